What follows belongs to an exercise in optimizing a design on an open flow for small area; a production flow would make more cautious choices.
In this exercise RTL edits were held to simulation tests only and were not proved equivalent to the original.
Runs are listed by start time; runs that overlapped did not see each other's results, and the first one shown may already differ from the original design.
Some runs may be left out. An edit can pass the tests and still lose a function that they never use.

File: design/flow/run.sh
#!/bin/bash
# synth_recipe.tcl (not shown) runs the flow's synth.tcl, then flattens the netlist and writes it again
# the make line also repeats each setting of config.mk as NAME=value (left out here)
make -C /OpenROAD-flow-scripts/flow DESIGN_CONFIG=/design/flow/config.mk WORK_HOME=/design/flow/orfs CLKGATE_MAP_FILE= SYNTH_SCRIPT=/design/flow/synth_recipe.tcl finish
File: design/flow/config.mk
export PLATFORM = sky130hd
export DESIGN_NAME = vliw_top
export DESIGN_NICKNAME = vliw_top
export VERILOG_FILES = /design/flow/design.v
export SDC_FILE = /design/flow/constraint.sdc
export NUM_CORES = 4
export LEC_CHECK = 0
export CAP_MARGIN = 20
export CORE_MARGIN = 2
export CORE_UTILIZATION = 40
export PLACE_DENSITY = 0.6
export SLEW_MARGIN = 20
File: design/flow/constraint.sdc
create_clock -name core_clock -period 10.0 [get_ports {clk}]
set_input_delay 2.0000 -clock core_clock [delete_from_list [all_inputs] [get_ports {clk}]]
set_output_delay 2.0000 -clock core_clock [all_outputs]
set_load 0.01 [all_outputs]
File: design/flow/design.v
module vliw_top(input clk, input reset, output [31:0] imem_addr, input [31:0] imem_data, output [31:0] A, output [31:0] B);
  wire p3_memWrite, p3_regWrite1, p3_regWrite2;
  wire [31:0] p3_memOut, p3_aluOut;
  wire p3_overflow, p3_carry, p3_neg, p3_zero;
  wire p3_NFlagWrite, p3_ZFlagWrite, p3_CFlagWrite, p3_VFlagWrite;
  wire [2:0] p3_writeReg1, p3_writeReg2;
  wire [31:0] pcOut, pc_adderOut, IR;
  wire [31:0] p0_pc, p0_intr;
  wire [31:0] regOut1, regOut2, regOut3, regOut4;
  wire [1:0] pc_in, aluOp;
  wire regWrite1, regWrite2, branch,  jump,  add_shift_bar, memRead, memWrite, IF_Flush;
  wire EPCWrite1, EPCWrite2, causeWrite1, causeWrite2, exception1, exception2;
  wire NFlagWrite1, NFlagWrite2, ZFlagWrite1, ZFlagWrite2, CFlagWrite1, CFlagWrite2, VFlagWrite1, VFlagWrite2;
  wire [31:0] t0, memOffset, shiftImm, addImm;
  wire [31:0] t1, t2, bAddress, jAddress, bvalue, PC1;
  wire [31:0] PC2;
  wire p1_regWrite1, p1_regWrite2, p1_add_shift_bar, p1_memRead, p1_memWrite;
  wire [1:0] p1_aluOp;
  wire p1_EPCWrite1, p1_EPCWrite2, p1_CauseWrite1, p1_CauseWrite2, p1_NFlagWrite1, p1_NFlagWrite2, p1_ZFlagWrite1, p1_ZFlagWrite2, p1_CFlagWrite1, p1_CFlagWrite2, p1_VFlagWrite1, p1_VFlagWrite2;
  wire [31:0] p1_p0_pc, p1_regOut1, p1_regOut2, p1_regOut3, p1_regOut4;
  wire [2:0] p1_writeReg1, p1_writeReg2, p1_writeReg3, p1_rn1, p1_rn2;
  wire [31:0] p1_memOffset, p1_shiftImm, p1_addImm;
wire  hd_stall, PC_write, if_id_write;
  wire overflow_mem, carry_mem;
  wire [31:0] adder_out;
  wire [31:0] mux_aluIn1, mux_aluIn2, aluOut;
  wire overflow_r, carry_r, neg_r, zero_r;
  wire OVERFLOW;
  wire [31:0] PC_final;
  wire [1:0] pc_in_sel;
  mux2to1_2bit mux_pc_in(pc_in, 2'b11, overflow_mem | overflow_r, pc_in_sel);
  mux4to1_32bit mux_pc(pc_adderOut, PC1, PC2, 32'd60, pc_in_sel, PC_final);
  register32bit_n PC( clk, reset, PC_write, 1'b1, PC_final, pcOut );
  adder PC_add(pcOut, 32'b0000_0000_0000_0000_0000_0000_0000_0100, pc_adderOut);
  assign imem_addr = pcOut;
  assign IR = imem_data;
  IF_ID if_id( clk, reset, if_id_write, 1'b1, IF_Flush | overflow_mem | overflow_r | exception1 | exception2, pc_adderOut, IR, p0_pc, p0_intr);
  registerFile RegFile(clk, reset, p3_regWrite1, p3_regWrite2, p0_intr[15:13], p0_intr[12:10], p0_intr[31:29], p0_intr[23:21], 
	p3_writeReg1, p3_writeReg2, p3_memOut, p3_aluOut, regOut1, regOut2, regOut3, regOut4 );
  ctrlCkt Ctrlckt( p0_intr[25:16], p0_intr[9:0], pc_in, regWrite1, regWrite2, 
  branch,  jump,  add_shift_bar, aluOp, memRead, memWrite, IF_Flush, 
  EPCWrite1, EPCWrite2, causeWrite1, causeWrite2, exception1, exception2, 
  NFlagWrite1, NFlagWrite2, ZFlagWrite1, ZFlagWrite2, CFlagWrite1, CFlagWrite2, VFlagWrite1, VFlagWrite2);
  hazardDetection hd(p1_memRead, add_shift_bar, p1_writeReg1, p0_intr[23:21], p0_intr[31:29],
  p0_intr[15:13], p0_intr[12:10], memRead, memWrite,
  hd_stall, PC_write, if_id_write);
  signExt5to32 sext_1( p0_intr[9:5], t0);
  leftshift32_2 lshift_1(t0, memOffset);  
  signExt5to32 sext_2( p0_intr[25:21], shiftImm);
  signExt8to32 sext_3( p0_intr[31:24], addImm);
  signExt8to32 sext_4( p0_intr[15:8], t1);
  leftshift32_2 lshift_2(t1, bAddress);
  signExt11to32 sext_5( p0_intr[15:5], t2);
  leftshift32_2 lshift_3(t2, jAddress);
  adder branch_add(p0_pc, bAddress, bvalue);
  assign PC2 = {p0_pc[31:28],jAddress[27:0]};
  mux2to1_32bit branch_mux(p0_pc, bvalue, branch & OVERFLOW , PC1);
  wire mux_regWrite1, mux_regWrite2, mux_memRead, mux_memWrite, mux_NFlagWrite1, mux_NFlagWrite2, mux_ZFlagWrite1, mux_ZFlagWrite2, mux_CFlagWrite1, mux_CFlagWrite2, mux_VFlagWrite1, mux_VFlagWrite2; 
  mux2to1_1bit ctrl_mux_1(regWrite1, 1'b0, hd_stall | exception1 | exception2  | overflow_r | overflow_mem, mux_regWrite1);
  mux2to1_1bit ctrl_mux_2(regWrite2, 1'b0, hd_stall | exception1 | exception2 |overflow_mem | overflow_r , mux_regWrite2);
  mux2to1_1bit ctrl_mux_3(memRead, 1'b0, hd_stall | exception1 | exception2 |overflow_mem | overflow_r, mux_memRead);
  mux2to1_1bit ctrl_mux_4(memWrite, 1'b0, hd_stall | exception1 | exception2 |overflow_mem | overflow_r, mux_memWrite);
  mux2to1_1bit ctrl_mux_5(NFlagWrite1, 1'b0, hd_stall | exception1 | exception2 |overflow_mem | overflow_r, mux_NFlagWrite1);
  mux2to1_1bit ctrl_mux_6(NFlagWrite2, 1'b0, hd_stall | exception1 | exception2 |overflow_mem | overflow_r, mux_NFlagWrite2);
  mux2to1_1bit ctrl_mux_7(ZFlagWrite1, 1'b0, hd_stall | exception1 | exception2 |overflow_mem | overflow_r, mux_ZFlagWrite1);
  mux2to1_1bit ctrl_mux_8(ZFlagWrite2, 1'b0, hd_stall | exception1 | exception2 |overflow_mem | overflow_r, mux_ZFlagWrite2);
  mux2to1_1bit ctrl_mux_9(CFlagWrite1, 1'b0, hd_stall | exception1 | exception2 |overflow_mem | overflow_r, mux_CFlagWrite1);
  mux2to1_1bit ctrl_mux_10(CFlagWrite2, 1'b0, hd_stall | exception1 | exception2 |overflow_mem | overflow_r, mux_CFlagWrite2);
  mux2to1_1bit ctrl_mux_11(VFlagWrite1, 1'b0, hd_stall | exception1 | exception2 |overflow_mem | overflow_r, mux_VFlagWrite1);
  mux2to1_1bit ctrl_mux_12(VFlagWrite2, 1'b0, hd_stall | exception1 | exception2 |overflow_mem | overflow_r, mux_VFlagWrite2);
  ID_EX if_ex(clk, reset, 1'b1, 1'b1, mux_regWrite1, mux_regWrite2, add_shift_bar, aluOp, mux_memRead, mux_memWrite, 
  EPCWrite1, EPCWrite2, causeWrite1, causeWrite2, mux_NFlagWrite1, mux_NFlagWrite2, mux_ZFlagWrite1, mux_ZFlagWrite2, mux_CFlagWrite1, mux_CFlagWrite2, mux_VFlagWrite1, mux_VFlagWrite2, 
  p0_pc, regOut1, regOut2, regOut3, regOut4,
  p0_intr[15:13], p0_intr[31:29],
  p0_intr[12:10],  p0_intr[23:21],  p0_intr[28:26], memOffset, shiftImm, addImm,
  p1_regWrite1, p1_regWrite2, p1_add_shift_bar, p1_aluOp, p1_memRead, p1_memWrite, 
  p1_EPCWrite1, p1_EPCWrite2, p1_CauseWrite1, p1_CauseWrite2, p1_NFlagWrite1, p1_NFlagWrite2, p1_ZFlagWrite1, p1_ZFlagWrite2, p1_CFlagWrite1, p1_CFlagWrite2, p1_VFlagWrite1, p1_VFlagWrite2,
  p1_p0_pc, p1_regOut1, p1_regOut2, p1_regOut3, p1_regOut4,
  p1_rn1, p1_rn2,
  p1_writeReg1, p1_writeReg2, p1_writeReg3, p1_memOffset, p1_shiftImm, p1_addImm);
  wire [31:0] EPC;
  register32bit_n EPC_reg( clk, reset, p1_EPCWrite1 | p1_EPCWrite2 | overflow_mem | overflow_r, 1'b1, p1_p0_pc, EPC );
  wire cause_value;
  wire CAUSE;
  mux2to1_1bit mux_Cause(1'b0, 1'b1, overflow_mem | overflow_r, cause_value);
  register1bit CAUSE_reg( clk, reset, p1_CauseWrite1 | p1_CauseWrite2 | overflow_mem | overflow_r, 1'b1, cause_value, CAUSE );
  wire p2_regWrite1, p2_regWrite2, p2_memRead, p2_memWrite;
  wire p2_NFlagWrite, p2_ZFlagWrite, p2_CFlagWrite, p2_VFlagWrite, p2_Overflow, p2_Carry, p2_Neg, p2_Zero;
  wire [31:0] p2_adderOut, p2_AluOut, p2_str;
  wire [2:0] p2_writeReg1, p2_muxOut;
  wire [31:0] mux_fwdc, mux_fwda, mux_fwdb, mux_fwdd;
  wire [2:0] fwdc, fwda, fwdb, fwdd;
  mux4to1_32bit FwdC(p1_regOut1, p2_AluOut, p3_aluOut, p3_memOut, fwdc, mux_fwdc);
  mux4to1_32bit FwdA(p1_regOut3, p2_AluOut, p3_aluOut, p3_memOut, fwda, mux_fwda);
  mux4to1_32bit FwdB(p1_regOut4, p2_AluOut, p3_aluOut, p3_memOut, fwdb, mux_fwdb);
  mux4to1_32bit FwdD(p1_regOut2, p2_AluOut, p3_aluOut, p3_memOut, fwdd, mux_fwdd);
  adder_mem Adder_mem(mux_fwdc, p1_memOffset, overflow_mem, carry_mem, adder_out);
  mux2to1_32bit mux_alu1(mux_fwda, p1_addImm, p1_add_shift_bar, mux_aluIn1);
  mux2to1_32bit mux_alu2(p1_shiftImm, mux_fwdb, p1_add_shift_bar, mux_aluIn2);
  alu ALU(mux_aluIn1, mux_aluIn2, p1_aluOp, overflow_r, carry_r, neg_r, zero_r, aluOut);
  wire [2:0] p1_muxOut;
  mux2to1_3bit mux_writeReg(p1_writeReg3, p1_writeReg2, p1_add_shift_bar, p1_muxOut);
  wire mux_p1_regWrite1, mux_p1_regWrite2, mux_p1_memRead, mux_p1_memWrite, NFlagWrite, ZFlagWrite, CFlagWrite, VFlagWrite;
  mux2to1_1bit ctrl1_mux_1(p1_regWrite1, 1'b0, overflow_mem | overflow_r, mux_p1_regWrite1);
  mux2to1_1bit ctrl1_mux_2(p1_regWrite2, 1'b0, overflow_mem | overflow_r, mux_p1_regWrite2);
  mux2to1_1bit ctrl1_mux_3(p1_memRead, 1'b0, overflow_mem | overflow_r, mux_p1_memRead);
  mux2to1_1bit ctrl1_mux_4(p1_memWrite, 1'b0, overflow_mem | overflow_r, mux_p1_memWrite);
  mux2to1_1bit ctrl1_mux_5(p1_NFlagWrite1 | p1_NFlagWrite2, 1'b0, overflow_mem | overflow_r, NFlagWrite);
  mux2to1_1bit ctrl1_mux_6(p1_ZFlagWrite1 | p1_ZFlagWrite2, 1'b0, overflow_mem | overflow_r, ZFlagWrite);
  mux2to1_1bit ctrl1_mux_7(p1_CFlagWrite1 | p1_CFlagWrite2, 1'b0, overflow_mem | overflow_r, CFlagWrite);
  EX_MEM ex_mem(clk, reset, 1'b1, 1'b1, mux_p1_regWrite1, mux_p1_regWrite2, mux_p1_memRead, mux_p1_memWrite,
  NFlagWrite,  ZFlagWrite,  CFlagWrite, p1_VFlagWrite1 | p1_VFlagWrite2,  overflow_mem | overflow_r,  carry_mem | carry_r,  neg_r,  zero_r,  
  adder_out, aluOut,  mux_fwdd,  p1_writeReg1,  p1_muxOut,
	p2_regWrite1, p2_regWrite2, p2_memRead, p2_memWrite, p2_NFlagWrite, p2_ZFlagWrite,  
	p2_CFlagWrite, p2_VFlagWrite, p2_Overflow, p2_Carry, p2_Neg, p2_Zero,
	p2_adderOut, p2_AluOut, p2_str, p2_writeReg1, p2_muxOut );
  wire [31:0] memOut;
  DataMem Data_mem(clk, reset, p2_memWrite, p2_memRead, p2_adderOut, p2_str, memOut );
  wire Neg, Zero;
  compareAndSetFlag cmp(memOut, p2_Neg, p2_Zero, Neg, Zero);
  MEM_WB mem_wb( clk, reset, 1'b1, 1'b1, p2_memWrite, p2_regWrite1, p2_regWrite2,
  p2_Overflow, p2_Carry, Neg , Zero,
  p2_NFlagWrite, p2_ZFlagWrite, p2_CFlagWrite, p2_VFlagWrite, 
  memOut, p2_AluOut, 
  p2_writeReg1, p2_muxOut,
  p3_memWrite, p3_regWrite1, p3_regWrite2, 
  p3_overflow, p3_carry, p3_neg, p3_zero, 
  p3_NFlagWrite, p3_ZFlagWrite, p3_CFlagWrite, p3_VFlagWrite,
  p3_memOut, p3_aluOut, 
  p3_writeReg1, p3_writeReg2);
  Forwarding fwd_ckt(p2_regWrite2, p2_muxOut, p1_writeReg2, p1_rn2, p1_rn1, 
	p3_regWrite2, p3_writeReg2, p3_writeReg1, p1_writeReg1, 
	fwda, fwdb, fwdc, fwdd);
	wire NEGATIVE, ZERO, CARRY;
	register1bit_flag Overflow_reg( clk, reset, p3_VFlagWrite, 1'b1, p3_overflow, OVERFLOW );
	register1bit_flag Negative_reg( clk, reset, p3_NFlagWrite, 1'b1, p3_neg, NEGATIVE );
	register1bit_flag Zero_reg( clk, reset, p3_ZFlagWrite, 1'b1, p3_zero, ZERO );
	register1bit_flag Carry_reg( clk, reset, p3_CFlagWrite, 1'b1, p3_carry, CARRY );
 assign A = p3_memOut;
 assign B = p3_aluOut;
endmodule
module D_ff_Mem (input clk, input reset, input regWrite, input decOut1b,input init, input d, output reg q);
	always @ (negedge clk)
	begin
	if(reset==1)
		q<=init;
	else
		if(regWrite == 1 && decOut1b==1) begin q<=d; end
	end
endmodule
module register_Mem(input clk,input reset,input regWrite,input decOut1b,input [31:0]init, input [31:0] d_in, output [31:0] q_out);
	D_ff_Mem dMem0 (clk,reset,regWrite,decOut1b,init[0],d_in[0],q_out[0]);
	D_ff_Mem dMem1 (clk,reset,regWrite,decOut1b,init[1],d_in[1],q_out[1]);
	D_ff_Mem dMem2 (clk,reset,regWrite,decOut1b,init[2],d_in[2],q_out[2]);
	D_ff_Mem dMem3 (clk,reset,regWrite,decOut1b,init[3],d_in[3],q_out[3]);
	D_ff_Mem dMem4 (clk,reset,regWrite,decOut1b,init[4],d_in[4],q_out[4]);
	D_ff_Mem dMem5 (clk,reset,regWrite,decOut1b,init[5],d_in[5],q_out[5]);
	D_ff_Mem dMem6 (clk,reset,regWrite,decOut1b,init[6],d_in[6],q_out[6]);
	D_ff_Mem dMem7 (clk,reset,regWrite,decOut1b,init[7],d_in[7],q_out[7]);
	D_ff_Mem dMem8 (clk,reset,regWrite,decOut1b,init[8],d_in[8],q_out[8]);
	D_ff_Mem dMem9 (clk,reset,regWrite,decOut1b,init[9],d_in[9],q_out[9]);
	D_ff_Mem dMem10 (clk,reset,regWrite,decOut1b,init[10],d_in[10],q_out[10]);
	D_ff_Mem dMem11 (clk,reset,regWrite,decOut1b,init[11],d_in[11],q_out[11]);
	D_ff_Mem dMem12 (clk,reset,regWrite,decOut1b,init[12],d_in[12],q_out[12]);
	D_ff_Mem dMem13 (clk,reset,regWrite,decOut1b,init[13],d_in[13],q_out[13]);
	D_ff_Mem dMem14 (clk,reset,regWrite,decOut1b,init[14],d_in[14],q_out[14]);
	D_ff_Mem dMem15 (clk,reset,regWrite,decOut1b,init[15],d_in[15],q_out[15]);
	D_ff_Mem dMem16 (clk,reset,regWrite,decOut1b,init[16],d_in[16],q_out[16]);
	D_ff_Mem dMem17 (clk,reset,regWrite,decOut1b,init[17],d_in[17],q_out[17]);
	D_ff_Mem dMem18 (clk,reset,regWrite,decOut1b,init[18],d_in[18],q_out[18]);
	D_ff_Mem dMem19 (clk,reset,regWrite,decOut1b,init[19],d_in[19],q_out[19]);
	D_ff_Mem dMem20 (clk,reset,regWrite,decOut1b,init[20],d_in[20],q_out[20]);
	D_ff_Mem dMem21 (clk,reset,regWrite,decOut1b,init[21],d_in[21],q_out[21]);
	D_ff_Mem dMem22 (clk,reset,regWrite,decOut1b,init[22],d_in[22],q_out[22]);
	D_ff_Mem dMem23 (clk,reset,regWrite,decOut1b,init[23],d_in[23],q_out[23]);
	D_ff_Mem dMem24 (clk,reset,regWrite,decOut1b,init[24],d_in[24],q_out[24]);
	D_ff_Mem dMem25 (clk,reset,regWrite,decOut1b,init[25],d_in[25],q_out[25]);
	D_ff_Mem dMem26 (clk,reset,regWrite,decOut1b,init[26],d_in[26],q_out[26]);
	D_ff_Mem dMem27 (clk,reset,regWrite,decOut1b,init[27],d_in[27],q_out[27]);
	D_ff_Mem dMem28 (clk,reset,regWrite,decOut1b,init[28],d_in[28],q_out[28]);
	D_ff_Mem dMem29 (clk,reset,regWrite,decOut1b,init[29],d_in[29],q_out[29]);
	D_ff_Mem dMem30 (clk,reset,regWrite,decOut1b,init[30],d_in[30],q_out[30]);
	D_ff_Mem dMem31 (clk,reset,regWrite,decOut1b,init[31],d_in[31],q_out[31]);
endmodule
module decoder4to16( input [3:0] destReg, output reg [15:0] decOut);
	always @(*)
	case(destReg)
			4'b0000: decOut=16'b0000000000000001; 
			4'b0001: decOut=16'b0000000000000010;
			4'b0010: decOut=16'b0000000000000100;
			4'b0011: decOut=16'b0000000000001000;
			4'b0100: decOut=16'b0000000000010000;
			4'b0101: decOut=16'b0000000000100000;
			4'b0110: decOut=16'b0000000001000000;
			4'b0111: decOut=16'b0000000010000000;
			4'b1000: decOut=16'b0000000100000000; 
			4'b1001: decOut=16'b0000001000000000;
			4'b1010: decOut=16'b0000010000000000;
			4'b1011: decOut=16'b0000100000000000;
			4'b1100: decOut=16'b0001000000000000;
			4'b1101: decOut=16'b0010000000000000;
			4'b1110: decOut=16'b0100000000000000;
			4'b1111: decOut=16'b1000000000000000;
	endcase
endmodule
module mux16to1( input [31:0] outR0,outR1,outR2,outR3,outR4,outR5,outR6,outR7,outR8,outR9,outR10,outR11,outR12,outR13,outR14,outR15, input [3:0] Sel, output reg [31:0] outBus );
	always @(*)
	case (Sel)
				4'b0000: outBus=outR0;
				4'b0001: outBus=outR1;
				4'b0010: outBus=outR2;
				4'b0011: outBus=outR3;
				4'b0100: outBus=outR4;
				4'b0101: outBus=outR5;
				4'b0110: outBus=outR6;
				4'b0111: outBus=outR7;
				4'b1000: outBus=outR8;
				4'b1001: outBus=outR9;
				4'b1010: outBus=outR10;
				4'b1011: outBus=outR11;
				4'b1100: outBus=outR12;
				4'b1101: outBus=outR13;
				4'b1110: outBus=outR14;
				4'b1111: outBus=outR15;
	endcase
endmodule
module D_ff (input clk, input reset, input regWrite1, input decOut1b1, input regWrite2, input decOut1b2, input d1, input d2, output reg q);
	always @ (posedge clk)
	begin
	if(reset==1'b1)
		q<=0;
	else
		if(regWrite1 == 1'b1 && decOut1b1 ==1'b1) begin q<=d1; end
		if(regWrite2 == 1'b1 && decOut1b2 ==1'b1) begin q<=d2; end
	end
endmodule
module register32bit( input clk, input reset, input regWrite1, input decOut1b1, input regWrite2, input decOut1b2, input [31:0] writeData1, input [31:0] writeData2, output  [31:0] outR );
	D_ff d0(clk, reset, regWrite1, decOut1b1, regWrite2, decOut1b2, writeData1[0], writeData2[0], outR[0]);
	D_ff d1(clk, reset, regWrite1, decOut1b1, regWrite2, decOut1b2, writeData1[1], writeData2[1], outR[1]);
	D_ff d2(clk, reset, regWrite1, decOut1b1, regWrite2, decOut1b2, writeData1[2], writeData2[2], outR[2]);
	D_ff d3(clk, reset, regWrite1, decOut1b1, regWrite2, decOut1b2, writeData1[3], writeData2[3], outR[3]);
	D_ff d4(clk, reset, regWrite1, decOut1b1, regWrite2, decOut1b2, writeData1[4], writeData2[4], outR[4]);
	D_ff d5(clk, reset, regWrite1, decOut1b1, regWrite2, decOut1b2, writeData1[5], writeData2[5], outR[5]);
	D_ff d6(clk, reset, regWrite1, decOut1b1, regWrite2, decOut1b2, writeData1[6], writeData2[6], outR[6]);
	D_ff d7(clk, reset, regWrite1, decOut1b1, regWrite2, decOut1b2, writeData1[7], writeData2[7], outR[7]);
	D_ff d8(clk, reset, regWrite1, decOut1b1, regWrite2, decOut1b2, writeData1[8], writeData2[8], outR[8]);
	D_ff d9(clk, reset, regWrite1, decOut1b1, regWrite2, decOut1b2, writeData1[9], writeData2[9], outR[9]);
	D_ff d10(clk, reset, regWrite1, decOut1b1, regWrite2, decOut1b2, writeData1[10], writeData2[10], outR[10]);
	D_ff d11(clk, reset, regWrite1, decOut1b1, regWrite2, decOut1b2, writeData1[11], writeData2[11], outR[11]);
	D_ff d12(clk, reset, regWrite1, decOut1b1, regWrite2, decOut1b2, writeData1[12], writeData2[12], outR[12]);
	D_ff d13(clk, reset, regWrite1, decOut1b1, regWrite2, decOut1b2, writeData1[13], writeData2[13], outR[13]);
	D_ff d14(clk, reset, regWrite1, decOut1b1, regWrite2, decOut1b2, writeData1[14], writeData2[14], outR[14]);
	D_ff d15(clk, reset, regWrite1, decOut1b1, regWrite2, decOut1b2, writeData1[15], writeData2[15], outR[15]);
  D_ff d16(clk, reset, regWrite1, decOut1b1, regWrite2, decOut1b2, writeData1[16], writeData2[16], outR[16]);
	D_ff d17(clk, reset, regWrite1, decOut1b1, regWrite2, decOut1b2, writeData1[17], writeData2[17], outR[17]);
	D_ff d18(clk, reset, regWrite1, decOut1b1, regWrite2, decOut1b2, writeData1[18], writeData2[18], outR[18]);
	D_ff d19(clk, reset, regWrite1, decOut1b1, regWrite2, decOut1b2, writeData1[19], writeData2[19], outR[19]);
	D_ff d20(clk, reset, regWrite1, decOut1b1, regWrite2, decOut1b2, writeData1[20], writeData2[20], outR[20]);
	D_ff d21(clk, reset, regWrite1, decOut1b1, regWrite2, decOut1b2, writeData1[21], writeData2[21], outR[21]);
	D_ff d22(clk, reset, regWrite1, decOut1b1, regWrite2, decOut1b2, writeData1[22], writeData2[22], outR[22]);
	D_ff d23(clk, reset, regWrite1, decOut1b1, regWrite2, decOut1b2, writeData1[23], writeData2[23], outR[23]);
  D_ff d24(clk, reset, regWrite1, decOut1b1, regWrite2, decOut1b2, writeData1[24], writeData2[24], outR[24]);
	D_ff d25(clk, reset, regWrite1, decOut1b1, regWrite2, decOut1b2, writeData1[25], writeData2[25], outR[25]);
	D_ff d26(clk, reset, regWrite1, decOut1b1, regWrite2, decOut1b2, writeData1[26], writeData2[26], outR[26]);
	D_ff d27(clk, reset, regWrite1, decOut1b1, regWrite2, decOut1b2, writeData1[27], writeData2[27], outR[27]);
	D_ff d28(clk, reset, regWrite1, decOut1b1, regWrite2, decOut1b2, writeData1[28], writeData2[28], outR[28]);
	D_ff d29(clk, reset, regWrite1, decOut1b1, regWrite2, decOut1b2, writeData1[29], writeData2[29], outR[29]);
	D_ff d30(clk, reset, regWrite1, decOut1b1, regWrite2, decOut1b2, writeData1[30], writeData2[30], outR[30]);
	D_ff d31(clk, reset, regWrite1, decOut1b1, regWrite2, decOut1b2, writeData1[31], writeData2[31], outR[31]);
endmodule
module registerSet( input clk, input reset, input regWrite1, input [7:0] decOut1, input regWrite2, input [7:0] decOut2, input [31:0] writeData1, input [31:0] writeData2, output [31:0] outR0,outR1,outR2,outR3,outR4,outR5,outR6,outR7 );
		register32bit r0( clk, reset, regWrite1, decOut1[0], regWrite2, decOut2[0], writeData1, writeData2, outR0 );
		register32bit r1( clk, reset, regWrite1, decOut1[1], regWrite2, decOut2[1], writeData1, writeData2, outR1 );
		register32bit r2( clk, reset, regWrite1, decOut1[2], regWrite2, decOut2[2], writeData1, writeData2, outR2 );
		register32bit r3( clk, reset, regWrite1, decOut1[3], regWrite2, decOut2[3], writeData1, writeData2, outR3 );
		register32bit r4( clk, reset, regWrite1, decOut1[4], regWrite2, decOut2[4], writeData1, writeData2, outR4 );
		register32bit r5( clk, reset, regWrite1, decOut1[5], regWrite2, decOut2[5], writeData1, writeData2, outR5 );
		register32bit r6( clk, reset, regWrite1, decOut1[6], regWrite2, decOut2[6], writeData1, writeData2, outR6 );
		register32bit r7( clk, reset, regWrite1, decOut1[7], regWrite2, decOut2[7], writeData1, writeData2, outR7 );
endmodule
module decoder3to8( input [2:0] destReg, output reg [7:0] decOut);
  always @(*)
    begin
      case(destReg)
        3'b000: decOut = 8'b00000001;
        3'b001: decOut = 8'b00000010;
        3'b010: decOut = 8'b00000100;
        3'b011: decOut = 8'b00001000;
        3'b100: decOut = 8'b00010000;
        3'b101: decOut = 8'b00100000;
        3'b110: decOut = 8'b01000000;
        3'b111: decOut = 8'b10000000;
    endcase
  end
endmodule
module mux8to1(input [31:0] outR0,outR1,outR2,outR3,outR4,outR5,outR6,outR7, input [2:0] Sel, output reg [31:0] muxOut );
  always @(*)
  begin
    case(Sel)
      3'b000 : muxOut = outR0;
      3'b001 : muxOut = outR1;
      3'b010 : muxOut = outR2;
      3'b011 : muxOut = outR3;
      3'b100 : muxOut = outR4;
      3'b101 : muxOut = outR5;
      3'b110 : muxOut = outR6;
      3'b111 : muxOut = outR7;
  endcase
end
endmodule
module registerFile(input clk, input reset, input regWrite1, input regWrite2, input [2:0] srcRegA, input [2:0] srcRegB, input [2:0] srcRegC, input [2:0] srcRegD, 
	input [2:0] writeReg1,  input [2:0] writeReg2, input [31:0] writeData1, input [31:0] writeData2, output [31:0] outBusA, output [31:0] outBusB, output [31:0] outBusC, output [31:0] outBusD );
 	wire [7:0] decOut1;
 	wire [7:0] decOut2;
	wire [31:0] outR0,outR1,outR2,outR3,outR4,outR5,outR6,outR7; 
	decoder3to8 decoder1_insideRegisterFile(writeReg1, decOut1);
	decoder3to8 decoder2_insideRegisterFile(writeReg2, decOut2);
  registerSet rSet0(clk, reset, regWrite1, decOut1, regWrite2, decOut2, writeData1, writeData2, outR0,outR1,outR2,outR3,outR4,outR5,outR6,outR7);
 	mux8to1 m1_insideRegisterFile(outR0,outR1,outR2,outR3,outR4,outR5,outR6,outR7,srcRegA,outBusA);
 	mux8to1 m2_insideRegisterFile(outR0,outR1,outR2,outR3,outR4,outR5,outR6,outR7,srcRegB,outBusB);
 	mux8to1 m3_insideRegisterFile(outR0,outR1,outR2,outR3,outR4,outR5,outR6,outR7,srcRegC,outBusC);
 	mux8to1 m4_insideRegisterFile(outR0,outR1,outR2,outR3,outR4,outR5,outR6,outR7,srcRegD,outBusD);
endmodule
module D_ff_n(input clk, input reset, input regWrite, input decOut1b, input d, output reg q);
	always @ (negedge clk)
	begin
	if(reset==1'b1)
		q<=0;
	else
		if(regWrite == 1'b1 && decOut1b==1'b1) begin q<=d; end
	end
endmodule
module D_ff_n_1(input clk, input reset, input flush, input regWrite, input decOut1b, input d, output reg q);
	always @ (negedge clk)
	begin
	if(reset==1'b1 || flush==1'b1)
		q<=0;
	else
		if(regWrite == 1'b1 && decOut1b==1'b1) begin q<=d; end
	end
endmodule
module register32bit_n( input clk, input reset, input regWrite, input decOut1b, input [31:0] writeData, output  [31:0] outR );
	D_ff_n d0(clk, reset, regWrite, decOut1b, writeData[0], outR[0]);
	D_ff_n d1(clk, reset, regWrite, decOut1b, writeData[1], outR[1]);
	D_ff_n d2(clk, reset, regWrite, decOut1b, writeData[2], outR[2]);
	D_ff_n d3(clk, reset, regWrite, decOut1b, writeData[3], outR[3]);
	D_ff_n d4(clk, reset, regWrite, decOut1b, writeData[4], outR[4]);
	D_ff_n d5(clk, reset, regWrite, decOut1b, writeData[5], outR[5]);
	D_ff_n d6(clk, reset, regWrite, decOut1b, writeData[6], outR[6]);
	D_ff_n d7(clk, reset, regWrite, decOut1b, writeData[7], outR[7]);
	D_ff_n d8(clk, reset, regWrite, decOut1b, writeData[8], outR[8]);
	D_ff_n d9(clk, reset, regWrite, decOut1b, writeData[9], outR[9]);
	D_ff_n d10(clk, reset, regWrite, decOut1b, writeData[10], outR[10]);
	D_ff_n d11(clk, reset, regWrite, decOut1b, writeData[11], outR[11]);
	D_ff_n d12(clk, reset, regWrite, decOut1b, writeData[12], outR[12]);
	D_ff_n d13(clk, reset, regWrite, decOut1b, writeData[13], outR[13]);
	D_ff_n d14(clk, reset, regWrite, decOut1b, writeData[14], outR[14]);
	D_ff_n d15(clk, reset, regWrite, decOut1b, writeData[15], outR[15]);
	D_ff_n d16(clk, reset, regWrite, decOut1b, writeData[16], outR[16]);
	D_ff_n d17(clk, reset, regWrite, decOut1b, writeData[17], outR[17]);
	D_ff_n d18(clk, reset, regWrite, decOut1b, writeData[18], outR[18]);
	D_ff_n d19(clk, reset, regWrite, decOut1b, writeData[19], outR[19]);
	D_ff_n d20(clk, reset, regWrite, decOut1b, writeData[20], outR[20]);
	D_ff_n d21(clk, reset, regWrite, decOut1b, writeData[21], outR[21]);
	D_ff_n d22(clk, reset, regWrite, decOut1b, writeData[22], outR[22]);
	D_ff_n d23(clk, reset, regWrite, decOut1b, writeData[23], outR[23]);
	D_ff_n d24(clk, reset, regWrite, decOut1b, writeData[24], outR[24]);
	D_ff_n d25(clk, reset, regWrite, decOut1b, writeData[25], outR[25]);
	D_ff_n d26(clk, reset, regWrite, decOut1b, writeData[26], outR[26]);
	D_ff_n d27(clk, reset, regWrite, decOut1b, writeData[27], outR[27]);
	D_ff_n d28(clk, reset, regWrite, decOut1b, writeData[28], outR[28]);
	D_ff_n d29(clk, reset, regWrite, decOut1b, writeData[29], outR[29]);
	D_ff_n d30(clk, reset, regWrite, decOut1b, writeData[30], outR[30]);
	D_ff_n d31(clk, reset, regWrite, decOut1b, writeData[31], outR[31]);
endmodule
module register32bit_n_1( input clk, input reset, input flush, input regWrite, input decOut1b, input [31:0] writeData, output  [31:0] outR );
	D_ff_n_1 d0(clk, reset, flush, regWrite, decOut1b, writeData[0], outR[0]);
	D_ff_n_1 d1(clk, reset, flush, regWrite, decOut1b, writeData[1], outR[1]);
	D_ff_n_1 d2(clk, reset, flush, regWrite, decOut1b, writeData[2], outR[2]);
	D_ff_n_1 d3(clk, reset, flush, regWrite, decOut1b, writeData[3], outR[3]);
	D_ff_n_1 d4(clk, reset, flush, regWrite, decOut1b, writeData[4], outR[4]);
	D_ff_n_1 d5(clk, reset, flush, regWrite, decOut1b, writeData[5], outR[5]);
	D_ff_n_1 d6(clk, reset, flush, regWrite, decOut1b, writeData[6], outR[6]);
	D_ff_n_1 d7(clk, reset, flush, regWrite, decOut1b, writeData[7], outR[7]);
	D_ff_n_1 d8(clk, reset, flush, regWrite, decOut1b, writeData[8], outR[8]);
	D_ff_n_1 d9(clk, reset, flush, regWrite, decOut1b, writeData[9], outR[9]);
	D_ff_n_1 d10(clk, reset, flush, regWrite, decOut1b, writeData[10], outR[10]);
	D_ff_n_1 d11(clk, reset, flush, regWrite, decOut1b, writeData[11], outR[11]);
	D_ff_n_1 d12(clk, reset, flush, regWrite, decOut1b, writeData[12], outR[12]);
	D_ff_n_1 d13(clk, reset, flush, regWrite, decOut1b, writeData[13], outR[13]);
	D_ff_n_1 d14(clk, reset, flush, regWrite, decOut1b, writeData[14], outR[14]);
	D_ff_n_1 d15(clk, reset, flush, regWrite, decOut1b, writeData[15], outR[15]);
	D_ff_n_1 d16(clk, reset, flush, regWrite, decOut1b, writeData[16], outR[16]);
	D_ff_n_1 d17(clk, reset, flush, regWrite, decOut1b, writeData[17], outR[17]);
	D_ff_n_1 d18(clk, reset, flush, regWrite, decOut1b, writeData[18], outR[18]);
	D_ff_n_1 d19(clk, reset, flush, regWrite, decOut1b, writeData[19], outR[19]);
	D_ff_n_1 d20(clk, reset, flush, regWrite, decOut1b, writeData[20], outR[20]);
	D_ff_n_1 d21(clk, reset, flush, regWrite, decOut1b, writeData[21], outR[21]);
	D_ff_n_1 d22(clk, reset, flush, regWrite, decOut1b, writeData[22], outR[22]);
	D_ff_n_1 d23(clk, reset, flush, regWrite, decOut1b, writeData[23], outR[23]);
	D_ff_n_1 d24(clk, reset, flush, regWrite, decOut1b, writeData[24], outR[24]);
	D_ff_n_1 d25(clk, reset, flush, regWrite, decOut1b, writeData[25], outR[25]);
	D_ff_n_1 d26(clk, reset, flush, regWrite, decOut1b, writeData[26], outR[26]);
	D_ff_n_1 d27(clk, reset, flush, regWrite, decOut1b, writeData[27], outR[27]);
	D_ff_n_1 d28(clk, reset, flush, regWrite, decOut1b, writeData[28], outR[28]);
	D_ff_n_1 d29(clk, reset, flush, regWrite, decOut1b, writeData[29], outR[29]);
	D_ff_n_1 d30(clk, reset, flush, regWrite, decOut1b, writeData[30], outR[30]);
	D_ff_n_1 d31(clk, reset, flush, regWrite, decOut1b, writeData[31], outR[31]);
endmodule
module register1bit( input clk, input reset, input regWrite, input decOut1b, input writeData, output outR );
	D_ff_n d0(clk, reset, regWrite, decOut1b, writeData, outR);
endmodule
module D_ff_flag(input clk, input reset, input regWrite, input decOut1b, input d, output reg q);
	always @ (posedge clk)
	begin
	if(reset==1'b1)
		q<=0;
	else
		if(regWrite == 1'b1 && decOut1b==1'b1) begin q<=d; end
	end
endmodule
module register1bit_flag( input clk, input reset, input regWrite, input decOut1b, input writeData, output outR );
	D_ff_flag d0(clk, reset, regWrite, decOut1b, writeData, outR);
endmodule
module register2bit( input clk, input reset, input regWrite, input decOut1b, input [1:0]writeData, output [1:0] outR );
	D_ff_n d0(clk, reset, regWrite, decOut1b, writeData[0], outR[0]);
	D_ff_n d1(clk, reset, regWrite, decOut1b, writeData[1], outR[1]);
endmodule
module register3bit( input clk, input reset, input regWrite, input decOut1b, input [2:0]writeData, output [2:0] outR );
	D_ff_n d0(clk, reset, regWrite, decOut1b, writeData[0], outR[0]);
	D_ff_n d1(clk, reset, regWrite, decOut1b, writeData[1], outR[1]);
	D_ff_n d2(clk, reset, regWrite, decOut1b, writeData[2], outR[2]);
endmodule
module adder(input [31:0] in1, input [31:0] in2, output reg [31:0] adder_out);
	always @(*)
		adder_out = in1 +in2;
endmodule  
module signExt5to32( input [4:0] offset, output reg [31:0] signExtOffset);
	always @(*)
	begin
			signExtOffset={{27{offset[4]}},offset[4:0]};
	end
endmodule
module signExt8to32( input [7:0] offset, output reg [31:0] signExtOffset);
	always @(*)
	begin
			signExtOffset={{24{offset[7]}},offset[7:0]};
	end
endmodule
module signExt11to32( input [10:0] offset, output reg [31:0] signExtOffset);
	always @(*)
	begin
			signExtOffset={{21{offset[10]}},offset[10:0]};
	end
endmodule
module leftshift32_1(input [31:0] offset, output reg [31:0] leftShiftOffset);
  always @(*)
  begin
    leftShiftOffset = offset << 1;
  end
endmodule  
module leftshift32_2(input [31:0] offset, output reg [31:0] leftShiftOffset);
  always @(*)
  begin
    leftShiftOffset = offset << 2;
  end
endmodule  
module mux2to1_2bit(input [1:0] in1, input [1:0] in2, input sel, output reg [1:0] muxout);
	 always @(*)
	 begin
		case(sel)
			1'b0 : muxout = in1;
			1'b1 : muxout = in2;			
		endcase
	 end
endmodule
module mux4to1_32bit(input [31:0] in1, input [31:0] in2, input [31:0] in3,input [31:0] in4, input [1:0] sel, output reg [31:0] muxout);
	 always @(*)
	 begin
		case(sel)
			2'b00 : muxout = in1;
			2'b01 : muxout = in2;
			2'b10 : muxout = in3;
			2'b11 : muxout = in4;
		endcase
	 end
endmodule
module mux2to1_1bit(input in1, input in2, input sel, output reg muxout);
	 always @(*)
	 begin
		case(sel)
			1'b0 : muxout = in1;
			1'b1 : muxout = in2;			
		endcase
	 end
endmodule
module mux2to1_3bit(input [2:0] in1, input [2:0] in2, input sel, output reg [2:0] muxout);
	 always @(*)
	 begin
		case(sel)
			1'b0 : muxout = in1;
			1'b1 : muxout = in2;			
		endcase
	 end
endmodule
module mux2to1_32bit(input [31:0] in1, input [31:0] in2, input sel, output reg [31:0] muxout);
	 always @(*)
	 begin
		case(sel)
			1'b0 : muxout = in1;
			1'b1 : muxout = in2;			
		endcase
	 end
endmodule
module alu(input [31:0] aluIn1, input [31:0] aluIn2, input [1:0] aluOp, output reg overflow, output reg carry, output reg neg, output reg zero, output reg [31:0] aluOut);
 reg [32:0] temp;
 reg [31:0] overflow_check;
 wire overflow1;
	always @(*)
	begin
		temp = 33'd0;
		overflow_check = 32'd0;
		case(aluOp)
			2'b00: begin
			       aluOut = aluIn1 + aluIn2;
			       temp = aluIn1 + aluIn2;
			       if((aluIn1[31]==aluIn2[31]) && (aluIn1[31]!=aluOut[31]))  overflow = 1'b1;
			       else                                                      overflow = 1'b0;
			       if(temp[32] == 1) carry = 1'b1;
			       else              carry = 1'b0;
			       if(aluOut[31] == 1)    neg = 1'b1;
			       else              neg = 1'b0;
			       if(aluOut == 0)   zero = 1'b1;
			       else              zero = 1'b0;
			       end	
			2'b01: begin
			       aluOut = aluIn2 - aluIn1;
			       overflow_check = ~(aluIn1) + 1;
			       if(aluIn1 < aluIn2) carry = 1'b1; 
			       else                carry = 1'b0;
			       if((aluIn1[31]==overflow_check[31]) && (aluIn1[31]!=aluOut[31]))  overflow = 1'b1;
			       else                                                      overflow = 1'b0;
			       if(aluIn1 == 32'b1000_0000_0000_0000_0000_0000_0000_0000 && aluIn2 == 32'd0) overflow = 1'b1;
			       if(aluOut[31] == 1)    neg = 1'b1;
			       else              neg = 1'b0;
			       if(aluOut == 0)   zero = 1'b1;
			       else              zero = 1'b0;
			       end
			2'b10: begin
			       aluOut = aluIn1 >> aluIn2;
			       if(aluIn2 >= 32)  carry = aluIn1[31];
			       else              carry = aluIn1[aluIn2-1];
			       if(aluOut[31] == 1)    neg = 1'b1;
			       else              neg = 1'b0;
			       if(aluOut == 0)   zero = 1'b1;
			       else              zero = 1'b0;
			       overflow = 1'b0;
			       end
			2'b11: begin
			       aluOut = ~(aluIn1) + 1;
			       if( ((aluOut[31]==0) && (aluIn1[31]!=aluOut[31])) || aluIn1 == 32'b1000_0000_0000_0000_0000_0000_0000_0000 )  
			         overflow = 1'b1;
			       else    
			         overflow = 1'b0;
			       if(aluIn1 != 0)   carry = 1'b1;
			       else              carry = 1'b0;
			       if(aluOut[31] == 1)    neg = 1'b1;
			       else              neg = 1'b0;
			       if(aluOut == 0)   zero = 1'b1;
			       else              zero = 1'b0;  
			       end  
		endcase
	end
	assign overflow1 = overflow;
endmodule
module adder_mem(input [31:0] in1, input [31:0] in2, output reg overflow, output reg carry, output reg [31:0] adder_out);
reg [32:0] temp;
always @(*)
  begin
		adder_out = in1 +in2;
		temp = in1 + in2;
	  if((in1[31]==in2[31]) && (in1[31]!=adder_out[31]))  overflow = 1'b1;
	  else                                                overflow = 1'b0;
	  if(temp[32] == 1) carry = 1'b1;
		else              carry = 1'b0;
	end		
endmodule  
module compareAndSetFlag(input [31:0] memOut, input neg_prev, input zero_prev, output reg N_Final, output reg Z_Final);
    always @(*)
    begin
        if(memOut<0)
        begin
            N_Final = 1;
            Z_Final = zero_prev;
        end
        else if(memOut==0)
        begin
            N_Final = neg_prev;
            Z_Final = 1;
        end
        else
        begin 
            Z_Final = zero_prev;
            N_Final = neg_prev;
        end            
    end
endmodule
module ctrlCkt( input [9:0] opcode_rtype, input [9:0] opcode_memtype, output reg [1:0] pc_in, output reg regWrite1, output reg regWrite2, 
output reg branch, output reg jump, output reg add_shift_bar, output reg[1:0] aluOp, output reg memRead, output reg memWrite, output reg IF_Flush, 
output reg EPCWrite1, output reg EPCWrite2, output reg causeWrite1, output reg causeWrite2, output reg exception1, output reg exception2, 
output reg NFlagWrite1, output reg NFlagWrite2, output reg ZFlagWrite1, output reg ZFlagWrite2, output reg CFlagWrite1, output reg CFlagWrite2, output reg VFlagWrite1, output reg VFlagWrite2);
  reg[1:0] pc_in1;
  reg[1:0] pc_in2;
 always @(*)
  begin
      pc_in1 = 2'b00; pc_in2 = 2'b00;
      regWrite1 = 1'b0; regWrite2 = 1'b0; branch = 1'b0; jump = 1'b0;
      add_shift_bar = 1'b0; aluOp = 2'b00; memRead = 1'b0; memWrite = 1'b0; IF_Flush = 1'b0;
      EPCWrite1 = 1'b0; EPCWrite2 = 1'b0; causeWrite1 = 1'b0; causeWrite2 = 1'b0;
      exception1 = 1'b0; exception2 = 1'b0;
      NFlagWrite1 = 1'b0; NFlagWrite2 = 1'b0; ZFlagWrite1 = 1'b0; ZFlagWrite2 = 1'b0;
      CFlagWrite1 = 1'b0; CFlagWrite2 = 1'b0; VFlagWrite1 = 1'b0; VFlagWrite2 = 1'b0;
      case(opcode_memtype[4:0])  
        5'b10001:      
          begin
            pc_in1 = 2'b00;
            regWrite1 = 1'b1;
            branch = 0;
            jump = 0;
            memRead = 1'b1;
            memWrite = 1'b0;
            IF_Flush = 1'b0;
            EPCWrite1 = 1'b0;
            causeWrite1 = 1'b0;
            exception1 = 1'b0;
            NFlagWrite1 = 1'b1;
            ZFlagWrite1 = 1'b1;
            CFlagWrite1 = 1'b1;
            VFlagWrite1 = 1'b1;
          end
         5'b10000:   
          begin
            pc_in1 = 2'b00;
            regWrite1 = 1'b0;
            branch = 0;
            jump = 0;
            memRead = 1'b0;
            memWrite = 1'b1;
            IF_Flush = 1'b0;
            EPCWrite1 = 1'b0;
            causeWrite1 = 1'b0;
            exception1 = 1'b0;
            NFlagWrite1 = 1'b0;
            ZFlagWrite1 = 1'b0;
            CFlagWrite1 = 1'b1;
            VFlagWrite1 = 1'b1;
          end 
        5'b11100:  
          begin 
            pc_in1 = 2'b10;
            regWrite1 = 1'b0;
            branch = 0;
            jump = 1;
            memRead = 1'b0;
            memWrite = 1'b0;
            IF_Flush = 1'b1;
            EPCWrite1 = 1'b0;
            causeWrite1 = 1'b0;
            exception1 = 1'b0;
            NFlagWrite1 = 1'b0;
            ZFlagWrite1 = 1'b0;
            CFlagWrite1 = 1'b0;
            VFlagWrite1 = 1'b0;
          end
        5'b11011:  
          begin
            pc_in1 = 2'b01;
            regWrite1 = 1'b0;
            branch = 1;
            jump = 0;
            memRead = 1'b0;
            memWrite = 1'b0;
            IF_Flush = 1'b1;
            case(opcode_memtype[7:5])
              3'b001:
              begin
                EPCWrite1 = 1'b0;
                causeWrite1 = 1'b0;
                exception1 = 1'b0;
              end
              default:
              begin
                pc_in1 = 2'b11;
                EPCWrite1 = 1'b1;
                causeWrite1 = 1'b1;
                exception1 = 1'b1;
              end
            endcase
            NFlagWrite1 = 1'b0;
            ZFlagWrite1 = 1'b0;
            CFlagWrite1 = 1'b0;
            VFlagWrite1 = 1'b0;
          end
          5'b00000:
          begin
                pc_in1 = 2'b00;
                VFlagWrite1 = 1'b0;
                IF_Flush = 1'b0; 
                exception1 = 1'b0; 
                NFlagWrite1 = 1'b0;
                ZFlagWrite1 = 1'b0;
                CFlagWrite1 = 1'b0;
                EPCWrite1 = 1'b0;
                causeWrite1 = 1'b0;             
          end      
          default:
          begin
            pc_in1 = 2'b11;
            IF_Flush = 1'b0;
            EPCWrite1 = 1'b1;
            causeWrite1 = 1'b1;
            exception1 = 1'b1;
          end
      endcase  
      case(opcode_rtype[4:0])
        5'b00100:      
          begin
            pc_in2 = 2'b00;
            regWrite2 = 1'b1;
            add_shift_bar = 1'b1;
            aluOp = 2'b00;
            EPCWrite2 = 1'b0;
            causeWrite2 = 1'b0;
            exception2 = 1'b0;
            NFlagWrite2 = 1'b1;
            ZFlagWrite2 = 1'b1;
            CFlagWrite2 = 1'b1;
            VFlagWrite2 = 1'b1;
          end
        5'b00101:      
          begin
            pc_in2 = 2'b00;
            regWrite2 = 1'b1;
            add_shift_bar = 1'b1;
            aluOp = 2'b01;
            EPCWrite2 = 1'b0;
            causeWrite2 = 1'b0;
            exception2 = 1'b0;
            NFlagWrite2 = 1'b1;
            ZFlagWrite2 = 1'b1;
            CFlagWrite2 = 1'b1;
            VFlagWrite2 = 1'b1;
          end
        5'b00010:      
          begin
            pc_in2 = 2'b00;
            regWrite2 = 1'b1;
            add_shift_bar = 1'b0;
            aluOp = 2'b10;
            EPCWrite2 = 1'b0;
            causeWrite2 = 1'b0;
            exception2 = 1'b0;
            NFlagWrite2 = 1'b1;
            ZFlagWrite2 = 1'b1;
            CFlagWrite2 = 1'b1;
            VFlagWrite2 = 1'b0;
          end
        5'b01000:      
          begin
            pc_in2 = 2'b00;
            regWrite2 = 1'b1;
            add_shift_bar = 1'b0;
            aluOp = 2'b11;
            case(opcode_rtype[9:5])
              5'b00110: 
              begin
                EPCWrite2 = 1'b0;
                causeWrite2 = 1'b0;
                exception2 = 1'b0;
              end
              default:
              begin
                EPCWrite2 = 1'b1;
                causeWrite2 = 1'b1;
                exception2 = 1'b1;
              end
            endcase         
            NFlagWrite2 = 1'b1;
            ZFlagWrite2 = 1'b1;
            CFlagWrite2 = 1'b1;
            VFlagWrite2 = 1'b1;
          end  
          5'b00000:
          begin
                pc_in2 = 2'b00;
                VFlagWrite2 = 1'b0;
                exception2 = 1'b0;     
                NFlagWrite2 = 1'b0;
                ZFlagWrite2 = 1'b0;
                CFlagWrite2 = 1'b0;    
                EPCWrite2 = 1'b0;
                causeWrite2 = 1'b0;
          end
          default:
              begin
                pc_in2 = 2'b11;
                EPCWrite2 = 1'b1;
                causeWrite2 = 1'b1;
                exception2 = 1'b1;
              end
      endcase
      pc_in = pc_in1 | pc_in2;
  end
endmodule
module IF_ID(input clk, input reset,input regWrite, input decOut1b, input flush, input [31:0] pc, input [31:0] instr, output [31:0] p0_pc, output [31:0] p0_intr);
	register32bit_n_1 r0( clk, reset, flush, regWrite, decOut1b, pc, p0_pc);
	register32bit_n_1 r1( clk, reset, flush, regWrite, decOut1b,  instr	, p0_intr);
endmodule
module ID_EX(input clk, input reset,input regWrite, input decOut1b, input regWrite1, input regWrite2, input add_shift_bar, input [1:0] aluOp, input memRead, input memWrite, 
  input EPCWrite1, input EPCWrite2, input CauseWrite1, input CauseWrite2, input NFlagWrite1, input NFlagWrite2, input ZFlagWrite1, input ZFlagWrite2, input CFlagWrite1, input CFlagWrite2, input VFlagWrite1, input VFlagWrite2, 
  input [31:0] p0_pc, input [31:0] regOut1, input [31:0] regOut2, input [31:0] regOut3, input [31:0] regOut4,
  input [2:0] rn1, input [2:0] rn2,
  input [2:0] writeReg1, input [2:0] writeReg2, input [2:0] writeReg3, input [31:0] memOffset, input [31:0] shiftImm, input [31:0] addImm,
  output p1_regWrite1, output p1_regWrite2, output p1_add_shift_bar, output [1:0] p1_aluOp, output p1_memRead, output p1_memWrite, 
  output p1_EPCWrite1, output p1_EPCWrite2, output p1_CauseWrite1, output p1_CauseWrite2, output p1_NFlagWrite1, output p1_NFlagWrite2, output p1_ZFlagWrite1, output p1_ZFlagWrite2, output p1_CFlagWrite1, output p1_CFlagWrite2, output p1_VFlagWrite1, output p1_VFlagWrite2,
  output [31:0] p1_p0_pc, output [31:0] p1_regOut1, output [31:0] p1_regOut2, output [31:0] p1_regOut3, output [31:0] p1_regOut4,
  output [2:0] p1_rn1, output [2:0] p1_rn2,
  output [2:0] p1_writeReg1, output [2:0] p1_writeReg2, output [2:0] p1_writeReg3, output [31:0] p1_memOffset, output [31:0] p1_shiftImm, output [31:0] p1_addImm);
  register1bit r0(clk, reset, regWrite, decOut1b, regWrite1, p1_regWrite1 );
  register1bit r1(clk, reset, regWrite, decOut1b, regWrite2, p1_regWrite2 );
  register1bit r2(clk, reset, regWrite, decOut1b, add_shift_bar, p1_add_shift_bar );
  register2bit r3(clk, reset, regWrite, decOut1b, aluOp, p1_aluOp );
  register1bit r4(clk, reset, regWrite, decOut1b, memRead, p1_memRead );
  register1bit r5(clk, reset, regWrite, decOut1b, memWrite, p1_memWrite );
  register1bit r6(clk, reset, regWrite, decOut1b, EPCWrite1, p1_EPCWrite1 );
  register1bit r7(clk, reset, regWrite, decOut1b, EPCWrite2, p1_EPCWrite2 );
  register1bit r8(clk, reset, regWrite, decOut1b, CauseWrite1, p1_CauseWrite1 );
  register1bit r9(clk, reset, regWrite, decOut1b, CauseWrite2, p1_CauseWrite2 );
  register1bit r10(clk, reset, regWrite, decOut1b, NFlagWrite1, p1_NFlagWrite1 );
  register1bit r11(clk, reset, regWrite, decOut1b, NFlagWrite2, p1_NFlagWrite2 );
  register1bit r12(clk, reset, regWrite, decOut1b, ZFlagWrite1, p1_ZFlagWrite1 );
  register1bit r13(clk, reset, regWrite, decOut1b, ZFlagWrite2, p1_ZFlagWrite2 );
  register1bit r14(clk, reset, regWrite, decOut1b, CFlagWrite1, p1_CFlagWrite1 );
  register1bit r15(clk, reset, regWrite, decOut1b, CFlagWrite2, p1_CFlagWrite2 );
  register1bit r16(clk, reset, regWrite, decOut1b, VFlagWrite1, p1_VFlagWrite1 );
  register1bit r17(clk, reset, regWrite, decOut1b, VFlagWrite2, p1_VFlagWrite2 );
  register32bit_n r18(clk, reset, regWrite, decOut1b, p0_pc, p1_p0_pc );
  register32bit_n r19(clk, reset, regWrite, decOut1b, regOut1, p1_regOut1 );
  register32bit_n r20(clk, reset, regWrite, decOut1b, regOut2, p1_regOut2 );
  register32bit_n r21(clk, reset, regWrite, decOut1b, regOut3, p1_regOut3 );
  register32bit_n r22(clk, reset, regWrite, decOut1b, regOut4, p1_regOut4 );
  register3bit r23(clk, reset, regWrite, decOut1b, writeReg1, p1_writeReg1 );
  register3bit r24(clk, reset, regWrite, decOut1b, writeReg2, p1_writeReg2 );
  register3bit r25(clk, reset, regWrite, decOut1b, writeReg3, p1_writeReg3 );
  register32bit_n r26(clk, reset, regWrite, decOut1b, memOffset, p1_memOffset );
  register32bit_n r27(clk, reset, regWrite, decOut1b, shiftImm, p1_shiftImm );
  register32bit_n r28(clk, reset, regWrite, decOut1b, addImm, p1_addImm );
  register3bit r29(clk, reset, regWrite, decOut1b, rn1, p1_rn1 );
  register3bit r30(clk, reset, regWrite, decOut1b, rn2, p1_rn2 );
endmodule
module EX_MEM(input clk, input reset, input regWrite, input decOut1b, input p1_regWrite1, input p1_regWrite2, input p1_memRead, input p1_memWrite,
   input p1_NFlagWrite,  input p1_ZFlagWrite,  input p1_CFlagWrite,  input p1_VFlagWrite,  input p1_Overflow,  input p1_Carry,  input p1_Neg,  input p1_Zero,  
   input [31:0] p1_adderOut, input [31:0] p1_AluOut,  input [31:0] p1_str,  input [2:0] p1_writeReg1,  input [2:0] p1_muxOut,
	output p2_regWrite1, output p2_regWrite2, output p2_memRead, output p2_memWrite, output p2_NFlagWrite, output p2_ZFlagWrite,  
	output p2_CFlagWrite, output p2_VFlagWrite, output p2_Overflow, output p2_Carry, output p2_Neg, output p2_Zero, output [31:0] p2_adderOut, 
	output [31:0] p2_AluOut, output [31:0] p2_str, output [2:0] p2_writeReg1, output [2:0] p2_muxOut );
	register1bit rp2_regWrite1 ( clk, reset, regWrite, decOut1b, p1_regWrite1, p2_regWrite1 );
	register1bit rp2_regWrite2 ( clk, reset, regWrite, decOut1b, p1_regWrite2, p2_regWrite2 );
	register1bit rp2_memRead ( clk, reset, regWrite, decOut1b, p1_memRead, p2_memRead );
	register1bit rp2_memWrite ( clk, reset, regWrite, decOut1b, p1_memWrite, p2_memWrite );
	register1bit rp2_NFlagWrite ( clk, reset, regWrite, decOut1b, p1_NFlagWrite, p2_NFlagWrite );
  register1bit rp2_ZFlagWrite ( clk, reset, regWrite, decOut1b, p1_ZFlagWrite, p2_ZFlagWrite );
  register1bit rp2_CFlagWrite ( clk, reset, regWrite, decOut1b, p1_CFlagWrite, p2_CFlagWrite );
  register1bit rp2_VFlagWrite ( clk, reset, regWrite, decOut1b, p1_VFlagWrite, p2_VFlagWrite );
  register1bit rp2_Overflow ( clk, reset, regWrite, decOut1b, p1_Overflow, p2_Overflow );
  register1bit rp2_Carry ( clk, reset, regWrite, decOut1b, p1_Carry, p2_Carry );
  register1bit rp2_Neg ( clk, reset, regWrite, decOut1b, p1_Neg, p2_Neg );
  register1bit rp2_Zero ( clk, reset, regWrite, decOut1b, p1_Zero, p2_Zero );
  register32bit_n rp2_adderOut ( clk, reset, regWrite, decOut1b, p1_adderOut, p2_adderOut );
  register32bit_n rp2_AluOut ( clk, reset, regWrite, decOut1b, p1_AluOut, p2_AluOut );
  register32bit_n rp2_str ( clk, reset, regWrite, decOut1b, p1_str, p2_str );
  register3bit rp2_writeReg1 ( clk, reset, regWrite, decOut1b, p1_writeReg1, p2_writeReg1 );
  register3bit rp2_muxOut ( clk, reset, regWrite, decOut1b, p1_muxOut, p2_muxOut );
endmodule  
module MEM_WB(input clk, input reset,input regWrite, input decOut1b, input p2_memWrite, input p2_regWrite1, input p2_regWrite2,
 input p2_overflow, input p2_carry, input p2_neg, input p2_zero, 
 input p2_NFlagWrite, input p2_ZFlagWrite, input p2_CFlagWrite, input p2_VFlagWrite,
 input [31:0] memOut, input [31:0] p2_aluOut, 
 input [2:0] p2_writeReg1, input [2:0] p2_muxOut,
 output p3_memWrite, output p3_regWrite1, output p3_regWrite2, 
 output p3_overflow, output p3_carry, output p3_neg, output p3_zero,
 output p3_NFlagWrite, output p3_ZFlagWrite, output p3_CFlagWrite, output p3_VFlagWrite,
 output [31:0] p3_memOut, output [31:0] p3_aluOut, 
 output [2:0] p3_writeReg1, output [2:0] p3_writeReg2);
  register1bit r0(clk, reset, regWrite, decOut1b, p2_memWrite, p3_memWrite );
  register1bit r1(clk, reset, regWrite, decOut1b, p2_regWrite1, p3_regWrite1 );
  register1bit r2(clk, reset, regWrite, decOut1b, p2_regWrite2, p3_regWrite2 );
  register1bit r3(clk, reset, regWrite, decOut1b, p2_overflow, p3_overflow );
  register1bit r4(clk, reset, regWrite, decOut1b, p2_carry, p3_carry );
  register1bit r5(clk, reset, regWrite, decOut1b, p2_neg, p3_neg );
  register1bit r6(clk, reset, regWrite, decOut1b, p2_zero, p3_zero );
  register32bit_n r7(clk, reset, regWrite, decOut1b, memOut, p3_memOut );
  register32bit_n r8(clk, reset, regWrite, decOut1b, p2_aluOut, p3_aluOut );
  register3bit r9(clk, reset, regWrite, decOut1b, p2_writeReg1, p3_writeReg1 );
  register3bit r10(clk, reset, regWrite, decOut1b, p2_muxOut, p3_writeReg2 );
  register1bit r11(clk, reset, regWrite, decOut1b, p2_NFlagWrite, p3_NFlagWrite );
  register1bit r12(clk, reset, regWrite, decOut1b, p2_ZFlagWrite, p3_ZFlagWrite );
  register1bit r13(clk, reset, regWrite, decOut1b, p2_CFlagWrite, p3_CFlagWrite );
  register1bit r14(clk, reset, regWrite, decOut1b, p2_VFlagWrite, p3_VFlagWrite );
 endmodule
module Forwarding (input Ex_Mem_Regwrite, input [2:0] Ex_Mem_RegRd_2, input [2:0] Id_Ex_RegRd2, input [2:0] Id_Ex_RegRn2, input [2:0] Id_Ex_RegRn1, 
					input Mem_Wb_Regwrite, input [2:0] Mem_Wb_RegRd_3, input [2:0] Mem_Wb_RegRd_3_ld_wb, input [2:0] Id_Ex_RegRd1, output reg [1:0] FwdA, output reg [1:0] FwdB,
					output reg [1:0] FwdC, output reg [1:0] FwdD);
	always @(*)
		begin
			if(Ex_Mem_Regwrite && Ex_Mem_RegRd_2 != 3'b000 && Ex_Mem_RegRd_2 == Id_Ex_RegRd2)
				FwdB=2'b01;
			else if(Mem_Wb_Regwrite && Mem_Wb_RegRd_3 != 3'b000 && Mem_Wb_RegRd_3 == Id_Ex_RegRd2)
				FwdB=2'b10;
			else if(Mem_Wb_Regwrite && Mem_Wb_RegRd_3 != 3'b000 && Mem_Wb_RegRd_3_ld_wb == Id_Ex_RegRd2)   
		    FwdB = 2'b11;
			else		
				FwdB=2'b00;
			if(Ex_Mem_Regwrite && Ex_Mem_RegRd_2 != 3'b000 && Ex_Mem_RegRd_2 == Id_Ex_RegRn2)
				FwdA=2'b01;
			else if(Mem_Wb_Regwrite && Mem_Wb_RegRd_3 != 3'b000 && Mem_Wb_RegRd_3 == Id_Ex_RegRn2)
				FwdA=2'b10;
		  else if(Mem_Wb_Regwrite && Mem_Wb_RegRd_3 != 3'b000 && Mem_Wb_RegRd_3_ld_wb == Id_Ex_RegRn2)   
		    FwdA = 2'b11;
			else
				FwdA=2'b00;
			if(Ex_Mem_Regwrite && Ex_Mem_RegRd_2 != 3'b000 && Ex_Mem_RegRd_2 == Id_Ex_RegRn1)
				FwdC=2'b01;
			else if(Mem_Wb_Regwrite && Mem_Wb_RegRd_3 != 3'b000 && Mem_Wb_RegRd_3 == Id_Ex_RegRn1)
				FwdC=2'b10;
		  else if(Mem_Wb_Regwrite && Mem_Wb_RegRd_3 != 3'b000 && Mem_Wb_RegRd_3_ld_wb == Id_Ex_RegRn1)   
		    FwdC = 2'b11;
			else
				FwdC=2'b00;
			if(Ex_Mem_Regwrite && Ex_Mem_RegRd_2 != 3'b000 && Ex_Mem_RegRd_2 == Id_Ex_RegRd1)
				FwdD=2'b01;
			else if(Mem_Wb_Regwrite && Mem_Wb_RegRd_3 != 3'b000 && Mem_Wb_RegRd_3 == Id_Ex_RegRd1)
				FwdD=2'b10;
			else if(Mem_Wb_Regwrite && Mem_Wb_RegRd_3 != 3'b000 && Mem_Wb_RegRd_3_ld_wb == Id_Ex_RegRd1)   
		    FwdD = 2'b11;
			else
				FwdD=2'b00;
		end
endmodule
module hazardDetection(input id_ex_memread1, input add_shift_bar, input [2:0] id_ex_regRd_load_5, input [2:0] if_id_regRd_add_6, input [2:0] if_id_regRm_shift, 
input [2:0] if_id_rn1, input [2:0] if_id_rd1, input memRead, input memWrite,
output reg id_ex_control_value, output reg pc_write, output reg if_id_write);
    always @(*)
    begin
        if (id_ex_memread1==1 && ( (add_shift_bar==1 && (id_ex_regRd_load_5==if_id_regRd_add_6)) || (add_shift_bar==0 && (id_ex_regRd_load_5==if_id_regRm_shift)) ) )
            begin
                id_ex_control_value=1;
                pc_write=0;
                if_id_write=0;
            end
      else if(id_ex_memread1==1 && ( ((memRead | memWrite)&&(id_ex_regRd_load_5 == if_id_rn1)) | ( memWrite && (id_ex_regRd_load_5 == if_id_rd1) ) ))
            begin
                id_ex_control_value=1;
                pc_write=0;
                if_id_write=0;
            end
        else
            begin
                id_ex_control_value=0;
                pc_write=1;
                if_id_write=1;
            end  
    end
endmodule
module DataMem(input clk, input reset,input memWrite,input memRead, input [31:0] pc, input [31:0] dataIn,output [31:0] IR );
	wire [31:0] Qout0, Qout1, Qout2, Qout3, Qout4, Qout5, Qout6, Qout7,
					Qout8, Qout9, Qout10, Qout11, Qout12, Qout13, Qout14, Qout15;
	wire [15:0]	decOut;
	decoder4to16 dec0( pc[5:2], decOut);
	register_Mem r0(clk,reset,memWrite,decOut[0],32'd1,dataIn,Qout0);
	register_Mem r1(clk,reset,memWrite,decOut[1],32'd3,dataIn,Qout1); 
	register_Mem r2(clk,reset,memWrite,decOut[2],32'd7,dataIn,Qout2); 
	register_Mem r3(clk,reset,memWrite,decOut[3],32'd6,dataIn,Qout3); 
	register_Mem r4(clk,reset,memWrite,decOut[4],32'd15,dataIn,Qout4);
	register_Mem r5(clk,reset,memWrite,decOut[5],32'd2,dataIn,Qout5); 
	register_Mem r6(clk,reset,memWrite,decOut[6],32'd0,dataIn,Qout6); 
	register_Mem r7(clk,reset,memWrite,decOut[7],32'd23,dataIn,Qout7); 
	register_Mem r8(clk,reset,memWrite,decOut[8],32'd1,dataIn,Qout8); 
	register_Mem r9(clk,reset,memWrite,decOut[9],32'd4,dataIn,Qout9);
	register_Mem r10(clk,reset,memWrite,decOut[10],32'd9,dataIn,Qout10); 
	register_Mem r11(clk,reset,memWrite,decOut[11],32'd8,dataIn,Qout11);
	register_Mem r12(clk,reset,memWrite,decOut[12],32'd0,dataIn,Qout12); 
	register_Mem r13(clk,reset,memWrite,decOut[13],32'd5,dataIn,Qout13); 
	register_Mem r14(clk,reset,memWrite,decOut[14],32'd4,dataIn,Qout14); 
	register_Mem r15(clk,reset,memWrite,decOut[15],32'b1000_0000_0000_0000_0000_0000_0000_0000,dataIn,Qout15);  
	mux16to1 mMem (Qout0,Qout1,Qout2,Qout3,Qout4,Qout5,Qout6,Qout7,Qout8,Qout9,Qout10,Qout11,Qout12,Qout13,Qout14,Qout15,pc[5:2],IR);
endmodule
==> results of run 1 <==
-- metal layers --
metal	vias to the layer above	part of all wire, %	global-route usage, %
met4	10	7.7	25.32
met2	4871	42	51.87
met5	-	0.029	0
met3	1165	13	11.63
met1	32869	38	44.14
li1	30295	-	-
-- cells by family (layout without fill, tap and decap cells) --
group,count (synthesis),after routing,share of synthesized area [%]
AOI/OAI and AO/OA,2593,2593,24.79
muxes,290,290,5.564
DFF,1207,1207,40.52
other,0,9,0
and+or+nand+nor,2808,2808,18.07
buffers and inverters,991,1706,6.364
xor gates and xnor gates,173,173,2.297
adders and majority gates,124,124,2.398
-- worst max-delay path by stage --
| stage | endpoint | slack [ns] | cells after the start |
|---|---|---|---|
| floorplan | PC.d0.q | 1.73 | 5 |
| global placement | if_id.r0.d11.q | 1.17 | 6 |
| detailed placement | if_id.r0.d5.q | 1.16 | 6 |
| CTS | B[8] | 0.62 | 1 |
| global route | B[8] | 0.54 | 1 |
| finish | B[8] | 0.56 | 1 |
-- layout by cell type (no fill, tap or decap), types with 72 or more instances in the layout --
| cell | instances |
|---|---|
| a221oi_1 | 114 |
| nand3_1 | 147 |
| nand2_1 | 1656 |
| clkbuf_16 | 145 |
| buf_4 | 223 |
| ha_1 | 120 |
| xnor2_1 | 107 |
| clkdlybuf4s50_1 | 128 |
| nor3_1 | 81 |
| a22oi_1 | 192 |
| o22ai_1 | 86 |
| o21ai_0 | 582 |
| mux2i_1 | 172 |
| inv_1 | 1104 |
| nor2b_1 | 72 |
| edfxtp_1 | 256 |
| a211oi_1 | 133 |
| dfxtp_1 | 938 |
| nor2_1 | 504 |
| a21oi_1 | 970 |
-- layout make-up --
class | count | area share [%]
antenna | 9 | 0.02923
clock buffer | 153 | 4.775
multi-input combinational | 5988 | 45.88
clock inverter | 1057 | 6.392
inverter | 141 | 0.6967
sequential | 1207 | 34.74
timing repair buffer | 355 | 3.933
tap | 2189 | 3.555
-- per-stage QoR --
step / util (%) / instances / cell area [um^2] / hold WS (ns) / setup slack [ns]
2_1_floorplan: - / 8186 / 65960 / 0.4050 / 1.730
3_3_place_gp: 41.60 / 9881 / 68400 / 0.4291 / 1.165
3_5_place_dp: 41.60 / 9881 / 68400 / 0.4209 / 1.162
4_1_cts: 46.83 / 11090 / 77000 / 0.3983 / 0.6164
5_1_grt: 46.84 / 11091 / 77030 / 0.4502 / 0.5409
6_report: 46.86 / 11099 / 77050 / 0.4115 / 0.5562
==> flow_summary.json, run 1 <==
{
  "crit_required_ns": 8.00,
  "crit_start": "mem_wb.r8.d8.q",
  "clk_transition_reported_paths_ns": 0.05,
  "cts_tree": "built",
  "die_y_um": 410.1,
  "hp-start": "ex_mem.rp2_writeReg1.d0.q",
  "setup_viol": 0,
  "vias": 69210,
  "syn-instance-count": 8186,
  "cts_sinks": 1207,
  "drc": 0,
  "clockBufferDepth": 3,
  "timing.rr.end": "if_id.r0.d4.q",
  "cp_slowest_cell": "clkdlybuf4s50_1",
  "synth_area_mm2": 0.06596,
  "r2r_cells": 20,
  "grt_pass1_vias": 66653,
  "hold_viol": 0,
  "max_slew_margin_pct": 11.19,
  "die_w_um": 410.1,
  "multi_input_area_mm2": 0.03535,
  "vias_per_cell": 6.236,
  "fp-row-count": 149,
  "yosys.cell_types.count": 109,
  "crit_path_end_kind": "output pin",
  "tns_ns": 0,
  "crit_path_start_kind": "register",
  "async_reset_ff_share_pct": 0,
  "ff2ff_setup_slack_ns": 1.77,
  "crit_buf_inv": 1,
  "cp_cell_sequence": "clkdlybuf4s50_1",
  "synth_edf_count": 256,
  "r2r_start": "ex_mem.rp2_muxOut.d2.q",
  "ios": 130,
  "grt_antenna_before_repair": 13,
  "insertion_delay_ns": 0.84,
  "drive_gt1_share_pct": 8.752,
  "yosys.area.top_type_share_pct": 28.86,
  "maxCapViolCount": 0,
  "die_area_mm2": 0.1682,
  "worst_pin_slew_ns": 1.332,
  "dr.pass1.iters": 9,
  "yosys_warnings": 33,
  "largest_register_ffs": 16,
  "grt-ovfl-total": 0,
  "yosys.area.top_type": "dfxtp_1",
  "clock-root-buffer": "clkbuf_16",
  "port_buffers": 129,
  "outcome": "no timing/DRC/antenna violations",
  "hold_path_class": "reg2reg",
  "htreeDepth": 4,
  "regArea_mm2": 0.02676,
  "yosysMostFrequentCell": "nand2_1",
  "hold_depth": 1,
  "path_delay_family": "buffers and inverters",
  "place_hpwl_um": 196000,
  "holdPathEnd": "RegFile.decOut1[2]",
  "slowest_delay_ns": 0.94,
  "synthTopCellsByArea": "dfxtp_1 29%, edfxtp_1 12%, nand2_1 9.6%, a21oi_1 7.4%, o21ai_0 4.4%",
  "synth_flop_cell": "dfxtp_1",
  "numCtsBuffers": 142,
  "post_cts_buffers": 0,
  "grt_pass1_wl_um": 445200,
  "synth.avg_cell_area_um2": 8.058,
  "ant_nets": 0,
  "routabilityCongestion": 1.022,
  "critical_path_class": "reg2out",
  "initialDrtViolationCount": 9984,
  "grt.total_usage_pct": 35.60,
  "area_growth_syn_to_layout_pct": 16.81,
  "worstPathMaxFanout": 13,
  "wl_per_cell_um": 27.97,
  "start_util_pct": 40.11,
  "rsz0062_at_grt": "no",
  "fin_nets": 8943,
  "final_max_slew_viol_count": 0,
  "ys_ff_latch": 1207,
  "cp_data_arrival_time_ns": 7.44,
  "core_area_mm2": 0.1644,
  "netlist_top_cells_count": "1682 x nand2_1, 970 x a21oi_1, 951 x dfxtp_1",
  "final.fill_count": 16169,
  "postCtsResizedCells": 0,
  "drt-total-wl_um": 310500,
  "clock_skew_ns": 0.09336,
  "yosysSeqAreaShare_pct": 40.52,
  "holdBufCountCts": 0,
  "grt_start_max_net_pins": 232
}
Power of run 1 is not shown: the default activity estimate is doubtful for this run.
==> run 2: changes to the inputs <==
==> design/flow/design.v (replaced) <==
module vliw_top(input clk, input reset, output [31:0] imem_addr, input [31:0] imem_data, output [31:0] A, output [31:0] B);
  reg [29:0] pc;                        
  reg [31:0] ir;                        
  reg        e_ld, e_rw2, e_st, e_vw, e_asb;
  reg  [1:0] e_op;
  reg  [2:0] e_rn1, e_rd1;
  reg  [4:0] e_off;
  reg [10:0] e_s2;                      
  reg        rst_q;                     
  reg        m_rw1, m_rw2, m_st, m_vw, m_ov;
  reg  [3:0] m_addr;
  reg [31:0] m_alu, m_str;
  reg  [2:0] m_wr1, m_wr2;
  reg        w_rw1, w_rw2, w_ov, w_vw;
  reg [31:0] w_mem, w_alu;
  reg  [2:0] w_wr1, w_wr2;
  reg        vflag;
  reg [255:0] rf;
  reg [511:0] dm;
  assign imem_addr = {pc, 2'b00};
  assign A = w_mem;
  assign B = w_alu;
  wire [4:0] op1 = ir[4:0];
  wire [4:0] op2 = ir[20:16];
  wire d_ld  = op1 == 5'b10001;
  wire d_st  = op1 == 5'b10000;
  wire d_j   = op1 == 5'b11100;
  wire d_br  = op1 == 5'b11011;
  wire d_n1  = op1 == 5'b00000;
  wire br_ok = ir[7:5] == 3'b001;
  wire exc1  = (d_br & ~br_ok) | ~(d_ld | d_st | d_j | d_br | d_n1);
  wire d_add = op2 == 5'b00100;
  wire d_sub = op2 == 5'b00101;
  wire d_sh  = op2 == 5'b00010;
  wire d_neg = op2 == 5'b01000;
  wire d_n2  = op2 == 5'b00000;
  wire und2  = ~(d_add | d_sub | d_sh | d_neg | d_n2);
  wire exc2  = und2 | (d_neg & (ir[25:21] != 5'b00110));
  wire d_asb = d_add | d_sub;
  wire [1:0] d_op = {d_sh | d_neg, d_sub | d_neg};
  wire d_rw2 = d_add | d_sub | d_sh | d_neg;
  wire d_vw  = d_ld | d_st | d_add | d_sub | d_neg;
  wire stall = e_ld & ( (d_asb ? (e_rd1 == ir[23:21]) : (e_rd1 == ir[31:29]))
                      | ((d_ld | d_st) & (e_rd1 == ir[15:13]))
                      | (d_st & (e_rd1 == ir[12:10])) );
  wire ovf;                             
  wire kill  = stall | exc1 | exc2 | ovf;
  wire flush = d_j | d_br | exc1 | exc2 | ovf;
  wire p_exc = exc1 | und2;             
  wire p_br  = d_br & br_ok;            
  wire [29:0] inc = p_br ? (vflag ? {{22{ir[15]}}, ir[15:8]} : 30'd0) : 30'd1;
  wire [29:0] pc_sum = pc + inc;
  wire [29:0] pc_next = (ovf | p_exc) ? 30'd15 :
                        d_j ? {pc[29:26], {15{ir[15]}}, ir[15:5]} : pc_sum;
  always @(negedge clk) begin
    if (reset) pc <= 30'd0;
    else if (!stall) pc <= pc_next;
    if (reset | flush) ir <= 32'd0;
    else if (!stall) ir <= imem_data;
    rst_q <= reset;
  end
  always @(negedge clk) begin
    if (reset) begin
      e_ld <= 1'b0; e_rw2 <= 1'b0; e_st <= 1'b0; e_vw <= 1'b0; e_asb <= 1'b0; e_op <= 2'b00;
      e_off <= 5'd0; e_s2 <= 11'd0;
    end else begin
      e_ld  <= d_ld & ~kill;
      e_rw2 <= d_rw2 & ~kill;
      e_st  <= d_st & ~kill;
      e_vw  <= d_vw & ~kill;
      e_asb <= d_asb;
      e_op  <= d_op;
      e_off <= ir[9:5];
      e_s2  <= ir[31:21];
    end
    e_rn1 <= ir[15:13];
    e_rd1 <= ir[12:10];
  end
  function [31:0] rsel(input [255:0] r, input [2:0] a);
    rsel = r[a*32 +: 32];
  endfunction
  wire m_fwd_ok = m_rw2 & (m_wr2 != 3'd0);
  wire w_fwd_ok = w_rw2 & (w_wr2 != 3'd0);
  function [31:0] fwd(input [2:0] a, input [31:0] rv);
    if (m_fwd_ok && m_wr2 == a)      fwd = m_alu;
    else if (w_fwd_ok && w_wr2 == a) fwd = w_alu;
    else if (w_fwd_ok && w_wr1 == a) fwd = w_mem;
    else                             fwd = rv;
  endfunction
  wire [2:0]  a_x = e_asb ? e_s2[2:0] : e_s2[10:8];
  wire [31:0] r_c = rst_q ? 32'd0 : rsel(rf, e_rn1);
  wire [31:0] r_d = rst_q ? 32'd0 : rsel(rf, e_rd1);
  wire [31:0] r_x = rst_q ? 32'd0 : rsel(rf, a_x);
  wire [31:0] C = fwd(e_rn1, r_c);
  wire [31:0] D = fwd(e_rd1, r_d);
  wire [31:0] X = fwd(a_x, r_x);
  wire [31:0] O = {{25{e_off[4]}}, e_off, 2'b00};
  wire [31:0] asum = C + O;
  wire ovf_m = (C[31] == O[31]) & (asum[31] != C[31]);
  wire [31:0] Y = e_asb ? {{24{e_s2[10]}}, e_s2[10:3]} : {{27{e_s2[4]}}, e_s2[4:0]};
  wire is_sub = e_op == 2'b01;
  wire is_neg = e_op == 2'b11;
  wire [31:0] ax = is_neg ? 32'd0 : X;
  wire [31:0] by = is_neg ? ~X : (is_sub ? ~Y : Y);
  wire [31:0] sum = ax + by + {31'd0, is_sub | is_neg};
  wire [31:0] shr = e_s2[4] ? 32'd0 : (X >> e_s2[3:0]);
  wire [31:0] alu = (e_op == 2'b10) ? shr : sum;
  reg ovf_r;
  always @(*) begin
    case (e_op)
      2'b00: ovf_r = (X[31] == Y[31]) & (sum[31] != X[31]);
      2'b01: ovf_r = (e_s2[10:3] == 8'd0) & X[31];
      2'b10: ovf_r = 1'b0;
      default: ovf_r = X[31];
    endcase
  end
  assign ovf = ovf_m | ovf_r;
  always @(negedge clk) begin
    if (reset) begin
      m_rw1 <= 1'b0; m_rw2 <= 1'b0; m_st <= 1'b0; m_vw <= 1'b0; m_ov <= 1'b0;
      m_addr <= 4'd0; m_alu <= 32'd0;
    end else begin
      m_rw1 <= e_ld & ~ovf;
      m_rw2 <= e_rw2 & ~ovf;
      m_st  <= e_st & ~ovf;
      m_vw  <= e_vw;
      m_ov  <= ovf;
      m_addr <= asum[5:2];
      m_alu <= alu;
    end
    m_str <= D;
    m_wr1 <= e_rd1;
    m_wr2 <= e_asb ? e_s2[2:0] : e_s2[7:5];
  end
  function [31:0] dinit(input integer w);
    case (w)
      0: dinit = 32'd1;   1: dinit = 32'd3;   2: dinit = 32'd7;   3: dinit = 32'd6;
      4: dinit = 32'd15;  5: dinit = 32'd2;   6: dinit = 32'd0;   7: dinit = 32'd23;
      8: dinit = 32'd1;   9: dinit = 32'd4;  10: dinit = 32'd9;  11: dinit = 32'd8;
     12: dinit = 32'd0;  13: dinit = 32'd5;  14: dinit = 32'd4;
      default: dinit = 32'h8000_0000;
    endcase
  endfunction
  wire [31:0] wd0 = m_str & {32{~reset}};
  wire [31:0] wd1 = m_str | {32{reset}};
  genvar gw, gb;
  generate
    for (gw = 0; gw < 16; gw = gw + 1) begin : g_dm
      wire en = reset | (m_st & (m_addr == gw));
      for (gb = 0; gb < 32; gb = gb + 1) begin : g_b
        always @(negedge clk)
          if (en) dm[gw*32 + gb] <= dinit(gw) >> gb & 1 ? wd1[gb] : wd0[gb];
      end
    end
  endgenerate
  wire [31:0] mem_out = dm[m_addr*32 +: 32];
  always @(negedge clk) begin
    if (reset) begin
      w_rw1 <= 1'b0; w_rw2 <= 1'b0; w_ov <= 1'b0; w_vw <= 1'b0;
      w_mem <= 32'd0; w_alu <= 32'd0;
    end else begin
      w_rw1 <= m_rw1; w_rw2 <= m_rw2; w_ov <= m_ov; w_vw <= m_vw;
      w_mem <= mem_out; w_alu <= m_alu;
    end
    w_wr1 <= m_wr1;
    w_wr2 <= m_wr2;
  end
  wire [31:0] wd_1 = w_mem & {32{~rst_q}};
  genvar gr;
  generate
    for (gr = 0; gr < 8; gr = gr + 1) begin : g_rf
      wire we2 = w_rw2 & (w_wr2 == gr);
      wire we1 = rst_q | (w_rw1 & (w_wr1 == gr));
      always @(negedge clk)
        if (we2) rf[gr*32 +: 32] <= w_alu;
        else if (we1) rf[gr*32 +: 32] <= wd_1;
    end
  endgenerate
  always @(posedge clk)
    if (reset) vflag <= 1'b0;
    else if (w_vw) vflag <= w_ov;
endmodule
==> flow_summary.json, run 2 <==
{
  "postCtsResizedCells": 0,
  "numCtsBuffers": 113,
  "yosysSeqAreaShare_pct": 54.17,
  "drt-total-wl_um": 163900,
  "synthTopCellsByArea": "edfxtp_1 45%, mux4_2 15%, dfxtp_1 9.5%, o21ai_0 4.6%, nand2_1 4.0%",
  "ys_ff_latch": 1014,
  "critical_path_class": "reg2out",
  "grt_antenna_before_repair": 8,
  "start_util_pct": 40.41,
  "yosysMostFrequentCell": "edfxtp_1",
  "setup_viol": 0,
  "slowest_delay_ns": 0.77,
  "htreeDepth": 3,
  "fin_nets": 5218,
  "synth.avg_cell_area_um2": 12.71,
  "area_growth_syn_to_layout_pct": 21.34,
  "grt_start_max_net_pins": 85,
  "fp-row-count": 131,
  "crit_start": "w_alu[28]",
  "ios": 130,
  "hold_viol": 0,
  "insertion_delay_ns": 0.74,
  "grt.total_usage_pct": 24.49,
  "worstPathMaxFanout": 12,
  "clk_transition_reported_paths_ns": 0.03,
  "synth_area_mm2": 0.05166,
  "cp_cell_sequence": "clkdlybuf4s50_1",
  "die_area_mm2": 0.1320,
  "vias_per_cell": 5.780,
  "cp_data_arrival_time_ns": 7.15,
  "tns_ns": 0,
  "post_cts_buffers": 0,
  "netlist_top_cells_count": "768 x edfxtp_1, 555 x nand2_1, 475 x o21ai_0",
  "worst_pin_slew_ns": 1.058,
  "largest_register_ffs": 512,
  "max_slew_margin_pct": 29.49,
  "crit_cells": 1,
  "core_area_mm2": 0.1278,
  "yosys.area.top_type_share_pct": 44.64,
  "timing.rr.end": "pc[29]",
  "ff2ff_setup_slack_ns": 1.22,
  "wl_per_cell_um": 23.92,
  "hold_path_class": "reg2reg",
  "holdBufCountCts": 0,
  "cts_sinks": 1014,
  "routabilityCongestion": 0.9670,
  "layout_common_cells": "1055 x inv_1, 768 x edfxtp_1, 551 x nand2_1",
  "yosys.area.top_type": "edfxtp_1",
  "drive_gt1_share_pct": 15.78,
  "cp_slowest_cell": "clkdlybuf4s50_1",
  "drc": 0,
  "initialDrtViolationCount": 4460,
  "crit_path_end_kind": "output pin",
  "grt_pass1_vias": 40259,
  "crit_required_ns": 8.00,
  "endpoint": "B[28]",
  "r2r_start": "vflag",
  "grt-ovfl-total": 0,
  "ant_nets": 0,
  "r2r_cells": 15,
  "outcome": "no timing/DRC/antenna violations",
  "clock-root-buffer": "clkbuf_16",
  "cts_tree": "built",
  "port_buffers": 127,
  "clock_skew_ns": 0.05415,
  "place_hpwl_um": 102000,
  "yosys.cell_types.count": 83,
  "dr.pass1.iters": 8,
  "die_w_um": 363.4,
  "crit_buf_inv": 1,
  "grt_pass1_wl_um": 243200,
  "final_max_slew_viol_count": 0,
  "die_y_um": 363.4,
  "rsz0062_at_grt": "no",
  "yosys_warnings": 1,
  "path_delay_family": "buffers and inverters",
  "clockBufferDepth": 3,
  "crit_path_start_kind": "register",
  "mostFrequentLayoutCell": "inv_1",
  "syn-instance-count": 4066,
  "synth_flop_cell": "edfxtp_1",
  "async_reset_ff_share_pct": 0,
  "synth_edf_count": 768,
  "maxCapViolCount": 0,
  "vias": 39587
}
[run 2: stage by stage]
stage                     hold WS [ns]  util [%]  setup WS [ns]  cell area [um^2]  cells
after detailed placement        0.3132     42.90          1.129             54850   5627
after global routing            0.3248     49.03         0.7818             62680   6846
after floorplan                 0.3096         -         0.7316             51670   4067
final                           0.3170     49.03         0.8528             62690   6849
after global placement          0.3105     42.90          1.143             54850   5627
after CTS                       0.3169     49.00         0.8657             62640   6846
[run 2: worst min path at each step]
stage / start / endpoint / slack (ns) / cells after the start
3_5_place_dp: m_wr1[0] / w_wr1[0] / 0.31 / 0
4_1_cts: m_wr1[2] / w_wr1[2] / 0.32 / 0
5_1_grt: m_wr1[2] / w_wr1[2] / 0.32 / 0
2_1_floorplan: m_wr1[0] / w_wr1[0] / 0.31 / 0
3_3_place_gp: m_wr1[0] / w_wr1[0] / 0.31 / 0
6_report: m_wr1[2] / w_wr1[2] / 0.32 / 0
[run 2: cell families after synthesis]
family,synth area share [%]
buffers and inverters,2.742
other,0.007259
AOI/OAI and AO/OA,11.35
muxes,18.55
DFF,54.17
and+or+nand+nor,9.516
adders and majority gates,2.286
xor gates and xnor gates,1.373
[run 2: layout make-up]
type / instances / area, um^2
multi-input cells: 2700 / 22690
flip-flops and latches: 1014 / 28020
fillers: 11349 / 65160
well taps: 1662 / 2079
inverters: 28 / 105.1
repair buffers: 222 / 1994
clock inverters: 1107 / 4967
clock buffers: 113 / 2828
diodes: 3 / 7.507
[run 2: metal layers]
| metal | track usage [%] | wire length (um) | vias to the layer above |
|---|---|---|---|
| li1 | - | - | 17702 |
| met1 | 32.39 | 67660 | 19543 |
| met2 | 37.09 | 76120 | 2010 |
| met3 | 6.444 | 14550 | 330 |
| met4 | 12.64 | 5506 | 2 |
| met5 | 0 | 13 | - |
[run 2: worst register-to-register path: stages (launching register included)]
cell      delay [ns]
dfxtp_1         0.44
and2_1          0.18
nand2_1         0.13
inv_1           0.31
buf_4           0.29
ha_1            0.31
nand2_1         0.13
inv_1           0.07
a221oi_1        0.43
nor2_1          0.12
o21ai_0         0.37
o21ai_0         0.23
mux2i_1         0.18
nor2_1          0.07
and3_1          0.17
a221o_1         0.25
Power of run 2 is not shown: the default activity estimate is doubtful for this run.
==> run 3: changes to the inputs <==
--- a/design/flow/design.v
+++ b/design/flow/design.v
@@ -11,7 +11,7 @@
   reg  [3:0] m_addr;
   reg [31:0] m_alu, m_str;
   reg  [2:0] m_wr1, m_wr2;
-  reg        w_rw1, w_rw2, w_ov, w_vw;
+  reg        w_rw1, w_rw2;
   reg [31:0] w_mem, w_alu;
   reg  [2:0] w_wr1, w_wr2;
   reg        vflag;
@@ -52,14 +52,14 @@
   wire [29:0] pc_sum = pc + inc;
   wire [29:0] pc_next = (ovf | p_exc) ? 30'd15 :
                         d_j ? {pc[29:26], {15{ir[15]}}, ir[15:5]} : pc_sum;
-  always @(negedge clk) begin
+  always @(posedge clk) begin
     if (reset) pc <= 30'd0;
     else if (!stall) pc <= pc_next;
     if (reset | flush) ir <= 32'd0;
     else if (!stall) ir <= imem_data;
     rst_q <= reset;
   end
-  always @(negedge clk) begin
+  always @(posedge clk) begin
     if (reset) begin
       e_ld <= 1'b0; e_rw2 <= 1'b0; e_st <= 1'b0; e_vw <= 1'b0; e_asb <= 1'b0; e_op <= 2'b00;
       e_off <= 5'd0; e_s2 <= 11'd0;
@@ -76,8 +76,15 @@
     e_rn1 <= ir[15:13];
     e_rd1 <= ir[12:10];
   end
-  function [31:0] rsel(input [255:0] r, input [2:0] a);
-    rsel = r[a*32 +: 32];
+  function [31:0] rsel(input [255:0] r, input [7:0] s);
+    integer i;
+    begin
+      rsel = 32'd0;
+      for (i = 0; i < 8; i = i + 1) rsel = rsel | (r[i*32 +: 32] & {32{s[i]}});
+    end
+  endfunction
+  function [7:0] dec8(input [2:0] a);
+    dec8 = 8'd1 << a;
   endfunction
   wire m_fwd_ok = m_rw2 & (m_wr2 != 3'd0);
   wire w_fwd_ok = w_rw2 & (w_wr2 != 3'd0);
@@ -88,9 +95,9 @@
     else                             fwd = rv;
   endfunction
   wire [2:0]  a_x = e_asb ? e_s2[2:0] : e_s2[10:8];
-  wire [31:0] r_c = rst_q ? 32'd0 : rsel(rf, e_rn1);
-  wire [31:0] r_d = rst_q ? 32'd0 : rsel(rf, e_rd1);
-  wire [31:0] r_x = rst_q ? 32'd0 : rsel(rf, a_x);
+  wire [31:0] r_c = rsel(rf, dec8(e_rn1) & {8{~rst_q}});
+  wire [31:0] r_d = rsel(rf, dec8(e_rd1) & {8{~rst_q}});
+  wire [31:0] r_x = rsel(rf, dec8(a_x) & {8{~rst_q}});
   wire [31:0] C = fwd(e_rn1, r_c);
   wire [31:0] D = fwd(e_rd1, r_d);
   wire [31:0] X = fwd(a_x, r_x);
@@ -115,7 +122,7 @@
     endcase
   end
   assign ovf = ovf_m | ovf_r;
-  always @(negedge clk) begin
+  always @(posedge clk) begin
     if (reset) begin
       m_rw1 <= 1'b0; m_rw2 <= 1'b0; m_st <= 1'b0; m_vw <= 1'b0; m_ov <= 1'b0;
       m_addr <= 4'd0; m_alu <= 32'd0;
@@ -148,18 +155,24 @@
     for (gw = 0; gw < 16; gw = gw + 1) begin : g_dm
       wire en = reset | (m_st & (m_addr == gw));
       for (gb = 0; gb < 32; gb = gb + 1) begin : g_b
-        always @(negedge clk)
+        always @(posedge clk)
           if (en) dm[gw*32 + gb] <= dinit(gw) >> gb & 1 ? wd1[gb] : wd0[gb];
       end
     end
   endgenerate
-  wire [31:0] mem_out = dm[m_addr*32 +: 32];
-  always @(negedge clk) begin
+  reg [31:0] mem_out;
+  integer mi;
+  always @(*) begin
+    mem_out = 32'd0;
+    for (mi = 0; mi < 16; mi = mi + 1)
+      mem_out = mem_out | (dm[mi*32 +: 32] & {32{m_addr == mi}});
+  end
+  always @(posedge clk) begin
     if (reset) begin
-      w_rw1 <= 1'b0; w_rw2 <= 1'b0; w_ov <= 1'b0; w_vw <= 1'b0;
+      w_rw1 <= 1'b0; w_rw2 <= 1'b0;
       w_mem <= 32'd0; w_alu <= 32'd0;
     end else begin
-      w_rw1 <= m_rw1; w_rw2 <= m_rw2; w_ov <= m_ov; w_vw <= m_vw;
+      w_rw1 <= m_rw1; w_rw2 <= m_rw2;
       w_mem <= mem_out; w_alu <= m_alu;
     end
     w_wr1 <= m_wr1;
@@ -171,12 +184,12 @@
     for (gr = 0; gr < 8; gr = gr + 1) begin : g_rf
       wire we2 = w_rw2 & (w_wr2 == gr);
       wire we1 = rst_q | (w_rw1 & (w_wr1 == gr));
-      always @(negedge clk)
+      always @(posedge clk)
         if (we2) rf[gr*32 +: 32] <= w_alu;
         else if (we1) rf[gr*32 +: 32] <= wd_1;
     end
   endgenerate
   always @(posedge clk)
     if (reset) vflag <= 1'b0;
-    else if (w_vw) vflag <= w_ov;
+    else if (m_vw) vflag <= m_ov;
 endmodule
==> flow_summary.json, run 3 <==
{
  "place_hpwl_um": 121900,
  "holdPathEnd": "w_wr1[2]",
  "hold_path_class": "reg2reg",
  "yosysMostFrequentCell": "edfxtp_1",
  "die_y_um": 355.8,
  "multi_input_area_mm2": 0.02051,
  "largest_register_ffs": 512,
  "yosys_warnings": 1,
  "max_slew_margin_pct": 23.61,
  "yosys.area_share.simple_pct": 11.54,
  "holdBufCountCts": 0,
  "initialDrtViolationCount": 5730,
  "drt-total-wl_um": 195400,
  "cp_common_cell": "o21ai_0",
  "dr.pass1.iters": 14,
  "port_buffers": 127,
  "clock-root-buffer": "clkbuf_16",
  "worstPathMaxFanout": 34,
  "htreeDepth": 3,
  "cts_tree": "built",
  "rsz0062_at_grt": "no",
  "worst_pin_slew_ns": 1.137,
  "wl_per_cell_um": 31.17,
  "layout_common_cells": "768 x edfxtp_1, 536 x nand2_1, 396 x a22oi_1",
  "hold_viol": 0,
  "insertion_delay_ns": 0.76,
  "outcome": "no timing/DRC/antenna violations",
  "yosys.area.top_type_share_pct": 46.59,
  "fin_nets": 4663,
  "routabilityCongestion": 0.9884,
  "synth_area_mm2": 0.04950,
  "cp_cell_sequence": "mux2i_4 -> buf_4 -> xnor2_1 -> or4_1 -> buf_4 -> nand3_1 -> a31oi_1 -> a21oi_1 -> o21ai_0 -> nor2_1 -> a211oi_1 -> ha_1 -> o211ai_1 -> o21ai_0 -> o21ai_0 -> a31oi_1 -> a211o_1 -> nand2_1 -> o21ai_0 -> a211oi_4 -> nor3_2 -> nand2_1 -> a21oi_1",
  "synth_edf_count": 768,
  "r2r_cells": 23,
  "postCtsResizedCells": 0,
  "finalCritPeriodShare_pct": 82.28,
  "die_w_um": 355.8,
  "grt_pass1_vias": 38564,
  "critical_path_class": "reg2reg",
  "min_period_ns": 8.228,
  "setup_viol": 0,
  "final_max_slew_viol_count": 0,
  "area_growth_syn_to_layout_pct": 14.51,
  "synthTopCellsByArea": "edfxtp_1 47%, dfxtp_1 9.9%, a22oi_1 6.0%, nand2_1 4.1%, o21ai_0 3.8%",
  "synthMuxAreaShare_pct": 4.646,
  "ys_ff_latch": 1012,
  "vias_per_cell": 6.511,
  "tns_ns": 0,
  "maxCapViolCount": 0,
  "synth_xor_area_share_pct": 1.486,
  "async_reset_ff_share_pct": 0,
  "post_cts_buffers": 0,
  "slowest_delay_ns": 0.71,
  "crit_path_end_kind": "register",
  "cp_slowest_cell": "dfxtp_2",
  "yosys.area.top_type": "edfxtp_1",
  "clk_transition_reported_paths_ns": 0.06,
  "synth.avg_cell_area_um2": 10.93,
  "timing.rr.end": "ir[5]",
  "drive_gt1_share_pct": 10.36,
  "synth_compound_area_share_pct": 20.51,
  "drc": 0,
  "fp-row-count": 129,
  "synth_top_family_by_area": "compound AO/OA/AOI/OAI gates",
  "crit_buf_inv": 2,
  "numCtsBuffers": 108,
  "cp_data_arrival_time_ns": 8.82,
  "clock_skew_ns": 0.07794,
  "ant_nets": 0,
  "grt_start_max_net_pins": 108,
  "grt_antenna_before_repair": 13,
  "r2r_start": "e_asb",
  "synth_flop_cell": "edfxtp_1",
  "grt.total_usage_pct": 29.98,
  "ff2ff_setup_slack_ns": 1.77,
  "core_area_mm2": 0.1233,
  "crit_path_start_kind": "register",
  "syn-instance-count": 4528,
  "grt-ovfl-total": 0,
  "regArea_mm2": 0.02795,
  "fmax_mhz": 121.5,
  "final.fill_count": 11352,
  "vias": 40821,
  "yosysSeqAreaShare_pct": 56.46,
  "crit_required_ns": 10.59,
  "die_area_mm2": 0.1266,
  "mostFrequentLayoutCell": "edfxtp_1",
  "grt_pass1_wl_um": 278100,
  "start_util_pct": 40.14,
  "cts_sinks": 1012,
  "clockBufferDepth": 3,
  "path_delay_family": "compound AO/OA/AOI/OAI gates",
  "hp-start": "m_wr1[2]",
  "yosys.cell_types.count": 88,
  "hold_depth": 0,
  "synth_fa_ha_area_share_pct": 2.386,
  "netlist_top_cells_count": "768 x edfxtp_1, 537 x nand2_1, 396 x a22oi_1",
  "ios": 130
}
==> run 3: cell count changes in the layout (fill, tap and decap cells not counted), sizes merged, moves of 91 or more <==
cell	change
a22oi	+389
o21ai	-105
a21oi	+92
nor2	+105
mux4	-334
a221oi	+96
a22o	+91
inv	-1041
==> run 3: worst reg2reg max path, cell delays in order (launching register included) <==
cell      delay (ns)
dfxtp_2         0.71
mux2i_4         0.38
buf_4           0.42
xnor2_1         0.20
or4_1           0.15
buf_4           0.41
nand3_1         0.67
a31oi_1         0.55
a21oi_1         0.08
o21ai_0         0.27
nor2_1          0.11
a211oi_1        0.24
ha_1            0.30
o211ai_1        0.10
o21ai_0         0.41
o21ai_0         0.23
a31oi_1         0.51
a211o_1         0.29
nand2_1         0.15
o21ai_0         0.45
a211oi_4        0.21
nor3_2          0.33
nand2_1         0.65
a21oi_1         0.34
==> run 3: worst max path at each step <==
stage,startpoint,end,slack [ns],cells past startpoint
floorplan,e_asb,m_alu[28],4.57,26
global placement,e_asb,ir[27],2.01,23
detailed placement,e_asb,ir[5],1.67,23
CTS,e_asb,ir[5],1.63,23
global route,e_asb,ir[26],1.22,23
finish,e_asb,ir[5],1.77,23
==> run 3: kinds of logic after synthesis <==
logic type / count (synthesis)
AOI/OAI and AO/OA: 1508
and+or+nand+nor: 1241
DFF: 1012
buffers and inverters: 381
muxes: 209
adders and majority gates: 92
xor gates and xnor gates: 84
other: 1
==> run 3: routing by layer <==
| layer | routed length [um] | GRT usage [%] |
|---|---|---|
| met1 | 75490 | 38.93 |
| met4 | 11050 | 15.20 |
| met5 | 43 | 0 |
| met3 | 20630 | 6.161 |
| met2 | 88200 | 47.55 |
==> run 3: final cells by class <==
type | instances | area share (%)
Clock inverter | 79 | 1.779
Antenna cell | 2 | 0.008830
Timing Repair Buffer | 250 | 3.896
Inverter | 29 | 0.1920
Sequential cell | 1012 | 49.31
Multi-Input combinational cell | 3136 | 36.18
Tap cell | 1637 | 3.614
Clock buffer | 125 | 5.024
==> run 3: metrics by stage <==
stage          worst slack (ns)  hold slack, ns  instance area [um^2]  std cells  utilization, %
4_1_cts                   1.627          0.3253                 56670       6268           45.96
6_report                  1.772          0.3252                 56680       6270           45.97
5_1_grt                   1.218          0.3350                 56680       6268           45.96
2_1_floorplan             4.575          0.3096                 49500       4529               -
3_5_place_dp              1.669          0.3121                 52820       6064           42.83
3_3_place_gp              2.005          0.3114                 52820       6064           42.83
Power of run 3 is not shown: the default activity estimate is doubtful for this run.
==> run 4: changes to the inputs <==
--- a/design/flow/design.v
+++ b/design/flow/design.v
@@ -88,28 +88,32 @@
   endfunction
   wire m_fwd_ok = m_rw2 & (m_wr2 != 3'd0);
   wire w_fwd_ok = w_rw2 & (w_wr2 != 3'd0);
-  function [31:0] fwd(input [2:0] a, input [31:0] rv);
-    if (m_fwd_ok && m_wr2 == a)      fwd = m_alu;
-    else if (w_fwd_ok && w_wr2 == a) fwd = w_alu;
-    else if (w_fwd_ok && w_wr1 == a) fwd = w_mem;
-    else                             fwd = rv;
+  function [31:0] rdf(input [2:0] a);
+    reg fm, fw, fl;
+    reg [7:0] sel;
+    begin
+      fm  = m_fwd_ok & (m_wr2 == a);
+      fw  = ~fm & w_fwd_ok & (w_wr2 == a);
+      fl  = ~fm & ~(w_fwd_ok & (w_wr2 == a)) & w_fwd_ok & (w_wr1 == a);
+      sel = dec8(a) & {8{~rst_q & ~fm & ~fw & ~fl}};
+      rdf = rsel(rf, sel) | (m_alu & {32{fm}}) | (w_alu & {32{fw}}) | (w_mem & {32{fl}});
+    end
   endfunction
   wire [2:0]  a_x = e_asb ? e_s2[2:0] : e_s2[10:8];
-  wire [31:0] r_c = rsel(rf, dec8(e_rn1) & {8{~rst_q}});
-  wire [31:0] r_d = rsel(rf, dec8(e_rd1) & {8{~rst_q}});
-  wire [31:0] r_x = rsel(rf, dec8(a_x) & {8{~rst_q}});
-  wire [31:0] C = fwd(e_rn1, r_c);
-  wire [31:0] D = fwd(e_rd1, r_d);
-  wire [31:0] X = fwd(a_x, r_x);
-  wire [31:0] O = {{25{e_off[4]}}, e_off, 2'b00};
-  wire [31:0] asum = C + O;
-  wire ovf_m = (C[31] == O[31]) & (asum[31] != C[31]);
+  wire [31:0] C = rdf(e_rn1);
+  wire [31:0] D = rdf(e_rd1);
+  wire [31:0] X = rdf(a_x);
+  wire [5:0] alo = {1'b0, C[6:2]} + {1'b0, e_off};
+  wire c7 = alo[5];
+  wire ovf_m = e_off[4] ? (C[31] & ~c7 & ~|C[30:7]) : (~C[31] & c7 & &C[30:7]);
+  wire [3:0] a_mem = alo[3:0];
   wire [31:0] Y = e_asb ? {{24{e_s2[10]}}, e_s2[10:3]} : {{27{e_s2[4]}}, e_s2[4:0]};
   wire is_sub = e_op == 2'b01;
   wire is_neg = e_op == 2'b11;
-  wire [31:0] ax = is_neg ? 32'd0 : X;
-  wire [31:0] by = is_neg ? ~X : (is_sub ? ~Y : Y);
-  wire [31:0] sum = ax + by + {31'd0, is_sub | is_neg};
+  wire [31:0] ax = X ^ {32{is_neg}};
+  wire [31:0] by = (Y ^ {32{is_sub}}) & {32{~is_neg}};
+  wire [32:0] sum_c = {ax, 1'b1} + {by, is_sub | is_neg};
+  wire [31:0] sum = sum_c[32:1];
   wire [31:0] shr = e_s2[4] ? 32'd0 : (X >> e_s2[3:0]);
   wire [31:0] alu = (e_op == 2'b10) ? shr : sum;
   reg ovf_r;
@@ -132,7 +136,7 @@
       m_st  <= e_st & ~ovf;
       m_vw  <= e_vw;
       m_ov  <= ovf;
-      m_addr <= asum[5:2];
+      m_addr <= a_mem;
       m_alu <= alu;
     end
     m_str <= D;
@@ -148,16 +152,14 @@
       default: dinit = 32'h8000_0000;
     endcase
   endfunction
-  wire [31:0] wd0 = m_str & {32{~reset}};
-  wire [31:0] wd1 = m_str | {32{reset}};
-  genvar gw, gb;
+  genvar gw;
   generate
     for (gw = 0; gw < 16; gw = gw + 1) begin : g_dm
-      wire en = reset | (m_st & (m_addr == gw));
-      for (gb = 0; gb < 32; gb = gb + 1) begin : g_b
-        always @(posedge clk)
-          if (en) dm[gw*32 + gb] <= dinit(gw) >> gb & 1 ? wd1[gb] : wd0[gb];
-      end
+      wire hit  = m_st & (m_addr == gw);
+      wire we   = ~reset & hit;
+      wire hold = ~reset & ~hit;
+      always @(posedge clk)
+        dm[gw*32 +: 32] <= (m_str & {32{we}}) | (dinit(gw) & {32{reset}}) | (dm[gw*32 +: 32] & {32{hold}});
     end
   endgenerate
   reg [31:0] mem_out;
@@ -182,11 +184,11 @@
   genvar gr;
   generate
     for (gr = 0; gr < 8; gr = gr + 1) begin : g_rf
-      wire we2 = w_rw2 & (w_wr2 == gr);
-      wire we1 = rst_q | (w_rw1 & (w_wr1 == gr));
+      wire we2  = w_rw2 & (w_wr2 == gr);
+      wire we1  = ~we2 & (rst_q | (w_rw1 & (w_wr1 == gr)));
+      wire hold = ~we2 & ~we1;
       always @(posedge clk)
-        if (we2) rf[gr*32 +: 32] <= w_alu;
-        else if (we1) rf[gr*32 +: 32] <= wd_1;
+        rf[gr*32 +: 32] <= (w_alu & {32{we2}}) | (wd_1 & {32{we1}}) | (rf[gr*32 +: 32] & {32{hold}});
     end
   endgenerate
   always @(posedge clk)
==> design/flow/flow/run.sh (new file) <==
#!/bin/bash
# Layout flow for this design: the standard layout (standard.sh), changed in three ways:
#  - synthesis maps the logic with an area-oriented abc script (flow/area.abc) in place of
#    ORFS's delay-oriented one; everything else in synth_recipe.tcl is kept, so the registers
#    and their names and cell types are those of the standard synthesis;
#  - the port buffers are sky130_fd_sc_hd__buf_1;
#  - the clock tree uses clkbuf_8 buffers (at most 16 sinks each, 60 um across) and no dummy loads.
# Each tool's full output goes to ORFS's logs under orfs/logs/; this script's own output goes to
# run_flow.log.
set -euo pipefail
W=$(pwd)
F="$W/flow"
{
  head -n 1 synth_recipe.tcl
  echo "proc abc {args} { set i [lsearch -exact \$args -script]; if {\$i >= 0} { lset args [expr {\$i + 1}] {$F/area.abc} }; yosys abc {*}\$args }"
  tail -n +2 synth_recipe.tcl
} > my_synth.tcl
sed "s|$W/synth_recipe.tcl|$W/my_synth.tcl|g" standard.sh > my_standard.sh
grep -q "my_synth.tcl" my_standard.sh || { echo "run.sh: could not swap the synthesis script" >&2; exit 1; }
export BUFFER_PORTS_ARGS="-buffer_cell sky130_fd_sc_hd__buf_1"
export CTS_ARGS="-sink_clustering_enable -repair_clock_nets -dont_use_dummy_load -buf_list sky130_fd_sc_hd__clkbuf_8 -sink_clustering_size 16 -sink_clustering_max_diameter 60"
bash my_standard.sh > run_flow.log 2>&1
==> design/flow/flow/area.abc (new file) <==
&get -n
&st
&dch
&nf -R 1000 -F 8 -A 4 -a
&st
&dch
&nf -R 1000 -F 8 -A 4 -a
&put
==> design/flow/standard.sh (new file) <==
#!/bin/bash
# synth_recipe.tcl (not shown) runs the flow's synth.tcl, then flattens the netlist and writes it again
# the make line also repeats each setting of config.mk as NAME=value (left out here)
make -C /OpenROAD-flow-scripts/flow DESIGN_CONFIG=/design/flow/config.mk WORK_HOME=/design/flow/orfs CLKGATE_MAP_FILE= SYNTH_SCRIPT=/design/flow/synth_recipe.tcl "${@:-finish}"
removed: design/flow/run.sh
==> flow_summary.json, run 4 <==
{
  "rsz0062_at_grt": "no",
  "synth_area_mm2": 0.04295,
  "multi_input_area_mm2": 0.02255,
  "grt-ovfl-total": 0,
  "crit_path_end_kind": "register",
  "vias_per_cell": 7.261,
  "regArea_mm2": 0.02026,
  "mostFrequentLayoutCell": "dfxtp_1",
  "yosys.area.top_type_share_pct": 47.17,
  "yosysSeqAreaShare_pct": 47.17,
  "crit_required_ns": 10.69,
  "hold_path_class": "reg2reg",
  "ys_ff_latch": 1012,
  "max_slew_margin_pct": 18.00,
  "place_hpwl_um": 113200,
  "cp_data_arrival_time_ns": 9.98,
  "grt_pass1_vias": 40976,
  "ff2ff_setup_slack_ns": 0.71,
  "die_area_mm2": 0.1100,
  "setup_viol": 0,
  "grt_pass1_wl_um": 284100,
  "drc": 0,
  "place_inst": 5860,
  "maxCapViolCount": 0,
  "met2_usage_pct": 48.60,
  "core_area_mm2": 0.1068,
  "cts_tree": "built",
  "fmax_mhz": 107.7,
  "busiest_layer": "met2",
  "numCtsBuffers": 90,
  "synth_edf_count": 0,
  "netlist_top_cells_count": "1012 x dfxtp_1, 573 x a222oi_1, 543 x a22o_1",
  "dr.pass1.iters": 23,
  "syn-instance-count": 4196,
  "clk_transition_reported_paths_ns": 0.10,
  "routabilityCongestion": 0.9446,
  "met3_usage_pct": 10.24,
  "synthTopCellsByArea": "dfxtp_1 47%, a222oi_1 13%, a22o_1 11%, nand2_1 3.0%, a21oi_1 2.6%",
  "groute.layer.met1.usage_pct": 45.76,
  "wl_per_cell_um": 33.28,
  "port_buffers": 127,
  "clock-root-buffer": "clkbuf_8",
  "die_w_um": 331.7,
  "htreeDepth": 3,
  "insertion_delay_ns": 0.85,
  "fin_cells": 5957,
  "hp-start": "m_wr1[0]",
  "timing.rr.end": "ir[21]",
  "critical_path_class": "reg2reg",
  "layout_common_cells": "1008 x dfxtp_1, 573 x a222oi_1, 543 x a22o_1",
  "fp-row-count": 120,
  "ios": 130,
  "drt-total-wl_um": 198200,
  "tns_ns": 0,
  "final_max_slew_viol_count": 0,
  "yosysMostFrequentCell": "dfxtp_1",
  "drive_gt1_share_pct": 7.736,
  "whs_ns": 0.3291,
  "crit_path_start_kind": "register",
  "final.fill_count": 10186,
  "finalCritPeriodShare_pct": 92.85,
  "largest_register_ffs": 512,
  "yosys.cell_types.count": 52,
  "hold_depth": 0,
  "area_growth_syn_to_layout_pct": 12.54,
  "grt_antenna_before_repair": 4,
  "async_reset_ff_share_pct": 0,
  "r2r_cells": 37,
  "initialDrtViolationCount": 11027,
  "yosys.area.top_type": "dfxtp_1",
  "vias": 43255,
  "hold_viol": 0,
  "grt_start_max_net_pins": 87,
  "min_period_ns": 9.285,
  "slowest_delay_ns": 1.06,
  "synth.avg_cell_area_um2": 10.24,
  "outcome": "no timing/DRC/antenna violations",
  "ant_nets": 0,
  "fin_nets": 4654,
  "yosys_warnings": 1,
  "worstPathMaxFanout": 32,
  "clockBufferDepth": 3,
  "grt.total_usage_pct": 34.16,
  "start_util_pct": 40.23,
  "r2r_start": "e_asb",
  "cp_slowest_cell": "or4_2",
  "holdPathEnd": "w_wr1[0]",
  "cts_sinks": 1012,
  "die_y_um": 331.7,
  "clock_skew_ns": 0.1677,
  "worst_pin_slew_ns": 1.223,
  "synth_flop_cell": "dfxtp_1"
}
## run 4: cell count changes after synthesis, sizes merged, moves of 303 or more
cell / delta
a222oi: +556
a22o: +452
clkbuf: -303
dfxtp: +768
edfxtp: -768
o21ai: -304
## run 4: cell type report
| cell class | count | area share (%) |
|---|---|---|
| multi-input combinational | 2920 | 46.66 |
| antenna | 4 | 0.02071 |
| clock buffer | 90 | 2.563 |
| inverter | 262 | 2.034 |
| timing repair buffer | 266 | 3.173 |
| tap | 1403 | 3.632 |
| sequential | 1012 | 41.92 |
## run 4: routing by layer
metal	share of wire (%)	up-vias
met5	0	-
met3	15	849
li1	-	17973
met1	38	20657
met4	6.8	0
met2	40	3776
## run 4: kinds of logic (layout without fill, tap and decap cells)
group | after synthesis | count (layout) | synth area share, %
flip-flops | 1012 | 1012 | 47.17
other | 1 | 6 | 0.008731
adder cells (fa/ha/maj) | 68 | 68 | 2.033
buffers and inverters | 265 | 618 | 2.333
multiplexers | 121 | 121 | 2.855
AO/OA/AOI/OAI | 1704 | 1704 | 33.13
AND/OR/NAND/NOR | 914 | 914 | 10.20
XOR/XNOR | 111 | 111 | 2.263
## run 4: timing repair
item | 4_1_cts | 5_1_grt
hold buffers | 0 | 0
endpoints found under the setup margin | 0 | 41
resized for setup | 0 | 8
setup buffers | 0 | 3
## run 4: worst max path at each step
stage,slack [ns],cells past startpoint,start,to
6_report,0.71,37,e_asb,ir[21]
5_1_grt,0.02,40,e_asb,pc[27]
4_1_cts,0.57,41,e_asb,pc[27]
3_5_place_dp,0.67,37,e_asb,ir[21]
3_3_place_gp,0.70,37,e_asb,ir[21]
2_1_floorplan,0.004,38,e_s2[1],pc[10]
## run 4: stage by stage
| step | worst slack, ns | util, % | area, um^2 |
|---|---|---|---|
| CTS | 0.5727 | 45.21 | 48260 |
| finish | 0.7148 | 45.28 | 48340 |
| global placement | 0.6967 | 44.05 | 47020 |
| floorplan | 0.003570 | - | 42970 |
| global route | 0.01808 | 45.28 | 48330 |
| detailed placement | 0.6697 | 44.05 | 47030 |
## run 4: worst max-delay path, delay by kind of cell (launching register included)
| family | cells | cell delay [ns] |
|---|---|---|
| compound gates | 13 | 3.38 |
| flops | 1 | 0.59 |
| xor+xnor | 2 | 0.34 |
| fa+ha+maj | 1 | 0.38 |
| buf+inv | 2 | 0.51 |
| simple gates | 18 | 3.58 |
| mux | 1 | 0.40 |
Power of run 4 is not shown: the default activity estimate is doubtful for this run.
==> run 5: changes to the inputs <==
==> design/flow/config.mk (replaced) <==
export PLATFORM = sky130hd
export DESIGN_NAME = vliw_top
export DESIGN_NICKNAME = vliw_top
export VERILOG_FILES = /design/flow/design.v
export SDC_FILE = /design/flow/constraint.sdc
export NUM_CORES = 4
export LEC_CHECK = 0
export CAP_MARGIN = 10
export CORE_MARGIN = 2
export CORE_UTILIZATION = 45
export PLACE_DENSITY = 0.62
export SLEW_MARGIN = 10
==> flow_summary.json, run 5 <==
{
  "cp_slowest_cell": "or4_2",
  "synthTopCellsByArea": "dfxtp_1 47%, a222oi_1 13%, a22o_1 11%, nand2_1 3.0%, a21oi_1 2.6%",
  "ant_nets": 0,
  "fin_cells": 5814,
  "place_inst": 5718,
  "grt_antenna_before_repair": 8,
  "finalCritPeriodShare_pct": 92.94,
  "hold_path_class": "reg2reg",
  "synth_flop_cell": "dfxtp_1",
  "crit_path_start_kind": "register",
  "synthMuxAreaShare_pct": 2.855,
  "grt-ovfl-total": 0,
  "ios": 130,
  "core_area_mm2": 0.09473,
  "dr.pass1.iters": 17,
  "yosysMostFrequentCell": "dfxtp_1",
  "synth_fa_ha_area_share_pct": 2.033,
  "cts_sinks": 1012,
  "maxCapViolCount": 0,
  "synth_edf_count": 0,
  "wl_per_cell_um": 33.21,
  "drc": 0,
  "start_util_pct": 45.34,
  "cp_common_cell": "nor3_1",
  "synth.avg_cell_area_um2": 10.24,
  "drt-total-wl_um": 193100,
  "post_cts_buffers": 0,
  "die_w_um": 312.9,
  "outcome": "no timing/DRC/antenna violations",
  "numCtsBuffers": 92,
  "grt_start_max_net_pins": 123,
  "grt_pass1_vias": 40768,
  "regArea_mm2": 0.02026,
  "cts_tree": "built",
  "worstPathMaxFanout": 32,
  "clk_transition_reported_paths_ns": 0.10,
  "ys_ff_latch": 1012,
  "whs_ns": 0.3340,
  "netlist_top_cells_count": "1012 x dfxtp_1, 573 x a222oi_1, 543 x a22o_1",
  "grt.total_usage_pct": 37.73,
  "vias": 43309,
  "crit_required_ns": 10.67,
  "clock_skew_ns": 0.1045,
  "synth_compound_area_share_pct": 33.13,
  "multi_input_area_mm2": 0.02253,
  "worst_pin_slew_ns": 1.267,
  "slowest_delay_ns": 1.06,
  "area_growth_syn_to_layout_pct": 12.03,
  "largest_register_ffs": 512,
  "clockBufferDepth": 3,
  "final_max_slew_viol_count": 0,
  "yosys.area.top_type": "dfxtp_1",
  "htreeDepth": 3,
  "clock-root-buffer": "clkbuf_8",
  "crit_path_end_kind": "register",
  "vias_per_cell": 7.449,
  "insertion_delay_ns": 0.82,
  "synth_area_mm2": 0.04295,
  "yosys_warnings": 1,
  "postCtsResizedCells": 0,
  "yosys.area_share.simple_pct": 10.20,
  "max_slew_margin_pct": 15.00,
  "fp-row-count": 113,
  "synth_xor_area_share_pct": 2.263,
  "fmax_mhz": 107.6,
  "syn-instance-count": 4196,
  "yosys.cell_types.count": 52,
  "place_hpwl_um": 110500,
  "port_buffers": 127,
  "drive_gt1_share_pct": 7.547,
  "setup_viol": 0,
  "async_reset_ff_share_pct": 0,
  "yosys.area.top_type_share_pct": 47.17,
  "yosysSeqAreaShare_pct": 47.17,
  "fin_nets": 4649,
  "layout_common_cells": "1008 x dfxtp_1, 573 x a222oi_1, 543 x a22o_1",
  "min_period_ns": 9.294,
  "cp_data_arrival_time_ns": 9.96,
  "initialDrtViolationCount": 12018,
  "synth_top_family_by_area": "compound AO/OA/AOI/OAI gates",
  "place_area_mm2": 0.04683,
  "die_y_um": 312.9,
  "critical_path_class": "reg2reg",
  "final_area_mm2": 0.04812,
  "mostFrequentLayoutCell": "dfxtp_1",
  "final.fill_count": 8841,
  "die_area_mm2": 0.09793,
  "grt_pass1_wl_um": 279600,
  "routabilityCongestion": 0.9955,
  "holdBufCountCts": 0,
  "hold_viol": 0
}
## run 5: cell counts after synthesis
No cell type changed its count.
## run 5: per-stage QoR
stage	setup TNS [ns]	setup WS, ns	util, %
after floorplan	0	0.003570	-
after global placement	0	0.4815	49.44
after detailed placement	0	0.3408	49.44
after CTS	0	0.2649	50.78
after global routing	-0.01628	-0.008408	50.80
final	0	0.7056	50.80
## run 5: cell families (layout without fill, tap and decap cells)
group	count (synthesis)	count (layout)
AO/OA/AOI/OAI	1704	1704
XOR/XNOR	111	111
adder cells (fa/ha/maj)	68	68
buffers and inverters	265	613
flip-flops	1012	1012
multiplexers	121	121
other	1	6
AND/OR/NAND/NOR	914	914
## run 5: final timing paths
| check | startpoint | endpoint | slack, ns | cells after the start |
|---|---|---|---|---|
| worst min register to register | m_wr1[2] | w_wr1[2] | 0.33 | 0 |
| worst min-delay path | m_wr1[2] | w_wr1[2] | 0.33 | 0 |
| worst max-delay path | e_asb | ir[21] | 0.71 | 29 |
| worst max register to register | e_asb | ir[21] | 0.71 | 29 |
## run 5: critical path: cells and delay by family (launching register included)
kind	cells	cell delay, ns
AO/OA/AOI/OAI	11	4.08
AND/OR/NAND/NOR	13	3.01
flip-flops	1	0.52
multiplexers	1	0.50
adder cells (fa/ha/maj)	1	0.40
XOR/XNOR	2	0.33
buffers and inverters	1	0.29
## run 5: layout make-up
type,instances,share of cell area [%]
Clock buffer,92,2.631
Timing Repair Buffer,259,3.084
Inverter,262,2.044
Multi-Input combinational cell,2920,46.82
Tap cell,1265,3.289
Sequential cell,1012,42.11
Antenna cell,4,0.02080
## run 5: per-layer routing
layer | up-vias | global-route usage, % | part of all wire [%]
li1 | 17981 | - | -
met1 | 20631 | 51.14 | 38
met2 | 3821 | 53.12 | 40
met3 | 874 | 12.93 | 16
met4 | 2 | 18.83 | 6.5
met5 | - | 0.09671 | 0.0067
Power of run 5 is not shown: the default activity estimate is doubtful for this run.
==> run 6: changes to the inputs <==
--- a/design/flow/design.v
+++ b/design/flow/design.v
@@ -52,11 +52,13 @@
   wire [29:0] pc_sum = pc + inc;
   wire [29:0] pc_next = (ovf | p_exc) ? 30'd15 :
                         d_j ? {pc[29:26], {15{ir[15]}}, ir[15:5]} : pc_sum;
+  wire pc_ld = ~reset & ~stall;
+  wire pc_hd = ~reset & stall;
+  wire ir_ld = ~reset & ~flush & ~stall;
+  wire ir_hd = ~reset & ~flush & stall;
   always @(posedge clk) begin
-    if (reset) pc <= 30'd0;
-    else if (!stall) pc <= pc_next;
-    if (reset | flush) ir <= 32'd0;
-    else if (!stall) ir <= imem_data;
+    pc <= (pc_next & {30{pc_ld}}) | (pc & {30{pc_hd}});
+    ir <= (imem_data & {32{ir_ld}}) | (ir & {32{ir_hd}});
     rst_q <= reset;
   end
   always @(posedge clk) begin
==> design/flow/config.mk (replaced) <==
export PLATFORM = sky130hd
export DESIGN_NAME = vliw_top
export DESIGN_NICKNAME = vliw_top
export VERILOG_FILES = /design/flow/design.v
export SDC_FILE = /design/flow/constraint.sdc
export NUM_CORES = 4
export LEC_CHECK = 0
export CAP_MARGIN = 5
export CORE_MARGIN = 2
export CORE_UTILIZATION = 48
export PLACE_DENSITY = 0.65
export SLEW_MARGIN = 5
==> flow_summary.json, run 6 <==
{
  "grt_pass1_wl_um": 279300,
  "clock-root-buffer": "clkbuf_8",
  "post_cts_buffers": 0,
  "multi_input_area_mm2": 0.02223,
  "holdBufCountCts": 0,
  "vias": 43253,
  "place_inst": 5550,
  "critical_path_class": "reg2reg",
  "wl_per_cell_um": 34.43,
  "synth.avg_cell_area_um2": 10.37,
  "clk_transition_reported_paths_ns": 0.10,
  "cp_slowest_cell": "nor2_4",
  "netlist_top_cells_count": "1012 x dfxtp_1, 603 x a222oi_1, 591 x a22o_1",
  "synth_area_mm2": 0.04274,
  "grt_start_max_net_pins": 71,
  "die_w_um": 302.4,
  "clock_skew_ns": 0.1075,
  "synth_edf_count": 0,
  "yosysMostFrequentCell": "dfxtp_1",
  "start_util_pct": 48.36,
  "port_buffers": 127,
  "ios": 130,
  "crit_path_end_kind": "register",
  "cp_data_arrival_time_ns": 9.84,
  "crit_required_ns": 10.71,
  "core_area_mm2": 0.08837,
  "maxCapViolCount": 0,
  "slowest_delay_ns": 0.73,
  "place_hpwl_um": 111700,
  "grt-ovfl-total": 0,
  "synthTopCellsByArea": "dfxtp_1 47%, a222oi_1 14%, a22o_1 12%, nand2_1 2.6%, a21oi_1 2.5%",
  "yosysSeqAreaShare_pct": 47.40,
  "fin_cells": 5643,
  "routabilityCongestion": 1.021,
  "cts_tree": "built",
  "fp-row-count": 109,
  "finalWorstSetupSlack_ns": 0.8625,
  "max_slew_margin_pct": 9.990,
  "dr.pass1.iters": 23,
  "mostFrequentLayoutCell": "dfxtp_1",
  "final_max_slew_viol_count": 0,
  "postCtsResizedCells": 0,
  "yosys.area.top_type_share_pct": 47.40,
  "synth_flop_cell": "dfxtp_1",
  "syn-instance-count": 4122,
  "hold_viol": 0,
  "yosys.cell_types.count": 55,
  "finalCritPeriodShare_pct": 91.38,
  "initialDrtViolationCount": 11284,
  "rsz0062_at_grt": "no",
  "hold_path_class": "reg2reg",
  "worst_pin_slew_ns": 1.342,
  "pre_cts_ws_ns": 1.125,
  "die_y_um": 302.4,
  "drc": 0,
  "insertion_delay_ns": 0.79,
  "grt.total_usage_pct": 40.78,
  "yosys.area.top_type": "dfxtp_1",
  "outcome": "no timing/DRC/antenna violations",
  "drive_gt1_share_pct": 7.734,
  "setup_viol": 0,
  "ant_nets": 0,
  "vias_per_cell": 7.665,
  "regArea_mm2": 0.02026,
  "layout_common_cells": "1008 x dfxtp_1, 603 x a222oi_1, 591 x a22o_1",
  "cts_sinks": 1012,
  "async_reset_ff_share_pct": 0,
  "worstPathMaxFanout": 19,
  "numCtsBuffers": 89,
  "area_growth_syn_to_layout_pct": 11.72,
  "yosys_warnings": 1,
  "grt_antenna_before_repair": 5,
  "final.fill_count": 7968,
  "grt_pass1_vias": 40624,
  "ys_ff_latch": 1012,
  "fin_nets": 4578,
  "htreeDepth": 3,
  "fmax_mhz": 109.4,
  "drt-total-wl_um": 194300,
  "largest_register_ffs": 512,
  "min_period_ns": 9.138,
  "clockBufferDepth": 3,
  "tns_ns": 0,
  "crit_path_start_kind": "register",
  "die_area_mm2": 0.09145
}
==> run 6: cells by family after synthesis <==
logic type | synth area share (%)
simple gates | 9.224
mux | 2.152
other cells | 0.008774
compound gates | 34.49
xor+xnor | 2.172
fa+ha+maj | 2.043
flops | 47.40
buf+inv | 2.512
==> run 6: area by class of cell <==
cell class,count,share of cell area (%)
multi-input cells,2827,46.54
flip-flops and latches,1012,42.44
repair buffers,265,3.176
well taps,1165,3.052
clock buffers,89,2.565
inverters,281,2.209
diodes,4,0.02096
==> run 6: routing by layer <==
layer  part of all wire (%)  track usage [%]
met3                     17            14.21
met5                  0.066            1.139
met4                    6.6            20.87
met2                     40            56.53
met1                     37            55.64
==> run 6: path summary, 6_finish.rpt <==
path	to	depth (start not counted)	startpoint	slack (ns)
max	pc[4]	31	e_asb	0.86
min	w_wr1[1]	0	m_wr1[1]	0.33
max reg2reg	pc[4]	31	e_asb	0.86
min reg2reg	w_wr1[1]	0	m_wr1[1]	0.33
==> run 6: metrics by stage <==
step	util [%]	cell area [um^2]	hold WS (ns)
after floorplan	-	42760	0.3096
after global placement	52.64	46520	0.3109
after detailed placement	52.64	46520	0.3121
after CTS	54.02	47740	0.3268
after global routing	54.03	47750	0.3322
final	54.04	47750	0.3279
==> run 6: worst max-delay path: cells and delay by family, from the launching register on <==
kind,cells,cell delay (ns)
AOI/OAI and AO/OA,15,3.67
adders and majority gates,1,0.37
DFF,1,0.33
xor gates and xnor gates,2,0.40
and+or+nand+nor,10,3.26
buffers and inverters,2,0.41
muxes,1,0.62
Power of run 6 is not shown: the default activity estimate is doubtful for this run.

==> separate check: timing with driven ports <==
The results above use ideal ports. As a check the final layouts listed here were re-extracted and re-timed, cells and wires unchanged. Step 1 assumes that a clkbuf_16 drives the clock port and a buf_2 every other input. Step 2 times the ports against the registers' clock, not the clock port: input delays grow and output delays shrink by t, the midpoint of the rising clock arrivals with the driver on. Three values: ideal ports, drivers, drivers and shift; two values: the first two.
run | t, ns | setup slack, ns | pins driven straight from the clock port
run 3 | 0.788 | 1.772 / 1.772 / 1.772 | 1
run 4 | 0.838 | 0.715 / 0.715 / 0.715 | 1
run 5 | 0.838 | 0.706 / 0.706 / 0.706 | 1
run 6 | 0.807 | 0.862 / 0.862 / 0.862 | 1
After both steps setup and hold are still met in every run listed.
